Background: an optimization exercise with open tools, aiming at a short achievable clock period and few clock cycles. Do not read the settings as production practice. The RTL was checked by simulation tests, not by an equivalence proof against the original design. Order is by start time. A run may have started before the one above it ended, and the first run may already hold edits. Not every run is shown, and edits may drop behaviour that the tests do not exercise. Power is estimated from default activity; no workload was simulated.

## flow/run.sh

```bash
#!/bin/bash
# synth_recipe.tcl (not shown) runs the flow's synth.tcl, then flattens the netlist and writes it again
# the make line also repeats each setting of config.mk as NAME=value (left out here)
make -C /OpenROAD-flow-scripts/flow DESIGN_CONFIG=/design/flow/config.mk WORK_HOME=/design/flow/orfs CLKGATE_MAP_FILE= SYNTH_SCRIPT=/design/flow/synth_recipe.tcl finish
```

## flow/config.mk

```make
export PLATFORM = sky130hd
export DESIGN_NAME = CPU
export DESIGN_NICKNAME = CPU
export VERILOG_FILES = /design/flow/design.v
export SDC_FILE = /design/flow/constraint.sdc
export NUM_CORES = 8
export LEC_CHECK = 0
export CAP_MARGIN = 40
export CORE_MARGIN = 2
export CORE_UTILIZATION = 40
export SLEW_MARGIN = 40
```

## flow/constraint.sdc

```tcl
create_clock -name core_clock -period 11.0 [get_ports {clk}]
set_input_delay 2.2000 -clock core_clock [delete_from_list [all_inputs] [get_ports {clk}]]
set_output_delay 2.2000 -clock core_clock [all_outputs]
set_load 0.01 [all_outputs]
```

## flow/design.v

```verilog
`timescale 1ns/1ps
module CPU (
  input clk,
  input rst,
  output [7:0] imem_addr,      
  input [31:0] imem_data,
  output [7:0] dmem_addr,      
  output [31:0] dmem_wdata,
  output dmem_we,
  input [31:0] dmem_rdata,
  output [7:0] io_addr,
  output [31:0] io_dout,
  output io_we,
  input [31:0] io_din,
  input [7:0] m_rf_addr,
  output [31:0] rf_data
);
localparam [6:0] OP_R = 7'b0110011, OP_I = 7'b0010011, OP_L = 7'b0000011,
                 OP_S = 7'b0100011, OP_B = 7'b1100011, OP_J = 7'b1101111;
localparam NFOLD = 8;
reg  [7:0]  pc;
reg         prev_seq;           
reg         e_wr;               
reg  [4:0]  e_rd;
reg         e_ld, e_st;
reg  [31:0] e_a, e_b, e_sd;
reg  [31:0] rf [1:31];
reg  [NFOLD-1:0] f_v;
reg  [7:0]  f_key [0:NFOLD-1];
reg  [7:0]  f_tgt [0:NFOLD-1];
reg  [2:0]  f_ptr;
wire [31:0] sum    = e_a + e_b;
wire        is_io  = sum[10];
wire [31:0] ld_data = is_io ? io_din : dmem_rdata;
wire [31:0] e_res  = e_ld ? ld_data : sum;
assign dmem_addr  = sum[9:2];
assign io_addr    = sum[7:0];
assign dmem_wdata = e_sd;
assign io_dout    = e_sd;
assign dmem_we    = e_st & ~is_io;
assign io_we      = e_st & is_io;
wire [31:0] ins = imem_data;
wire [6:0]  op  = ins[6:0];
wire [4:0]  rd  = ins[11:7];
wire [4:0]  rs1 = ins[19:15];
wire [4:0]  rs2 = ins[24:20];
wire is_r = (op == OP_R);
wire is_i = (op == OP_I);
wire is_l = (op == OP_L);
wire is_s = (op == OP_S);
wire is_b = (op == OP_B);
wire is_j = (op == OP_J);
wire [31:0] imm_i = {{20{ins[31]}}, ins[31:20]};
wire [31:0] imm_s = {{20{ins[31]}}, ins[31:25], ins[11:7]};
wire [7:0]  off_b = {ins[29:25], ins[11:9]};          
wire [7:0]  off_j = ins[29:22];                       
wire [31:0] rf1 = (rs1 == 5'd0) ? 32'd0 : rf[rs1];
wire [31:0] rf2 = (rs2 == 5'd0) ? 32'd0 : rf[rs2];
wire [31:0] r1  = (e_wr && e_rd == rs1) ? e_res : rf1;
wire [31:0] r2  = (e_wr && e_rd == rs2) ? e_res : rf2;
wire        taken  = is_j | (is_b & (r1 == r2));
wire [7:0]  target = pc + (is_j ? off_j : off_b);
reg         f_hit;
reg  [7:0]  f_hit_tgt;
integer k;
always @* begin
  f_hit = 1'b0;
  f_hit_tgt = 8'd0;
  for (k = 0; k < NFOLD; k = k + 1)
    if (f_v[k] && f_key[k] == pc) begin
      f_hit = 1'b1;
      f_hit_tgt = f_hit_tgt | f_tgt[k];
    end
end
wire [7:0] pc_seq  = pc + 8'd1;
wire [7:0] next_pc = taken ? target : (f_hit ? f_hit_tgt : pc_seq);
wire fixed = is_j | (is_b & (rs1 == rs2));
wire f_ins = fixed & prev_seq;
assign imem_addr = pc;
always @(posedge clk or posedge rst) begin
  if (rst) begin
    pc       <= 8'd0;
    prev_seq <= 1'b0;
    e_wr     <= 1'b0;
    e_rd     <= 5'd0;
    e_ld     <= 1'b0;
    e_st     <= 1'b0;
    e_a      <= 32'd0;
    e_b      <= 32'd0;
    e_sd     <= 32'd0;
  end else begin
    pc       <= next_pc;
    prev_seq <= ~taken & ~f_hit;
    e_wr     <= (is_r | is_i | is_l) & (rd != 5'd0);
    e_rd     <= rd;
    e_ld     <= is_l;
    e_st     <= is_s;
    e_a      <= r1;
    e_b      <= is_r ? r2 : (is_s ? imm_s : imm_i);
    e_sd     <= r2;
  end
end
integer i;
always @(posedge clk or posedge rst) begin
  if (rst) begin
    for (i = 1; i < 32; i = i + 1) rf[i] <= 32'd0;
  end else if (e_wr) begin
    rf[e_rd] <= e_res;
  end
end
always @(posedge clk or posedge rst) begin
  if (rst) begin
    f_v   <= {NFOLD{1'b0}};
    f_ptr <= 3'd0;
    for (i = 0; i < NFOLD; i = i + 1) begin
      f_key[i] <= 8'd0;
      f_tgt[i] <= 8'd0;
    end
  end else if (f_ins) begin
    f_v[f_ptr]   <= 1'b1;
    f_key[f_ptr] <= pc - 8'd1;
    f_tgt[f_ptr] <= target;
    f_ptr        <= f_ptr + 3'd1;
  end
end
wire [4:0] dbg = m_rf_addr[4:0];
assign rf_data = (dbg == 5'd0) ? 32'd0 : rf[dbg];
endmodule  
```

==> metrics.md, run 1 <==
| Metric | Value |
|---|---|
| Post-DR vias/cell | `7.81` |
| Initial Utilization | `0.403` |
| Die width | `417 um` |
| Max-cap violations | `0` |
| Full die area | `174,000 um2` |
| TritonCTS Buffers | `146` |
| Top FF cell, synth | `dfrtp_1` |
| Footprint of the multi-input gates | `35,300 um2` |
| P_leak | `0.0349 uW` |
| Final min period | `8.60 ns` |
| WP data required | `8.80 ns` |
| PortBufs | `221` |
| Slew @ Worst Pin | `1.03 ns` |
| Placed inst area | `74,900 um2` |
| CTS H-tree lvls | `4` |
| Seq/Total Area, Yosys | `0.455` |
| Routed wire length | `475 mm` |
| Hpwl dp | `296 mm` |
| Grt ovf | `0` |
| CP max stage cell | `nor2_4` |
| Hold Crit Class | `flip-flop to flip-flop` |
| GPL Wtd Cong | `1.11` |
| Async set-reset flop share out of synthesis | `1.00` |
| Syn_nets | `7,831` |
| Vias in the first global route | `70,300` |
| Worst Path Arrival | `6.40 ns` |
| RSZ-0062 raised after global routing | `false` |
| Tcrit/Tclk final | `0.782` |
| First-pass GRT wire length | `632 mm` |
| Final Max Slew Viols | `0` |
| Syn-to-layout area delta | `18.0%` |
| Sum Neg Setup Slack | `0 ns` |
| Run status | `timing/DRC/antenna clean` |
| Drt first pass iters | `14` |
| Core ar. | `170,000 um2` |
| I/O pins | `228` |
| Max Clock Skew | `0.0529 ns` |
| Post-synth EDFFs | `0` |
| Mapped Area | `68,400 um2` |
| PwrDens | `174 nW/um2` |
| Final Total Pwr | `14,000 uW` |
| Count of final setup violators | `0` |
| Hold Buf Count CTS | `0` |
| Row count | `151` |
| CTS tree | `yes` |
| Synth warn | `4` |
| FF/Latch Area | `31,100 um2` |
| CP max FO | `16` |
| Setup Crit Path Kind | `input pin to primary output` |
| Yosys cell types | `94` |
| Mean Syn Cell Area | `8.91 um2` |
| Largest net degree at the start of global routing | `158` |
| Reg2Reg Setup Slack | `5.05 ns` |
| Maximum vdd drop | `0.167 mV` |
| DIE HEIGHT | `417 um` |
| Via count | `78,900` |
| Rel. slew slack | `0.309` |
| FILL cells | `16,200` |
| Clock sink total | `1,244` |
| ANT nets after route | `0` |
| Reg clk slew, reported paths | `0.05 ns` |
| Startpoint types | `input pin` |
| Fmax | `116 MHz` |
| Most frequent CP cell | `clkdlybuf4s50_1` |
| Clock tree buffer depth | `3` |
| Mapped Cells | `7,674` |
| Nets | `7,829` |
| DRC Markers | `0` |
| Yosys reg bits | `1,244` |
| # Post-CTS Setup Buffers | `0` |
| Post-CTS Resized | `0` |
| Routed WL per cell | `47.1 um` |
| Max incr delay on CP | `0.90 ns` |
| CTS root buf | `clkbuf_16` |
| Gr usage total | `0.534` |
| Drt first-iter violations | `17,600` |
| CP endpoint kind | `primary output` |
| Critical path, cell by cell | `clkdlybuf4s50_1 > nand2_1 > nor2_4 > buf_4 > a221oi_1 > nand3_1 > nor3_1 > nor2_1 > clkdlybuf4s50_1` |
| Worst-Skew Late Latency | `0.91 ns` |
| Antenna violations before repair | `69` |
| Fraction of layout cells with a size suffix above 1 | `0.126` |
| Post-Layout Inst Area | `80,700 um2` |
| Endpoints failing hold | `0` |
| Min Hold Slack | `0.460 ns` |
## state kept, by name, indices dropped and copies added, names as in the netlist
signal / cells
e_a: 32
e_b: 32
e_ld: 1
e_rd: 5
e_sd: 32
e_st: 1
e_wr: 1
f_key: 64
f_ptr: 3
f_tgt: 64
f_v: 8
pc: 8
prev_seq: 1
rf: 992
## where the power goes
group / internal, uW / switching [uW]
clock: 2920 / 2290
sequential: 4820 / 352
combinational: 1090 / 2550
total: 8820 / 5190
## per-layer routing
layer  wire, um  global-route usage  vias up
li1           -                   -    28700
met2     176000               0.670     8757
met5       1270              0.0408        -
met4      52000               0.440       73
met1     165000               0.631    38200
met3      80100               0.325     3130
## cells in the mapped netlist (all sizes together), types with 39 or more instances
cell type  instances  area (um2)
a2111oi           47         463
a21oi            170         858
a221oi           250        2230
a222oi            39         390
a22o             249        2180
a22oi            683        5130
and3             162        1020
buf              193        1130
clkbuf           558        2100
dfrtp           1244       31100
ha                49         613
inv               47         176
mux2              71         811
mux2i             61         614
nand2           1316        4940
nand3            179         896
nand4            216        1350
nor2             243         957
nor3              79         395
nor4              48         322
o21ai           1203        6020
xnor2             87         762
xor2              64         561
## cell type report
class,instances,area share
tap,2218,0.0344
timing repair buffer,601,0.0749
multi-input combinational,5632,0.438
inverter,47,0.00223
sequential,1244,0.386
clock inverter,63,0.0114
clock buffer,192,0.0503
antenna,95,0.00295
## kinds of logic after synthesis
group,count (synthesis),synth area share
adders and majority gates,51,0.00955
muxes,132,0.0208
AOI/OAI and AO/OA,2867,0.281
DFF,1244,0.455
buffers and inverters,798,0.0498
xor gates and xnor gates,151,0.0193
and+or+nand+nor,2431,0.165
## stage by stage
step / setup WS (ns) / cells / util
final: 2.40 / 10100 / 0.475
after global routing: 2.56 / 10000 / 0.474
after CTS: 2.59 / 9976 / 0.471
after detailed placement: 2.60 / 9721 / 0.441
after global placement: 2.38 / 9678 / 0.435
after floorplan: -8.39 / 7674 / -
## placed cells by master, fill, tap and decap left out, drive strengths merged, types with 14 or more instances in the layout
cell type         n
a22o            249
a21oi           170
clkinv           40
a22oi           683
nand3           179
a2111oi          47
o221ai           21
nand2          1316
and4             17
nor2b            23
nand3b           15
clkdlybuf4s50   211
nor4             48
ha               49
and3            162
clkbuf          197
nor3             79
nand2b           26
buf             385
nor3b            16
a221oi          250
o211ai           14
and2             20
o21ai          1203
a222oi           39
diode            95
inv              54
nor2            243
mux2i            61
xnor2            87
dfrtp          1244
nand4           216
a221o            19
a211oi           16
mux2             71
xor2             64
## critical path, delay by kind of cell
family          cells  cell delay, ns
simple gates        5            2.05
buf+inv             3            1.90
compound gates      1            0.22
## path summary, 6_finish.rpt
check                                   from    endpoint  cells past startpoint
worst max-delay path            m_rf_addr[1]  rf_data[9]                      9
worst max register to register        e_a[0]       pc[0]                     18
max in group asynchronous                rst       pc[3]                      6
worst min-delay path                  f_v[3]      f_v[3]                      1
min in group asynchronous                rst   rf[31][4]                      3
worst min register to register        f_v[3]      f_v[3]                      1
Testbench counts, summed over its fixed seeds: cycles 38,522.
==> inputs of run 2 (changes only) <==
==> flow/design.v (replaced) <==
`timescale 1ns/1ps
module CPU (
  input clk,
  input rst,
  output [7:0] imem_addr,      
  input [31:0] imem_data,
  output [7:0] dmem_addr,      
  output [31:0] dmem_wdata,
  output dmem_we,
  input [31:0] dmem_rdata,
  output [7:0] io_addr,
  output [31:0] io_dout,
  output io_we,
  input [31:0] io_din,
  input [7:0] m_rf_addr,
  output [31:0] rf_data
);
localparam [6:0] OP_R = 7'b0110011, OP_I = 7'b0010011, OP_L = 7'b0000011,
                 OP_S = 7'b0100011, OP_B = 7'b1100011, OP_J = 7'b1101111;
localparam NFOLD = 8;
localparam NIC   = 32;         
reg  [7:0]  pc;
reg         prev_seq;           
reg         e0_wr, e1_wr;       
reg  [4:0]  e0_rd, e1_rd;
reg         e0_ld, e0_st, e1_ld, e1_st;
reg  [31:0] e0_a, e0_b, e0_sd;
reg  [31:0] e1_a, e1_b, e1_sd;
reg         e1_ca, e1_cb;       
reg  [31:0] rf [1:31];
reg  [NIC-1:0] ic_v;
reg  [2:0]  ic_tag [0:NIC-1];
reg  [31:0] ic_d   [0:NIC-1];
reg  [NFOLD-1:0] f_v;
reg  [7:0]  f_key [0:NFOLD-1];
reg  [7:0]  f_tgt [0:NFOLD-1];
reg  [2:0]  f_ptr;
wire [31:0] sum0 = e0_a + e0_b;
wire [31:0] x1a  = e1_ca ? sum0 : e1_a;
wire [31:0] x1b  = e1_cb ? sum0 : e1_b;
wire [31:0] sum1 = x1a + x1b;
wire        m0     = e0_ld | e0_st;
wire [31:0] maddr  = m0 ? sum0 : sum1;
wire [31:0] msd    = m0 ? e0_sd : e1_sd;
wire        mst    = e0_st | e1_st;
wire        is_io  = maddr[10];
wire [31:0] ld_data = is_io ? io_din : dmem_rdata;
wire [31:0] res0   = e0_ld ? ld_data : sum0;
wire [31:0] res1   = e1_ld ? ld_data : sum1;
assign dmem_addr  = maddr[9:2];
assign io_addr    = maddr[7:0];
assign dmem_wdata = msd;
assign io_dout    = msd;
assign dmem_we    = mst & ~is_io;
assign io_we      = mst & is_io;
function [8:0] fold;             
  input [7:0] a;
  integer k;
  begin
    fold = 9'd0;
    for (k = 0; k < NFOLD; k = k + 1)
      if (f_v[k] && f_key[k] == a)
        fold = fold | {1'b1, f_tgt[k]};
  end
endfunction
wire [8:0]  fo0 = fold(pc);
wire [7:0]  a1  = fo0[8] ? fo0[7:0] : pc + 8'd1;      
wire [31:0] i0 = imem_data;
wire [4:0]  ic_ix = a1[4:0];
wire        hit1 = ic_v[ic_ix] && (ic_tag[ic_ix] == a1[7:5]);
wire [31:0] i1 = ic_d[ic_ix];
wire [8:0]  fo1 = fold(a1);
wire [7:0]  a2  = fo1[8] ? fo1[7:0] : a1 + 8'd1;      
wire [6:0] op0 = i0[6:0], op1 = i1[6:0];
wire [4:0] rd0 = i0[11:7], rd1 = i1[11:7];
wire [4:0] s0a = i0[19:15], s0b = i0[24:20];
wire [4:0] s1a = i1[19:15], s1b = i1[24:20];
wire r0 = op0 == OP_R, ii0 = op0 == OP_I, l0 = op0 == OP_L, st0 = op0 == OP_S, b0 = op0 == OP_B, j0 = op0 == OP_J;
wire r1 = op1 == OP_R, ii1 = op1 == OP_I, l1 = op1 == OP_L, st1 = op1 == OP_S, b1 = op1 == OP_B, j1 = op1 == OP_J;
wire w0 = (r0 | ii0 | l0) & (rd0 != 5'd0);
wire w1 = (r1 | ii1 | l1) & (rd1 != 5'd0);
wire [31:0] immi0 = {{20{i0[31]}}, i0[31:20]};
wire [31:0] imms0 = {{20{i0[31]}}, i0[31:25], i0[11:7]};
wire [31:0] immi1 = {{20{i1[31]}}, i1[31:20]};
wire [31:0] imms1 = {{20{i1[31]}}, i1[31:25], i1[11:7]};
wire [7:0]  off0  = j0 ? i0[29:22] : {i0[29:25], i0[11:9]};    
wire [7:0]  off1  = j1 ? i1[29:22] : {i1[29:25], i1[11:9]};
function [31:0] rdreg;
  input [4:0] r;
  begin
    if (r == 5'd0)                rdreg = 32'd0;
    else if (e1_wr && e1_rd == r) rdreg = res1;
    else if (e0_wr && e0_rd == r) rdreg = res0;
    else                          rdreg = rf[r];
  end
endfunction
wire [31:0] v0a = rdreg(s0a), v0b = rdreg(s0b);
wire [31:0] v1a = rdreg(s1a), v1b = rdreg(s1b);
wire [31:0] b0v = r0 ? v0b : (st0 ? imms0 : immi0);    
wire d1a = w0 && (rd0 == s1a);
wire d1b = w0 && (rd0 == s1b) && (r1 | st1 | b1);
function eqsum;
  input [31:0] x, y, z;
  reg [31:0] c;
  begin
    c = {((x[30:0] & y[30:0]) | ((x[30:0] | y[30:0]) & ~z[30:0])), 1'b0};
    eqsum = ((x ^ y ^ z) == c);
  end
endfunction
wire taken0 = j0 | (b0 & (v0a == v0b));
wire eq1 = (d1a & d1b) ? 1'b1 :
           d1a ? eqsum(v0a, b0v, v1b) :
           d1b ? eqsum(v0a, b0v, v1a) :
           (v1a == v1b);
wire taken1 = j1 | (b1 & eq1);
wire mem0 = l0 | st0, mem1 = l1 | st1;
wire can1 = hit1 & ~(mem0 & mem1) & ~((d1a | d1b) & (l0 | mem1));
wire iss1 = can1 & ~taken0;
wire [7:0] t0 = pc + off0;
wire [7:0] t1 = a1 + off1;
wire [7:0] next_pc = taken0 ? t0 : (can1 ? (taken1 ? t1 : a2) : a1);
wire       next_seq = ~taken0 & (can1 ? (~taken1 & ~fo1[8]) : ~fo0[8]);
wire fx0 = j0 | (b0 & (s0a == s0b));
wire fx1 = j1 | (b1 & (s1a == s1b));
wire ins0 = fx0 & prev_seq;
wire ins1 = fx1 & iss1 & ~fo0[8];
wire [7:0] ins_key = ins0 ? pc - 8'd1 : pc;
wire [7:0] ins_tgt = ins0 ? t0 : t1;
assign imem_addr = pc;
always @(posedge clk or posedge rst) begin
  if (rst) begin
    pc       <= 8'd0;
    prev_seq <= 1'b0;
    e0_wr <= 1'b0; e0_rd <= 5'd0; e0_ld <= 1'b0; e0_st <= 1'b0;
    e0_a  <= 32'd0; e0_b <= 32'd0; e0_sd <= 32'd0;
    e1_wr <= 1'b0; e1_rd <= 5'd0; e1_ld <= 1'b0; e1_st <= 1'b0;
    e1_a  <= 32'd0; e1_b <= 32'd0; e1_sd <= 32'd0;
    e1_ca <= 1'b0; e1_cb <= 1'b0;
  end else begin
    pc       <= next_pc;
    prev_seq <= next_seq;
    e0_wr <= w0;
    e0_rd <= rd0;
    e0_ld <= l0;
    e0_st <= st0;
    e0_a  <= v0a;
    e0_b  <= b0v;
    e0_sd <= v0b;
    e1_wr <= w1 & iss1;
    e1_rd <= rd1;
    e1_ld <= l1 & iss1;
    e1_st <= st1 & iss1;
    e1_a  <= v1a;
    e1_b  <= r1 ? v1b : (st1 ? imms1 : immi1);
    e1_sd <= v1b;
    e1_ca <= d1a;
    e1_cb <= d1b & r1;
  end
end
integer i;
always @(posedge clk or posedge rst) begin
  if (rst) begin
    for (i = 1; i < 32; i = i + 1) rf[i] <= 32'd0;
  end else begin
    for (i = 1; i < 32; i = i + 1) begin
      if (e1_wr && e1_rd == i)      rf[i] <= res1;
      else if (e0_wr && e0_rd == i) rf[i] <= res0;
    end
  end
end
always @(posedge clk or posedge rst) begin
  if (rst) begin
    ic_v <= {NIC{1'b0}};
  end else begin
    ic_v[pc[4:0]] <= 1'b1;
  end
end
always @(posedge clk) begin
  ic_tag[pc[4:0]] <= pc[7:5];
  ic_d[pc[4:0]]   <= i0;
end
always @(posedge clk or posedge rst) begin
  if (rst) begin
    f_v   <= {NFOLD{1'b0}};
    f_ptr <= 3'd0;
    for (i = 0; i < NFOLD; i = i + 1) begin
      f_key[i] <= 8'd0;
      f_tgt[i] <= 8'd0;
    end
  end else if (ins0 | ins1) begin
    f_v[f_ptr]   <= 1'b1;
    f_key[f_ptr] <= ins_key;
    f_tgt[f_ptr] <= ins_tgt;
    f_ptr        <= f_ptr + 3'd1;
  end
end
wire [4:0] dbg = m_rf_addr[4:0];
assign rf_data = (dbg == 5'd0) ? 32'd0 : rf[dbg];
endmodule  
--- a/flow/config.mk
+++ b/flow/config.mk
@@ -9,3 +9,4 @@
 export CORE_MARGIN = 2
 export CORE_UTILIZATION = 40
+export SETUP_SLACK_MARGIN = 5
 export SLEW_MARGIN = 40
==> run 2 against run 1 <==
- the run now fails in global routing
- synthesized area grew 110%
- synthesized cell count rose by 100%
==> metrics.md, run 2 <==
| Metric | Value |
|---|---|
| Hold Buf Count CTS | `0 (unchanged)` |
| Clock tree buffer depth | `4 (+1)` |
| Grt ovf | `2` |
| Top-count cell post-synth | `nand2_1` |
| Area leader, netlist | `dfrtp_1` |
| Async set-reset flop share out of synthesis | `0.574 (-0.426)` |
| DIE HEIGHT | `604 um (+45%)` |
| Top FF cell, synth | `dfrtp_1` |
| Hpwl dp | `804 mm (+170%)` |
| CTS H-tree lvls | `5 (+1)` |
| Largest net degree at the start of global routing | `138` |
| Yosys reg bits | `2,406 (+93%)` |
| Post-synth EDFFs | `1,024 (+1,024)` |
| Area fraction of the dominant cell type after synthesis | `0.240 (-0.215)` |
| Syn_nets | `15,900 (+100%)` |
| Die width | `604 um (+45%)` |
| Initial Utilization | `0.401 (-0.00159)` |
| Most instantiated cells after synthesis | `nand2_1, dfrtp_1, clkbuf_1` |
| Clock sink total | `2,406 (+93%)` |
| Gr usage total | `0.745` |
| Area contributors post-synth | `dfrtp_1, edfxtp_1, nand2_1` |
| Run status | `stopped before the end` |
| TritonCTS Buffers | `286 (+96%)` |
| Synth warn | `36 (+32)` |
| Seq/Total Area, Yosys | `0.453 (-0.00186)` |
| Mean Syn Cell Area | `9.20 um2 (+3.3%)` |
| Placed inst area | `162,000 um2 (+120%)` |
| CTS root buf | `clkbuf_16` |
| GPL Wtd Cong | `1.17 (+5.8%)` |
| Error message | `[ERROR GRT-0232] Routing congestion too high. Check the congestion heatmap in the GUI.` |
| Yosys cell types | `107 (+14%)` |
| Mapped Cells | `15,700 (+100%)` |
| PortBufs | `221 (unchanged)` |
| Mapped Area | `144,000 um2 (+110%)` |
| I/O pins | `228 (unchanged)` |
| Failing step | `global routing` |
| Row count | `220 (+46%)` |
==> run 2: cell types whose count changed after synthesis, moves of 220 or more <==
cell / delta
edfxtp_1: +1024
nor2_1: +855
a21oi_1: +835
nand2_1: +815
o211ai_1: +687
clkbuf_1: +634
nand3_1: +384
a22oi_1: +362
a22o_1: +220
==> run 2: worst max path at each step <==
stage / start / endpoint / slack [ns] / depth (start not counted)
floorplan: rst / e0_a[0] / -10.32 / 1
global placement: pc[1] / pc[5] / -0.06 / 34
detailed placement: pc[1] / pc[0] / 0.48 / 36
CTS: e0_b[0] / f_key[6][7] / 2.23 / 43
==> run 2: kinds of logic after synthesis <==
logic type,share of synthesized area
AOI/OAI and AO/OA,0.279
xor gates and xnor gates,0.0250
adders and majority gates,0.0172
buffers and inverters,0.0487
DFF,0.453
muxes,0.0237
and+or+nand+nor,0.153
==> run 2: timing repair <==
item / 4_1_cts
resized for setup: 2279
setup endpoints to repair: 1017
pin swaps: 507
buffers inserted: 770
cloned: 89
==> run 2: through the flow <==
| stage | setup TNS (ns) | cells | setup slack, ns | hold slack (ns) |
|---|---|---|---|---|
| 2_1_floorplan | - | 15700 | -10.32 | 0.428 |
| 3_3_place_gp | -0.155 | 20300 | -0.0554 | 0.438 |
| 3_5_place_dp | 0 | 20400 | 0.482 | 0.444 |
| 4_1_cts | 0 | 21800 | 2.23 | 0.457 |
==> run 2: power by group through the flow <==
stage	combinational [uW]	sequential, uW	clock [uW]
4_1_cts	77100	12200	10000
3_5_place_dp	61500	12400	0
3_3_place_gp	61300	12400	0
2_1_floorplan	23800	11600	0
==> run 2: routing by layer <==
layer / overflow / GRT usage
met4: 2 / 0.705
met1: 0 / 0.773
met5: 0 / 0.408
met2: 0 / 0.863
met3: 0 / 0.618
Testbench counts for the RTL of run 2, summed over its fixed seeds: cycles 24,971.
==> inputs of run 3 (changes only) <==
==> flow/design.v (replaced) <==
`timescale 1ns/1ps
module CPU (
  input clk,
  input rst,
  output [7:0] imem_addr,      
  input [31:0] imem_data,
  output [7:0] dmem_addr,      
  output [31:0] dmem_wdata,
  output dmem_we,
  input [31:0] dmem_rdata,
  output [7:0] io_addr,
  output [31:0] io_dout,
  output io_we,
  input [31:0] io_din,
  input [7:0] m_rf_addr,
  output [31:0] rf_data
);
localparam W     = 3;          
localparam NQB   = 3;          
localparam NQ    = 1 << NQB;
localparam NFOLD = 8;          
localparam IXB   = 5;          
localparam NIC   = 1 << IXB;   
localparam PD    = 16;         
localparam NLP   = 4;          
localparam NA    = 2 * W;      
localparam QWB   = 32 + 11 + 8 + 1 + NLP + 8;    
localparam [6:0] OP_R = 7'b0110011, OP_I = 7'b0010011, OP_L = 7'b0000011,
                 OP_S = 7'b0100011, OP_B = 7'b1100011, OP_J = 7'b1101111;
reg  [7:0]      fa;
reg  [8*W-1:0]  adr;       
reg  [W-1:0]    sqr;       
reg  [7:0]      pf;        
reg  [QWB-1:0]  q [0:NQ-1];
reg  [NQB-1:0]  qh;        
reg  [NQB*W-1:0] qhk;      
reg  [NQB:0]    qn;        
reg  [W-1:0]    e_v, e_wr, e_ld, e_br;
reg  [W*W-1:0]  e_D1, e_D2;        
reg  [5*W-1:0]  e_rd;
reg  [32*W-1:0] e_a, e_b, e_c;     
reg  [W*W-1:0]  e_fa, e_fb, e_fc;  
reg  [32*W-1:0] lr;                
reg  [8*W-1:0]  e_tgt;             
reg  [W-1:0]    e_pt;              
reg  [W*NLP-1:0] e_lph;            
reg  [8*W-1:0]  e_pc;
reg             m_ld, m_st;        
reg  [W-1:0]    m_slot;
reg  [10:0]     m_addr;
reg  [31:0]     m_sd;
reg  [W-1:0]    m_fsd;             
reg  [31:0]     rf [1:31];
reg  [NIC-1:0]  ic_v;
reg  [7-IXB:0]  ic_tag [0:NIC-1];
reg  [31:0]     ic_d   [0:NIC-1];
reg  [10:0]     ic_p   [0:NIC-1];    
reg  [7:0]      ic_t   [0:NIC-1];    
reg  [NLP-1:0]  lp_v, lp_tv;
reg  [7:0]      lp_pc   [0:NLP-1];
reg  [3:0]      lp_cc   [0:NLP-1];
reg  [3:0]      lp_cs   [0:NLP-1];
reg  [3:0]      lp_trip [0:NLP-1];
reg  [1:0]      lp_ptr;
reg  [NFOLD-1:0] f_v;
reg  [7:0]      f_key [0:NFOLD-1];
reg  [7:0]      f_tgt [0:NFOLD-1];
reg  [8*W-1:0]  f_sc  [0:NFOLD-1];    
reg  [W-1:0]    f_sq  [0:NFOLD-1];    
reg  [2:0]      f_ptr;
reg             fi_en;                
reg  [7:0]      fi_key, fi_tgt;
wire [10:0] maddr   = m_addr;
wire        is_io   = maddr[10];
wire [31:0] ld_data = is_io ? io_din : dmem_rdata;
function [31:0] fwd;
  input [31:0] v;
  input [W-1:0] sel;
  integer q;
  begin
    fwd = v;
    for (q = 0; q < W; q = q + 1)
      if (sel[q]) fwd = lr[32*q +: 32];
  end
endfunction
reg [32*W-1:0] oa, ob, oc;
integer q3;
always @*
  for (q3 = 0; q3 < W; q3 = q3 + 1) begin
    oa[32*q3 +: 32] = fwd(e_a[32*q3 +: 32], e_fa[W*q3 +: W]);
    ob[32*q3 +: 32] = fwd(e_b[32*q3 +: 32], e_fb[W*q3 +: W]);
    oc[32*q3 +: 32] = fwd(e_c[32*q3 +: 32], e_fc[W*q3 +: W]);
  end
reg [32*W-1:0] res;
reg [31:0] ea, eb, ec, cs, cc;
integer q0;
always @* begin
  for (q0 = 0; q0 < W; q0 = q0 + 1) begin
    ea = oa[32*q0 +: 32];
    eb = ob[32*q0 +: 32];
    ec = oc[32*q0 +: 32];
    cs = ea ^ eb ^ ec;
    cc = {(ea[30:0] & eb[30:0]) | (ea[30:0] & ec[30:0]) | (eb[30:0] & ec[30:0]), 1'b0};
    res[32*q0 +: 32] = e_ld[q0] ? ld_data : (cs + cc);
  end
end
function eqsum;
  input [31:0] x, y, z;
  reg [31:0] c;
  begin
    c = {((x[30:0] & y[30:0]) | ((x[30:0] | y[30:0]) & ~z[30:0])), 1'b0};
    eqsum = ~|((x ^ y ^ z) ^ c);
  end
endfunction
reg [W-1:0] e_eq;
integer k20, j20;
always @* begin
  for (k20 = 0; k20 < W; k20 = k20 + 1) begin
    e_eq[k20] = ~|(oa[32*k20 +: 32] ^ ob[32*k20 +: 32]);
    for (j20 = 0; j20 < k20; j20 = j20 + 1) begin
      if (e_D1[k20*W+j20] && e_D2[k20*W+j20])
        e_eq[k20] = 1'b1;
      else if (e_D1[k20*W+j20])
        e_eq[k20] = eqsum(oa[32*j20 +: 32], ob[32*j20 +: 32], ob[32*k20 +: 32]);
      else if (e_D2[k20*W+j20])
        e_eq[k20] = eqsum(oa[32*j20 +: 32], ob[32*j20 +: 32], oa[32*k20 +: 32]);
    end
  end
end
reg [W-1:0] e_tk, e_kill;
reg         rdir;
reg [7:0]   rtgt, rpf, dq;
integer q1;
always @* begin
  rdir = 1'b0;
  rtgt = 8'd0;
  rpf  = 8'd0;
  for (q1 = 0; q1 < W; q1 = q1 + 1) begin
    e_kill[q1] = rdir;
    e_tk[q1]   = e_v[q1] & e_br[q1] & (e_eq[q1] ^ e_pt[q1]) & ~rdir;
    dq = pf - e_tgt[8*q1 +: 8];
    if (e_tk[q1]) begin
      rtgt = e_tgt[8*q1 +: 8];
      rpf  = (dq < PD - 1) ? pf + 8'd1 : (dq < NIC) ? pf : e_tgt[8*q1 +: 8];
    end
    rdir = rdir | e_tk[q1];
  end
end
assign dmem_addr  = maddr[9:2];
assign io_addr    = maddr[7:0];
wire [31:0] msd = fwd(m_sd, m_fsd);
assign dmem_wdata = msd;
assign io_dout    = msd;
assign dmem_we    = m_st & ~is_io;
assign io_we      = m_st & is_io;
function [8:0] nseq;             
  input [7:0] a;
  integer q;
  reg hit;
  reg [7:0] t;
  begin
    hit = 1'b0;
    t = 8'd0;
    for (q = 0; q < NFOLD; q = q + 1)
      if (f_v[q] && f_key[q] == a) begin
        hit = 1'b1;
        t = t | f_tgt[q];
      end
    nseq = hit ? {1'b0, t} : {1'b1, a + 8'd1};
  end
endfunction
reg [8*NA-1:0] A;           
reg [NA-1:0]   SQ;
reg [8*W-1:0]  PL;          
reg [W-1:0]    PH;          
reg [8*W*W-1:0] PC;         
reg [W*W-1:0]  PQ;
reg            pdone;
reg [7:0]      pkey;
integer m2, j2, q2;
always @* begin
  A[7:0] = fa;
  SQ[0]  = sqr[0];
  for (m2 = 1; m2 < W; m2 = m2 + 1) begin
    A[8*m2 +: 8] = adr[8*m2 +: 8];
    SQ[m2]       = sqr[m2];
  end
  PH = {W{1'b0}};
  PC = {8*W*W{1'b0}};
  PQ = {W*W{1'b0}};
  for (j2 = 0; j2 < W; j2 = j2 + 1) begin
    pkey = A[8*(W-1) +: 8] + j2;
    PL[8*j2 +: 8] = pkey + 8'd1;
    for (q2 = 0; q2 < NFOLD; q2 = q2 + 1)
      if (f_v[q2] && f_key[q2] == pkey) begin
        PH[j2] = 1'b1;
        PC[8*W*j2 +: 8*W] = PC[8*W*j2 +: 8*W] | f_sc[q2];
        PQ[W*j2 +: W] = PQ[W*j2 +: W] | f_sq[q2];
      end
  end
  for (m2 = 0; m2 < W; m2 = m2 + 1) begin
    A[8*(W+m2) +: 8] = PL[8*m2 +: 8];
    SQ[W+m2]         = 1'b1;
  end
  pdone = 1'b0;
  for (j2 = 0; j2 < W; j2 = j2 + 1)
    if (!pdone && PH[j2]) begin
      pdone = 1'b1;
      for (m2 = j2; m2 < W; m2 = m2 + 1) begin
        A[8*(W+m2) +: 8] = PC[8*W*j2 + 8*(m2-j2) +: 8];
        SQ[W+m2]         = (m2 == j2) ? 1'b0 : PQ[W*j2 + (m2-j2)];
      end
    end
end
function [10:0] pdec;
  input [31:0] ins;
  reg r, i, l, st, b, j;
  begin
    r  = ins[6:0] == OP_R;
    i  = ins[6:0] == OP_I;
    l  = ins[6:0] == OP_L;
    st = ins[6:0] == OP_S;
    b  = ins[6:0] == OP_B;
    j  = ins[6:0] == OP_J;
    pdec = {j | (b & (ins[19:15] == ins[24:20])),
            l | st,
            (r | st | b) & (ins[24:20] != 5'd0),
            (r | i | l | st | b) & (ins[19:15] != 5'd0),
            (r | i | l) & (ins[11:7] != 5'd0),
            j, b, st, l, i, r};
  end
endfunction
wire [10:0] imem_p = pdec(imem_data);
wire [7:0]  imem_t = pf + (imem_p[5] ? imem_data[29:22] : {imem_data[29:25], imem_data[11:9]});
reg [32*W-1:0] I;
reg [11*W-1:0] IP;
reg [8*W-1:0]  IT;
reg [W-1:0]    H, HC;
integer k3;
always @* begin
  for (k3 = 0; k3 < W; k3 = k3 + 1) begin
    HC[k3] = ic_v[A[8*k3 +: IXB]] && (ic_tag[A[8*k3 +: IXB]] == A[8*k3+IXB +: 8-IXB]);
    I[32*k3 +: 32]  = HC[k3] ? ic_d[A[8*k3 +: IXB]] : imem_data;
    IP[11*k3 +: 11] = HC[k3] ? ic_p[A[8*k3 +: IXB]] : imem_p;
    IT[8*k3 +: 8]   = HC[k3] ? ic_t[A[8*k3 +: IXB]] : imem_t;
    H[k3] = HC[k3] | (A[8*k3 +: 8] == pf);
  end
end
reg [W-1:0]    fx, fb;
reg [8*W-1:0]  T;
reg [8*W*W-1:0] TT;         
integer k4, r4;
always @* begin
  for (k4 = 0; k4 < W; k4 = k4 + 1) begin
    fx[k4] = IP[11*k4 + 10];
    fb[k4] = IP[11*k4 + 4] & ~IP[11*k4 + 10];       
    T[8*k4 +: 8] = IT[8*k4 +: 8];
    for (r4 = 0; r4 < W; r4 = r4 + 1)
      TT[8*(k4*W+r4) +: 8] = IT[8*k4 +: 8] + r4;
  end
end
reg [W*NLP-1:0] LPH;
reg [W-1:0]     pt;
integer k18, e18;
always @* begin
  for (k18 = 0; k18 < W; k18 = k18 + 1) begin
    pt[k18] = 1'b0;
    for (e18 = 0; e18 < NLP; e18 = e18 + 1) begin
      LPH[k18*NLP+e18] = fb[k18] && lp_v[e18] && (lp_pc[e18] == A[8*k18 +: 8]);
      if (LPH[k18*NLP+e18] && lp_tv[e18] && (lp_cs[e18] == lp_trip[e18])) pt[k18] = 1'b1;
    end
  end
end
wire        room = qn <= NQ - W;
reg [W-1:0] fv;
integer k6;
always @* begin
  fv[0] = H[0] & room;
  for (k6 = 1; k6 < W; k6 = k6 + 1)
    fv[k6] = fv[k6-1] & H[k6] & ~fx[k6-1] & ~pt[k6-1];
end
reg [W-1:0]   FEH;
reg [8*W*W-1:0] FES;
reg [W*W-1:0] FEQ;
reg [7:0]     fkey;
integer k23, q23;
always @* begin
  FEH = {W{1'b0}};
  FES = {8*W*W{1'b0}};
  FEQ = {W*W{1'b0}};
  for (k23 = 0; k23 < W; k23 = k23 + 1) begin
    fkey = A[8*k23 +: 8] - 8'd1;
    for (q23 = 0; q23 < NFOLD; q23 = q23 + 1)
      if (f_v[q23] && f_key[q23] == fkey) begin
        FEH[k23] = 1'b1;
        FES[8*W*k23 +: 8*W] = FES[8*W*k23 +: 8*W] | f_sc[q23];
        FEQ[W*k23 +: W] = FEQ[W*k23 +: W] | f_sq[q23];
      end
  end
end
reg [7:0]     nfa;
reg [8*W-1:0] nadr;
reg [W-1:0]   nsqr;
reg           fxgo, fxc;
reg [8*W-1:0] fxt, fxs;
reg [W-1:0]   fxq;
integer k7, m7;
always @* begin
  nfa  = A[8*W +: 8];
  nadr = {8*W{1'b0}};
  for (m7 = 1; m7 < W; m7 = m7 + 1) nadr[8*m7 +: 8] = A[8*(W+m7) +: 8];
  nsqr = SQ[W +: W];
  for (k7 = W - 1; k7 >= 0; k7 = k7 - 1)
    if (!fv[k7]) begin
      nfa = A[8*k7 +: 8];
      for (m7 = 1; m7 < W; m7 = m7 + 1) nadr[8*m7 +: 8] = A[8*(k7+m7) +: 8];
      nsqr = SQ[k7 +: W];
    end
  fxgo = 1'b0;
  fxc  = 1'b0;
  fxt  = {8*W{1'b0}};
  fxs  = {8*W{1'b0}};
  fxq  = {W{1'b0}};
  for (k7 = 0; k7 < W; k7 = k7 + 1)
    if (fv[k7] && (fx[k7] || pt[k7])) begin
      fxgo = 1'b1;
      fxt  = fxt | TT[8*k7*W +: 8*W];
      if (fx[k7] && FEH[k7]) begin
        fxc = 1'b1;
        fxs = FES[8*W*k7 +: 8*W];
        fxq = FEQ[W*k7 +: W];
      end
    end
  if (fxgo) begin
    nfa  = fxt[7:0];
    for (m7 = 1; m7 < W; m7 = m7 + 1) nadr[8*m7 +: 8] = fxc ? fxs[8*m7 +: 8] : fxt[8*m7 +: 8];
    nsqr = fxc ? {fxq[W-1:1], 1'b0} : {{(W-1){1'b1}}, 1'b0};
  end
end
reg       ins_en;
reg [7:0] ins_key, ins_tgt;
integer k8;
always @* begin
  ins_en  = 1'b0;
  ins_key = 8'd0;
  ins_tgt = 8'd0;
  for (k8 = W - 1; k8 >= 0; k8 = k8 - 1)
    if (fv[k8] && fx[k8] && SQ[k8]) begin
      ins_en  = 1'b1;
      ins_key = A[8*k8 +: 8] - 8'd1;
      ins_tgt = T[8*k8 +: 8];
    end
end
reg [8*W-1:0] fi_sc;
reg [W-1:0]   fi_sq;
reg [8:0]     fi_t9;
integer m24;
always @* begin
  fi_sc[7:0] = fi_tgt;
  fi_sq[0]   = 1'b0;
  for (m24 = 1; m24 < W; m24 = m24 + 1) begin
    fi_t9 = nseq(fi_sc[8*(m24-1) +: 8]);
    fi_sc[8*m24 +: 8] = fi_t9[7:0];
    fi_sq[m24] = fi_t9[8];
  end
end
reg fi_dup;
integer q9;
always @* begin
  fi_dup = 1'b0;
  for (q9 = 0; q9 < NFOLD; q9 = q9 + 1)
    if (f_v[q9] && f_key[q9] == fi_key) fi_dup = 1'b1;
end
reg [7:0] npf;
reg       hcw;
reg [7:0] dpf;
integer k22;
always @* begin
  hcw  = ic_v[A[8*W +: IXB]] && (ic_tag[A[8*W +: IXB]] == A[8*W+IXB +: 8-IXB]);
  dpf  = pf - A[7:0];
  npf  = (dpf < PD - 1) ? pf + 8'd1 : (dpf < PD) ? pf :
         dpf[7] ? A[8*W +: 8] : pf;
  if (!hcw && A[8*W +: 8] != pf) npf = A[8*W +: 8];
  for (k22 = W - 1; k22 >= 0; k22 = k22 - 1)
    if (!HC[k22] && A[8*k22 +: 8] != pf) npf = A[8*k22 +: 8];
  if (rdir)  npf = rpf;
end
assign imem_addr = pf;
reg [QWB*W-1:0] fq;
reg [7:0]       alt;
integer k25;
always @* begin
  for (k25 = 0; k25 < W; k25 = k25 + 1) begin
    alt = pt[k25] ? A[8*k25 +: 8] + 8'd1 : T[8*k25 +: 8];
    fq[QWB*k25 +: QWB] = {alt, LPH[k25*NLP +: NLP], pt[k25], A[8*k25 +: 8],
                          IP[11*k25 +: 11], I[32*k25 +: 32]};
  end
end
reg [QWB*W-1:0] xq;
reg [W-1:0]     xv;
reg [NQB-1:0]   xi;
integer k26;
always @* begin
  for (k26 = 0; k26 < W; k26 = k26 + 1) begin
    xi = qhk[NQB*k26 +: NQB];
    xq[QWB*k26 +: QWB] = q[xi];
    xv[k26] = qn > k26;
  end
end
reg [W-1:0]    isr, isi, isl, iss, isb, isj, wr, u1, u2, mem, xfx, xpt;
reg [5*W-1:0]  rd, s1, s2;
reg [12*W-1:0] IMMI;
reg [11*W-1:0] MIMM;
reg [8*W-1:0]  XALT, XPC;
reg [W*NLP-1:0] XLPH;
reg [31:0]     xins;
integer k27;
always @* begin
  for (k27 = 0; k27 < W; k27 = k27 + 1) begin
    xins = xq[QWB*k27 +: 32];
    {xfx[k27], mem[k27], u2[k27], u1[k27], wr[k27], isj[k27], isb[k27], iss[k27], isl[k27], isi[k27], isr[k27]}
      = xq[QWB*k27 + 32 +: 11];
    XPC[8*k27 +: 8]      = xq[QWB*k27 + 43 +: 8];
    xpt[k27]             = xq[QWB*k27 + 51];
    XLPH[NLP*k27 +: NLP] = xq[QWB*k27 + 52 +: NLP];
    XALT[8*k27 +: 8]     = xq[QWB*k27 + 52 + NLP +: 8];
    rd[5*k27 +: 5] = xins[11:7];
    s1[5*k27 +: 5] = xins[19:15];
    s2[5*k27 +: 5] = xins[24:20];
    IMMI[12*k27 +: 12] = xins[31:20];
    MIMM[11*k27 +: 11] = iss[k27] ? {xins[30:25], xins[11:7]} : xins[30:20];
  end
end
reg [W*W-1:0] D1, D2;
reg [W-1:0]   d1, d2, dep;
integer k5, j5, m5;
always @* begin
  D1 = {W*W{1'b0}};
  D2 = {W*W{1'b0}};
  for (k5 = 1; k5 < W; k5 = k5 + 1) begin
    for (j5 = 0; j5 < k5; j5 = j5 + 1) begin
      if (wr[j5] && rd[5*j5 +: 5] == s1[5*k5 +: 5] && u1[k5]) begin
        for (m5 = 0; m5 < W; m5 = m5 + 1) D1[k5*W+m5] = 1'b0;
        D1[k5*W+j5] = 1'b1;
      end
      if (wr[j5] && rd[5*j5 +: 5] == s2[5*k5 +: 5] && u2[k5]) begin
        for (m5 = 0; m5 < W; m5 = m5 + 1) D2[k5*W+m5] = 1'b0;
        D2[k5*W+j5] = 1'b1;
      end
    end
  end
  for (k5 = 0; k5 < W; k5 = k5 + 1) begin
    d1[k5]  = |D1[k5*W +: W];
    d2[k5]  = |D2[k5*W +: W];
    dep[k5] = d1[k5] | d2[k5];
  end
end
reg [W-1:0] xgo, memb4, brb4;
reg         bad;
integer k28, j28;
always @* begin
  xgo[0]   = xv[0];
  memb4[0] = 1'b0;
  brb4[0]  = 1'b0;
  for (k28 = 1; k28 < W; k28 = k28 + 1) begin
    memb4[k28] = memb4[k28-1] | mem[k28-1];
    brb4[k28]  = brb4[k28-1] | (isb[k28-1] & ~xfx[k28-1]);
    bad = ~xv[k28] | (mem[k28] & memb4[k28]) | (dep[k28] & mem[k28]) |
          (iss[k28] & brb4[k28]) |
          (d1[k28] & d2[k28] & ~isb[k28]);
    for (j28 = 0; j28 < k28; j28 = j28 + 1)
      if (D1[k28*W+j28] | D2[k28*W+j28])
        bad = bad | isl[j28] | dep[j28];
    if (isb[k28] && d1[k28] && d2[k28] && (D1[k28*W +: W] != D2[k28*W +: W]))
      bad = 1'b1;
    xgo[k28] = xgo[k28-1] & ~bad;
  end
end
function [31:0] rdreg;
  input [4:0] r;
  integer rr;
  begin
    rdreg = 32'd0;
    for (rr = 1; rr < 32; rr = rr + 1)
      rdreg = rdreg | ({32{r == rr}} & rf[rr]);
  end
endfunction
function [W-1:0] efw;
  input [4:0] r;
  integer q;
  begin
    efw = {W{1'b0}};
    for (q = 0; q < W; q = q + 1)
      if (e_wr[q] && e_rd[5*q +: 5] == r) begin
        efw = {W{1'b0}};
        efw[q] = 1'b1;
      end
  end
endfunction
reg [32*W-1:0] V1, V2, BOP;
reg [W*W-1:0]  F1, F2, FB;
integer k11;
always @* begin
  for (k11 = 0; k11 < W; k11 = k11 + 1) begin
    V1[32*k11 +: 32] = u1[k11] ? rdreg(s1[5*k11 +: 5]) : 32'd0;
    V2[32*k11 +: 32] = u2[k11] ? rdreg(s2[5*k11 +: 5]) : 32'd0;
    F1[W*k11 +: W]   = u1[k11] ? efw(s1[5*k11 +: 5]) : {W{1'b0}};
    F2[W*k11 +: W]   = u2[k11] ? efw(s2[5*k11 +: 5]) : {W{1'b0}};
    BOP[32*k11 +: 32] = isr[k11] ? V2[32*k11 +: 32] :
                        {{20{IMMI[12*k11+11]}}, IMMI[12*k11 +: 12]};
    FB[W*k11 +: W]   = isr[k11] ? F2[W*k11 +: W] : {W{1'b0}};
  end
end
reg [11*W-1:0] V1A;
integer k33, q33;
always @*
  for (k33 = 0; k33 < W; k33 = k33 + 1) begin
    V1A[11*k33 +: 11] = V1[32*k33 +: 11];
    for (q33 = 0; q33 < W; q33 = q33 + 1)
      if (F1[W*k33 + q33]) V1A[11*k33 +: 11] = res[32*q33 +: 11];
  end
reg [32*W-1:0] na, nb, nc;
reg [W*W-1:0]  nfa_, nfb, nfc;
reg [W-1:0]    xbr;
integer k13, j13;
always @* begin
  na   = V1;
  nfa_ = F1;
  nc   = {32*W{1'b0}};
  nfc  = {W*W{1'b0}};
  for (k13 = 0; k13 < W; k13 = k13 + 1) begin
    xbr[k13] = isb[k13] & ~xfx[k13];
    nb[32*k13 +: 32] = xbr[k13] ? V2[32*k13 +: 32] : BOP[32*k13 +: 32];
    nfb[W*k13 +: W]  = xbr[k13] ? F2[W*k13 +: W] : FB[W*k13 +: W];
  end
  for (k13 = 1; k13 < W; k13 = k13 + 1)
    for (j13 = 0; j13 < k13; j13 = j13 + 1) begin
      if (xbr[k13]) begin
      end else if (D1[k13*W+j13]) begin
        na[32*k13 +: 32] = V1[32*j13 +: 32];
        nb[32*k13 +: 32] = BOP[32*j13 +: 32];
        nc[32*k13 +: 32] = BOP[32*k13 +: 32];
        nfa_[W*k13 +: W] = F1[W*j13 +: W];
        nfb[W*k13 +: W]  = FB[W*j13 +: W];
        nfc[W*k13 +: W]  = FB[W*k13 +: W];
      end else if (D2[k13*W+j13] && isr[k13]) begin
        na[32*k13 +: 32] = V1[32*j13 +: 32];
        nb[32*k13 +: 32] = BOP[32*j13 +: 32];
        nc[32*k13 +: 32] = V1[32*k13 +: 32];
        nfa_[W*k13 +: W] = F1[W*j13 +: W];
        nfb[W*k13 +: W]  = FB[W*j13 +: W];
        nfc[W*k13 +: W]  = F1[W*k13 +: W];
      end
    end
end
reg [11*W-1:0] XMA;
integer k32;
always @*
  for (k32 = 0; k32 < W; k32 = k32 + 1)
    XMA[11*k32 +: 11] = V1A[11*k32 +: 11] + MIMM[11*k32 +: 11];
reg [10:0] n_maddr;
reg [31:0] n_msd;
reg        n_mld, n_mst;
reg [W-1:0] n_mslot, n_mfsd;
integer k14;
always @* begin
  n_msd = 32'd0; n_mld = 1'b0; n_mst = 1'b0; n_mfsd = {W{1'b0}};
  n_mslot = {W{1'b0}};
  n_maddr = 11'd0;
  for (k14 = W - 1; k14 >= 0; k14 = k14 - 1)
    if (xgo[k14] && mem[k14]) begin
      n_mld  = isl[k14];
      n_mst  = iss[k14];
      n_maddr = XMA[11*k14 +: 11];
      n_msd  = V2[32*k14 +: 32];
      n_mfsd = F2[W*k14 +: W];
      n_mslot = {W{1'b0}};
      n_mslot[k14] = 1'b1;
    end
end
reg [NQB:0] xn;
integer k29;
always @* begin
  xn = 0;
  for (k29 = 0; k29 < W; k29 = k29 + 1)
    if (xgo[k29]) xn = k29 + 1;
end
reg [NQB:0] fn;
integer k30;
always @* begin
  fn = 0;
  for (k30 = 0; k30 < W; k30 = k30 + 1)
    if (fv[k30]) fn = k30 + 1;
end
wire [W-1:0] x_go = xgo & {W{~rdir}};    
integer i15;
always @(posedge clk or posedge rst) begin
  if (rst) begin
    fa   <= 8'd0;
    for (i15 = 0; i15 < W; i15 = i15 + 1) adr[8*i15 +: 8] <= i15;
    sqr  <= {{(W-1){1'b1}}, 1'b0};
    qh   <= {NQB{1'b0}};
    for (i15 = 0; i15 < W; i15 = i15 + 1) qhk[NQB*i15 +: NQB] <= i15;
    qn   <= {(NQB+1){1'b0}};
    e_v  <= {W{1'b0}};
    e_wr <= {W{1'b0}};
    e_ld <= {W{1'b0}};
    e_br <= {W{1'b0}};
    e_D1 <= {W*W{1'b0}};
    e_D2 <= {W*W{1'b0}};
    e_rd <= {5*W{1'b0}};
    e_a  <= {32*W{1'b0}};
    e_b  <= {32*W{1'b0}};
    e_c  <= {32*W{1'b0}};
    e_fa <= {W*W{1'b0}};
    e_fb <= {W*W{1'b0}};
    e_fc <= {W*W{1'b0}};
    lr   <= {32*W{1'b0}};
    m_fsd <= {W{1'b0}};
    e_tgt <= {8*W{1'b0}};
    e_pt  <= {W{1'b0}};
    e_lph <= {W*NLP{1'b0}};
    e_pc  <= {8*W{1'b0}};
    m_ld <= 1'b0;
    m_st <= 1'b0;
    m_slot <= {W{1'b0}};
    m_addr <= 11'd0;
    m_sd <= 32'd0;
  end else begin
    if (rdir) begin
      fa  <= rtgt;
      for (i15 = 1; i15 < W; i15 = i15 + 1) adr[8*i15 +: 8] <= rtgt + i15;
      sqr <= {{(W-1){1'b1}}, 1'b0};
    end else begin
      fa  <= nfa;
      for (i15 = 1; i15 < W; i15 = i15 + 1) adr[8*i15 +: 8] <= nadr[8*i15 +: 8];
      sqr <= nsqr;
    end
    if (rdir) begin
      qn <= {(NQB+1){1'b0}};
    end else begin
      qh <= qh + xn[NQB-1:0];
      for (i15 = 0; i15 < W; i15 = i15 + 1) qhk[NQB*i15 +: NQB] <= qh + xn[NQB-1:0] + i15;
      qn <= qn - xn + fn;
    end
    e_v  <= x_go;
    e_wr <= x_go & wr;
    e_ld <= x_go & isl;
    e_br <= x_go & xbr;
    e_D1 <= D1;
    e_D2 <= D2;
    e_rd <= rd;
    e_a  <= na;
    e_b  <= nb;
    e_c  <= nc;
    e_fa <= nfa_;
    e_fb <= nfb;
    e_fc <= nfc;
    lr   <= res;
    m_fsd <= n_mfsd;
    e_tgt <= XALT;
    e_pt  <= xpt;
    e_lph <= XLPH;
    e_pc  <= XPC;
    m_ld <= n_mld & ~rdir;
    m_st <= n_mst & ~rdir;
    m_slot <= n_mslot;
    m_addr <= n_maddr;
    m_sd <= n_msd;
  end
end
reg [NQB-1:0] wi;
integer i31;
always @(posedge clk) begin
  for (i31 = 0; i31 < W; i31 = i31 + 1)
    if (fv[i31] && !rdir) begin
      wi = qh + qn[NQB-1:0] + i31;
      q[wi] <= fq[QWB*i31 +: QWB];
    end
end
integer i16, k16;
always @(posedge clk or posedge rst) begin
  if (rst) begin
    for (i16 = 1; i16 < 32; i16 = i16 + 1) rf[i16] <= 32'd0;
  end else begin
    for (i16 = 1; i16 < 32; i16 = i16 + 1)
      for (k16 = 0; k16 < W; k16 = k16 + 1)
        if (e_wr[k16] && !e_kill[k16] && e_rd[5*k16 +: 5] == i16) rf[i16] <= res[32*k16 +: 32];
  end
end
always @(posedge clk or posedge rst) begin
  if (rst) begin
    ic_v <= {NIC{1'b0}};
    pf   <= 8'd0;
  end else begin
    ic_v[pf[IXB-1:0]] <= 1'b1;
    pf <= npf;
  end
end
always @(posedge clk) begin
  ic_tag[pf[IXB-1:0]] <= pf[7:IXB];
  ic_d[pf[IXB-1:0]]   <= imem_data;
  ic_p[pf[IXB-1:0]]   <= imem_p;
  ic_t[pf[IXB-1:0]]   <= imem_t;
end
integer i17;
always @(posedge clk or posedge rst) begin
  if (rst) begin
    fi_en  <= 1'b0;
    fi_key <= 8'd0;
    fi_tgt <= 8'd0;
    f_v    <= {NFOLD{1'b0}};
    f_ptr  <= 3'd0;
    for (i17 = 0; i17 < NFOLD; i17 = i17 + 1) begin
      f_key[i17] <= 8'd0;
      f_tgt[i17] <= 8'd0;
      f_sc[i17]  <= {8*W{1'b0}};
      f_sq[i17]  <= {W{1'b0}};
    end
  end else begin
    fi_en  <= ins_en;
    fi_key <= ins_key;
    fi_tgt <= ins_tgt;
    if (fi_en && !fi_dup) begin
      f_v[f_ptr]   <= 1'b1;
      f_key[f_ptr] <= fi_key;
      f_tgt[f_ptr] <= fi_tgt;
      f_sc[f_ptr]  <= fi_sc;
      f_sq[f_ptr]  <= fi_sq;
      f_ptr        <= f_ptr + 3'd1;
    end
  end
end
reg [3:0] ncc [0:NLP-1];
reg [3:0] ntrip [0:NLP-1];
reg [NLP-1:0] ntv;
reg [NLP-1:0] lp_alloc;
reg [7:0] lp_apc;
integer k19, e19;
always @* begin
  for (e19 = 0; e19 < NLP; e19 = e19 + 1) begin
    ncc[e19]   = lp_cc[e19];
    ntrip[e19] = lp_trip[e19];
    ntv[e19]   = lp_tv[e19];
  end
  lp_alloc = {NLP{1'b0}};
  lp_apc   = 8'd0;
  for (k19 = 0; k19 < W; k19 = k19 + 1)
    if (e_v[k19] && e_br[k19] && !e_kill[k19]) begin
      for (e19 = 0; e19 < NLP; e19 = e19 + 1)
        if (e_lph[k19*NLP+e19]) begin
          if (e_eq[k19]) begin
            ntrip[e19] = ncc[e19];
            ntv[e19]   = 1'b1;
            ncc[e19]   = 4'd0;
          end else if (ncc[e19] != 4'd15) begin
            ncc[e19]   = ncc[e19] + 4'd1;
          end else begin
            ntv[e19]   = 1'b0;
          end
        end
      if (e_eq[k19] && !(|e_lph[k19*NLP +: NLP])) begin
        lp_alloc = {NLP{1'b0}};
        lp_alloc[lp_ptr] = 1'b1;
        lp_apc = e_pc[8*k19 +: 8];
      end
    end
end
integer e21, k21;
always @(posedge clk or posedge rst) begin
  if (rst) begin
    lp_v   <= {NLP{1'b0}};
    lp_tv  <= {NLP{1'b0}};
    lp_ptr <= 2'd0;
    for (e21 = 0; e21 < NLP; e21 = e21 + 1) begin
      lp_pc[e21]   <= 8'd0;
      lp_cc[e21]   <= 4'd0;
      lp_cs[e21]   <= 4'd0;
      lp_trip[e21] <= 4'd0;
    end
  end else begin
    for (e21 = 0; e21 < NLP; e21 = e21 + 1) begin
      if (lp_alloc[e21]) begin
        lp_v[e21]    <= 1'b1;
        lp_tv[e21]   <= 1'b0;
        lp_pc[e21]   <= lp_apc;
        lp_cc[e21]   <= 4'd0;
        lp_cs[e21]   <= 4'd0;
        lp_trip[e21] <= 4'd0;
      end else begin
        lp_cc[e21]   <= ncc[e21];
        lp_trip[e21] <= ntrip[e21];
        lp_tv[e21]   <= ntv[e21];
        if (rdir) begin
          lp_cs[e21] <= ncc[e21];
        end else begin
          for (k21 = 0; k21 < W; k21 = k21 + 1)
            if (LPH[k21*NLP+e21] && fv[k21])
              lp_cs[e21] <= pt[k21] ? 4'd0 : lp_cs[e21] + 4'd1;
        end
      end
    end
    if (|lp_alloc) lp_ptr <= lp_ptr + 2'd1;
  end
end
wire [4:0] dbg = m_rf_addr[4:0];
assign rf_data = (dbg == 5'd0) ? 32'd0 : rf[dbg];
endmodule  
--- a/flow/config.mk
+++ b/flow/config.mk
@@ -8,5 +8,5 @@
 export CAP_MARGIN = 40
 export CORE_MARGIN = 2
-export CORE_UTILIZATION = 40
+export CORE_UTILIZATION = 25
 export SETUP_SLACK_MARGIN = 5
 export SLEW_MARGIN = 40
==> run 3 against run 2 <==
- the flow again stops in global routing
- synthesized cell count rose by 88%
- synthesized area rose by 100%
==> metrics.md, run 3 <==
| Metric | Value |
|---|---|
| Clock tree buffer depth | `5 (+1)` |
| Most instantiated cells after synthesis | `clkbuf_1, nor2_1, a22oi_1` |
| GPL Wtd Cong | `1.29 (+9.9%)` |
| Post-synth EDFFs | `1,760 (+72%)` |
| Error message | `[ERROR GRT-0232] Routing congestion too high. Check the congestion heatmap in the GUI.` |
| Synth warn | `44 (+22%)` |
| Die width | `1.08 mm (+78%)` |
| PortBufs | `221 (unchanged)` |
| Area fraction of the dominant cell type after synthesis | `0.183 (-0.0568)` |
| CTS H-tree lvls | `5 (unchanged)` |
| Row count | `394 (+79%)` |
| Initial Utilization | `0.251 (-0.151)` |
| TritonCTS Buffers | `434 (+52%)` |
| Gr usage total | `0.461` |
| DIE HEIGHT | `1.08 mm (+78%)` |
| Largest net degree at the start of global routing | `138` |
| Syn_nets | `30,100 (+89%)` |
| Area leader, netlist | `edfxtp_1` |
| Hold Buf Count CTS | `0 (unchanged)` |
| Yosys cell types | `104 (-2.8%)` |
| Area contributors post-synth | `edfxtp_1, dfrtp_1, mux4_2` |
| Mapped Cells | `29,400 (+88%)` |
| Run status | `stopped before the end` |
| Mapped Area | `288,000 um2 (+100%)` |
| Async set-reset flop share out of synthesis | `0.529 (-0.0450)` |
| Top-count cell post-synth | `clkbuf_1` |
| Mean Syn Cell Area | `9.81 um2 (+6.6%)` |
| Top FF cell, synth | `dfrtp_1` |
| Failing step | `global routing` |
| Grt ovf | `5` |
| Seq/Total Area, Yosys | `0.355 (-0.0983)` |
| Clock sink total | `3,740 (+55%)` |
| I/O pins | `228 (unchanged)` |
| DP Cell Count | `42,800 (+110%)` |
| CTS root buf | `clkbuf_16` |
| Yosys reg bits | `3,740 (+55%)` |
| Hpwl dp | `1510 mm (+88%)` |
[run 3: cell types whose count changed after synthesis, sizes merged, moves of 497 or more]
cell,change
a211oi,+1149
a21oi,+667
a22oi,+1027
buf,+497
clkbuf,+1916
dfrtp,+592
edfxtp,+736
mux2,+553
mux4,+1529
nor2,+1125
[run 3: what timing repair did]
action	in CTS
hold endpoints to repair	0
pin swaps	450
gates resized for setup	2125
setup buffers	947
cloned	182
endpoints found under the setup margin	2361
[run 3: cell families after synthesis]
kind of cell    after synthesis  synth area share
mux                        2781             0.166
fa+ha+maj                   613            0.0334
flops                      3740             0.355
compound gates             9597             0.236
simple gates               6932             0.110
xor+xnor                   1258            0.0386
buf+inv                    4478            0.0609
[run 3: worst min-delay path by stage]
stage                     endpoint  slack, ns  depth (start not counted)
after CTS                  lp_v[1]       0.52                          1
after detailed placement   lp_v[1]       0.50                          1
after global placement     lp_v[1]       0.49                          1
after floorplan            lp_v[1]       0.48                          1
[run 3: metal layers]
metal  overflow  GRT usage
met2          3      0.526
met1          0      0.475
met4          1      0.415
met5          0      0.319
met3          1      0.402
[run 3: power by group through the flow]
stage               clock (uW)  sequential, uW  combinational, uW
CTS                      15200           28400             108000
detailed placement           0           29000             100000
global placement             0           29100              98400
floorplan                    0           20800              53000
[run 3: metrics by stage]
step	utilization	power (uW)	area, um2	worst slack, ns
after floorplan	-	73800	288000	-18.68
after global placement	0.274	127000	315000	1.80
after CTS	0.309	152000	355000	4.15
after detailed placement	0.277	129000	319000	2.04
Testbench counts for the RTL of run 3, summed over its fixed seeds: cycles 19,967.
==> inputs of run 4 (changes only) <==
--- a/flow/design.v
+++ b/flow/design.v
@@ -20,7 +20,7 @@
 localparam NQ    = 1 << NQB;
 localparam NFOLD = 8;          
-localparam IXB   = 5;          
+localparam IXB   = 6;          
 localparam NIC   = 1 << IXB;   
-localparam PD    = 16;         
+localparam PD    = 32;         
 localparam NLP   = 4;          
 localparam NA    = 2 * W;      
@@ -43,12 +43,28 @@
 reg  [32*W-1:0] lr;                
 reg  [8*W-1:0]  e_tgt;             
+reg  [8*W*W-1:0] e_tgtm;           
 reg  [W-1:0]    e_pt;              
 reg  [W*NLP-1:0] e_lph;            
 reg  [8*W-1:0]  e_pc;
-reg             m_ld, m_st;        
-reg  [W-1:0]    m_slot;
-reg  [10:0]     m_addr;
-reg  [31:0]     m_sd;
-reg  [W-1:0]    m_fsd;             
+reg             m_ld;              
+reg  [10:0]     m_a, m_imm;        
+reg  [W-1:0]    m_fa;
+reg             s_st;              
+reg  [W-1:0]    s_slot;
+reg  [10:0]     s_a, s_imm;        
+reg  [W-1:0]    s_fa;
+reg  [31:0]     s_d;
+reg  [W-1:0]    s_fd;              
+reg  [W-1:0]    s_dj;              
+localparam SBB = 2;
+localparam SB  = 1 << SBB;
+reg  [7:0]      sd_a [0:SB-1];
+reg  [31:0]     sd_d [0:SB-1];
+reg  [SBB-1:0]  sd_h;
+reg  [SBB:0]    sd_n;
+reg  [7:0]      si_a [0:SB-1];
+reg  [31:0]     si_d [0:SB-1];
+reg  [SBB-1:0]  si_h;
+reg  [SBB:0]    si_n;
 reg  [31:0]     rf [1:31];
 reg  [NIC-1:0]  ic_v;
@@ -71,7 +87,4 @@
 reg             fi_en;                
 reg  [7:0]      fi_key, fi_tgt;
-wire [10:0] maddr   = m_addr;
-wire        is_io   = maddr[10];
-wire [31:0] ld_data = is_io ? io_din : dmem_rdata;
 function [31:0] fwd;
   input [31:0] v;
@@ -84,4 +97,28 @@
   end
 endfunction
+function [10:0] eaddr;
+  input [10:0] a, imm;
+  input [W-1:0] sel;
+  integer q;
+  begin
+    eaddr = a;
+    for (q = 0; q < W; q = q + 1)
+      if (sel[q]) eaddr = lr[32*q +: 11] + imm;
+  end
+endfunction
+wire [10:0] m_addr = eaddr(m_a, m_imm, m_fa);
+wire [10:0] s_addr = eaddr(s_a, s_imm, s_fa);
+wire        is_io = m_addr[10];
+reg  [31:0] dm_data;
+reg  [SBB-1:0] sqi;
+integer q35;
+always @* begin
+  dm_data = dmem_rdata;
+  for (q35 = 0; q35 < SB; q35 = q35 + 1) begin
+    sqi = sd_h + q35;
+    if (q35 < sd_n && sd_a[sqi] == m_addr[9:2]) dm_data = sd_d[sqi];
+  end
+end
+wire [31:0] ld_data = is_io ? io_din : dm_data;
 reg [32*W-1:0] oa, ob, oc;
 integer q3;
@@ -131,8 +168,10 @@
 reg         rdir;
 reg [7:0]   rtgt, rpf, dq;
+reg [8*W-1:0] rtgtm;
 integer q1;
 always @* begin
   rdir = 1'b0;
   rtgt = 8'd0;
+  rtgtm = {8*W{1'b0}};
   rpf  = 8'd0;
   for (q1 = 0; q1 < W; q1 = q1 + 1) begin
@@ -142,4 +181,5 @@
     if (e_tk[q1]) begin
       rtgt = e_tgt[8*q1 +: 8];
+      rtgtm = e_tgtm[8*W*q1 +: 8*W];
       rpf  = (dq < PD - 1) ? pf + 8'd1 : (dq < NIC) ? pf : e_tgt[8*q1 +: 8];
     end
@@ -147,11 +187,20 @@
   end
 end
-assign dmem_addr  = maddr[9:2];
-assign io_addr    = maddr[7:0];
-wire [31:0] msd = fwd(m_sd, m_fsd);
-assign dmem_wdata = msd;
-assign io_dout    = msd;
-assign dmem_we    = m_st & ~is_io;
-assign io_we      = m_st & is_io;
+reg [31:0] sdat;
+integer q36;
+always @* begin
+  sdat = fwd(s_d, s_fd);
+  for (q36 = 0; q36 < W; q36 = q36 + 1)
+    if (s_dj[q36]) sdat = res[32*q36 +: 32];
+end
+wire s_go  = s_st & ~|(s_slot & e_kill);
+wire sd_out = (sd_n != 0) & ~m_ld;      
+wire si_out = (si_n != 0) & ~m_ld;
+assign dmem_addr  = m_ld ? m_addr[9:2] : sd_a[sd_h];
+assign dmem_wdata = sd_d[sd_h];
+assign dmem_we    = sd_out;
+assign io_addr    = m_ld ? m_addr[7:0] : si_a[si_h];
+assign io_dout    = si_d[si_h];
+assign io_we      = si_out;
 function [8:0] nseq;             
   input [7:0] a;
@@ -456,19 +505,20 @@
   end
 end
-reg [W-1:0] xgo, memb4, brb4;
+wire sroom = (sd_n <= SB - 2) & (si_n <= SB - 2);
+reg [W-1:0] xgo, ldb4, stb4;
 reg         bad;
 integer k28, j28;
 always @* begin
-  xgo[0]   = xv[0];
-  memb4[0] = 1'b0;
-  brb4[0]  = 1'b0;
+  xgo[0]   = xv[0] & ~(iss[0] & ~sroom);
+  ldb4[0]  = 1'b0;
+  stb4[0]  = 1'b0;
   for (k28 = 1; k28 < W; k28 = k28 + 1) begin
-    memb4[k28] = memb4[k28-1] | mem[k28-1];
-    brb4[k28]  = brb4[k28-1] | (isb[k28-1] & ~xfx[k28-1]);
-    bad = ~xv[k28] | (mem[k28] & memb4[k28]) | (dep[k28] & mem[k28]) |
-          (iss[k28] & brb4[k28]) |
+    ldb4[k28] = ldb4[k28-1] | isl[k28-1];
+    stb4[k28] = stb4[k28-1] | iss[k28-1];
+    bad = ~xv[k28] | (isl[k28] & (ldb4[k28] | stb4[k28])) |
+          (iss[k28] & (stb4[k28] | ~sroom)) | (mem[k28] & d1[k28]) |
           (d1[k28] & d2[k28] & ~isb[k28]);
     for (j28 = 0; j28 < k28; j28 = j28 + 1)
-      if (D1[k28*W+j28] | D2[k28*W+j28])
+      if (D1[k28*W+j28] | (D2[k28*W+j28] & ~iss[k28]))
         bad = bad | isl[j28] | dep[j28];
     if (isb[k28] && d1[k28] && d2[k28] && (D1[k28*W +: W] != D2[k28*W +: W]))
@@ -512,12 +562,4 @@
   end
 end
-reg [11*W-1:0] V1A;
-integer k33, q33;
-always @*
-  for (k33 = 0; k33 < W; k33 = k33 + 1) begin
-    V1A[11*k33 +: 11] = V1[32*k33 +: 11];
-    for (q33 = 0; q33 < W; q33 = q33 + 1)
-      if (F1[W*k33 + q33]) V1A[11*k33 +: 11] = res[32*q33 +: 11];
-  end
 reg [32*W-1:0] na, nb, nc;
 reg [W*W-1:0]  nfa_, nfb, nfc;
@@ -554,28 +596,33 @@
     end
 end
-reg [11*W-1:0] XMA;
-integer k32;
-always @*
-  for (k32 = 0; k32 < W; k32 = k32 + 1)
-    XMA[11*k32 +: 11] = V1A[11*k32 +: 11] + MIMM[11*k32 +: 11];
-reg [10:0] n_maddr;
-reg [31:0] n_msd;
-reg        n_mld, n_mst;
-reg [W-1:0] n_mslot, n_mfsd;
+reg [10:0] n_ma, n_mimm, n_sa, n_simm;
+reg [W-1:0] n_mfa, n_sfa;
+reg [31:0] n_sd;
+reg        n_mld, n_sst;
+reg [W-1:0] n_sslot, n_sfd, n_sdj;
 integer k14;
 always @* begin
-  n_msd = 32'd0; n_mld = 1'b0; n_mst = 1'b0; n_mfsd = {W{1'b0}};
-  n_mslot = {W{1'b0}};
-  n_maddr = 11'd0;
-  for (k14 = W - 1; k14 >= 0; k14 = k14 - 1)
-    if (xgo[k14] && mem[k14]) begin
-      n_mld  = isl[k14];
-      n_mst  = iss[k14];
-      n_maddr = XMA[11*k14 +: 11];
-      n_msd  = V2[32*k14 +: 32];
-      n_mfsd = F2[W*k14 +: W];
-      n_mslot = {W{1'b0}};
-      n_mslot[k14] = 1'b1;
+  n_mld = 1'b0; n_ma = 11'd0; n_mimm = 11'd0; n_mfa = {W{1'b0}};
+  n_sst = 1'b0; n_sa = 11'd0; n_simm = 11'd0; n_sfa = {W{1'b0}}; n_sd = 32'd0;
+  n_sslot = {W{1'b0}}; n_sfd = {W{1'b0}}; n_sdj = {W{1'b0}};
+  for (k14 = W - 1; k14 >= 0; k14 = k14 - 1) begin
+    if (xgo[k14] && isl[k14]) begin
+      n_mld   = 1'b1;
+      n_ma    = V1[32*k14 +: 11] + MIMM[11*k14 +: 11];
+      n_mimm  = MIMM[11*k14 +: 11];
+      n_mfa   = F1[W*k14 +: W];
+    end
+    if (xgo[k14] && iss[k14]) begin
+      n_sst   = 1'b1;
+      n_sa    = V1[32*k14 +: 11] + MIMM[11*k14 +: 11];
+      n_simm  = MIMM[11*k14 +: 11];
+      n_sfa   = F1[W*k14 +: W];
+      n_sd    = V2[32*k14 +: 32];
+      n_sfd   = F2[W*k14 +: W];
+      n_sdj   = D2[k14*W +: W];
+      n_sslot = {W{1'b0}};
+      n_sslot[k14] = 1'b1;
     end
+  end
 end
 reg [NQB:0] xn;
@@ -594,5 +641,5 @@
 end
 wire [W-1:0] x_go = xgo & {W{~rdir}};    
-integer i15;
+integer i15, j15;
 always @(posedge clk or posedge rst) begin
   if (rst) begin
@@ -617,18 +664,25 @@
     e_fc <= {W*W{1'b0}};
     lr   <= {32*W{1'b0}};
-    m_fsd <= {W{1'b0}};
     e_tgt <= {8*W{1'b0}};
+    e_tgtm <= {8*W*W{1'b0}};
     e_pt  <= {W{1'b0}};
     e_lph <= {W*NLP{1'b0}};
     e_pc  <= {8*W{1'b0}};
     m_ld <= 1'b0;
-    m_st <= 1'b0;
-    m_slot <= {W{1'b0}};
-    m_addr <= 11'd0;
-    m_sd <= 32'd0;
+    m_a <= 11'd0;
+    m_imm <= 11'd0;
+    m_fa <= {W{1'b0}};
+    s_st <= 1'b0;
+    s_slot <= {W{1'b0}};
+    s_a <= 11'd0;
+    s_imm <= 11'd0;
+    s_fa <= {W{1'b0}};
+    s_d <= 32'd0;
+    s_fd <= {W{1'b0}};
+    s_dj <= {W{1'b0}};
   end else begin
     if (rdir) begin
       fa  <= rtgt;
-      for (i15 = 1; i15 < W; i15 = i15 + 1) adr[8*i15 +: 8] <= rtgt + i15;
+      for (i15 = 1; i15 < W; i15 = i15 + 1) adr[8*i15 +: 8] <= rtgtm[8*i15 +: 8];
       sqr <= {{(W-1){1'b1}}, 1'b0};
     end else begin
@@ -658,14 +712,23 @@
     e_fc <= nfc;
     lr   <= res;
-    m_fsd <= n_mfsd;
     e_tgt <= XALT;
+    for (i15 = 0; i15 < W; i15 = i15 + 1)
+      for (j15 = 0; j15 < W; j15 = j15 + 1)
+        e_tgtm[8*(i15*W+j15) +: 8] <= XALT[8*i15 +: 8] + j15;
     e_pt  <= xpt;
     e_lph <= XLPH;
     e_pc  <= XPC;
     m_ld <= n_mld & ~rdir;
-    m_st <= n_mst & ~rdir;
-    m_slot <= n_mslot;
-    m_addr <= n_maddr;
-    m_sd <= n_msd;
+    m_a <= n_ma;
+    m_imm <= n_mimm;
+    m_fa <= n_mfa;
+    s_st <= n_sst & ~rdir;
+    s_slot <= n_sslot;
+    s_a <= n_sa;
+    s_imm <= n_simm;
+    s_fa <= n_sfa;
+    s_d <= n_sd;
+    s_fd <= n_sfd;
+    s_dj <= n_sdj;
   end
 end
@@ -674,9 +737,36 @@
 always @(posedge clk) begin
   for (i31 = 0; i31 < W; i31 = i31 + 1)
-    if (fv[i31] && !rdir) begin
+    if (fv[i31]) begin
       wi = qh + qn[NQB-1:0] + i31;
       q[wi] <= fq[QWB*i31 +: QWB];
     end
 end
+reg [SBB-1:0] sqw;
+integer i37;
+always @(posedge clk or posedge rst) begin
+  if (rst) begin
+    sd_h <= {SBB{1'b0}};
+    sd_n <= {(SBB+1){1'b0}};
+    si_h <= {SBB{1'b0}};
+    si_n <= {(SBB+1){1'b0}};
+  end else begin
+    sd_h <= sd_h + sd_out;
+    sd_n <= sd_n - sd_out + (s_go & ~s_addr[10]);
+    si_h <= si_h + si_out;
+    si_n <= si_n - si_out + (s_go & s_addr[10]);
+  end
+end
+always @(posedge clk) begin
+  if (s_go && !s_addr[10]) begin
+    sqw = sd_h + sd_n[SBB-1:0];
+    sd_a[sqw] <= s_addr[9:2];
+    sd_d[sqw] <= sdat;
+  end
+  if (s_go && s_addr[10]) begin
+    sqw = si_h + si_n[SBB-1:0];
+    si_a[sqw] <= s_addr[7:0];
+    si_d[sqw] <= sdat;
+  end
+end
 integer i16, k16;
 always @(posedge clk or posedge rst) begin
@@ -804,5 +894,25 @@
   end
 end
+reg  [31:0] rfd [1:31];
+reg  [W-1:0]    dw;
+reg  [5*W-1:0]  dwr;
+reg  [32*W-1:0] dwd;
+integer i34, k34;
+always @(posedge clk or posedge rst) begin
+  if (rst) begin
+    dw  <= {W{1'b0}};
+    dwr <= {5*W{1'b0}};
+    dwd <= {32*W{1'b0}};
+    for (i34 = 1; i34 < 32; i34 = i34 + 1) rfd[i34] <= 32'd0;
+  end else begin
+    dw  <= e_wr & ~e_kill;
+    dwr <= e_rd;
+    dwd <= res;
+    for (i34 = 1; i34 < 32; i34 = i34 + 1)
+      for (k34 = 0; k34 < W; k34 = k34 + 1)
+        if (dw[k34] && dwr[5*k34 +: 5] == i34) rfd[i34] <= dwd[32*k34 +: 32];
+  end
+end
 wire [4:0] dbg = m_rf_addr[4:0];
-assign rf_data = (dbg == 5'd0) ? 32'd0 : rf[dbg];
+assign rf_data = (dbg == 5'd0) ? 32'd0 : rfd[dbg];
 endmodule  
--- a/flow/config.mk
+++ b/flow/config.mk
@@ -9,4 +9,5 @@
 export CORE_MARGIN = 2
 export CORE_UTILIZATION = 25
+export PLACE_DENSITY = 0.4
 export SETUP_SLACK_MARGIN = 5
 export SLEW_MARGIN = 40
==> run 4 against run 3 <==
- synthesized cell count grew 35%
- the flow again stops in global routing
- synthesized area is 49% higher
==> metrics.md, run 4 <==
| Metric | Value |
|---|---|
| Run status | `stopped before the end` |
| Failing step | `global routing` |
| Error message | `[ERROR GRT-0232] Routing congestion too high. Check the congestion heatmap in the GUI.` |
| Top-count cell post-synth | `nand2_1` |
| Synth warn | `45 (+2.3%)` |
| Gr usage total | `0.391` |
| Mapped Area | `431,000 um2 (+49%)` |
| Syn_nets | `40,600 (+35%)` |
| Yosys reg bits | `6,481 (+73%)` |
| Area fraction of the dominant cell type after synthesis | `0.234 (+0.0509)` |
| DIE HEIGHT | `1.32 mm (+22%)` |
| Largest net degree at the start of global routing | `135` |
| Grt ovf | `4` |
| Mapped Cells | `39,800 (+35%)` |
| Die width | `1.32 mm (+22%)` |
| Top FF cell, synth | `edfxtp_1` |
| Placed inst area | `477,000 um2 (+50%)` |
| I/O pins | `228 (unchanged)` |
| Async set-reset flop share out of synthesis | `0.482 (-0.0479)` |
| Clock tree buffer depth | `5 (unchanged)` |
| Area contributors post-synth | `edfxtp_1, dfrtp_1, mux4_2` |
| Seq/Total Area, Yosys | `0.415 (+0.0604)` |
| Clock sink total | `6,481 (+73%)` |
| CTS H-tree lvls | `6 (+1)` |
| Initial Utilization | `0.250 (-0.000262)` |
| Mean Syn Cell Area | `10.8 um2 (+10%)` |
| PortBufs | `221 (unchanged)` |
| GPL Wtd Cong | `1.13 (-12%)` |
| Pre-CTS setup slack | `1.72 ns (-0.324 ns)` |
| Row count | `482 (+22%)` |
| Most instantiated cells after synthesis | `nand2_1, edfxtp_1, clkbuf_1` |
| TritonCTS Buffers | `821 (+89%)` |
| Area leader, netlist | `edfxtp_1` |
| Hpwl dp | `2250 mm (+49%)` |
| Post-synth EDFFs | `3,360 (+91%)` |
| CTS root buf | `clkbuf_16` |
| Yosys cell types | `114 (+9.6%)` |
-- run 4: metrics by stage --
| step | instances | hold WS (ns) | total power, uW | utilization |
|---|---|---|---|---|
| 4_1_cts | 64300 | 0.483 | 220000 | 0.309 |
| 3_5_place_dp | 61600 | 0.469 | 177000 | 0.277 |
| 3_3_place_gp | 61400 | 0.462 | 176000 | 0.275 |
| 2_1_floorplan | 39800 | 0.352 | 101000 | - |
-- run 4: how the worst min path moves through the flow --
stage / start / slack, ns / endpoint
after floorplan: e_rd[0] / 0.35 / dwr[0]
after CTS: rfd[7][28] / 0.48 / rfd[7][28]
after detailed placement: rfd[1][17] / 0.47 / rfd[1][17]
after global placement: rfd[2][29] / 0.46 / rfd[2][29]
-- run 4: metal layers --
layer / track usage / GRT overflow
met1: 0.446 / 0
met2: 0.534 / 4
met3: 0.203 / 0
met4: 0.320 / 0
met5: 0.0752 / 0
-- run 4: power by group through the flow --
stage	clock, uW	sequential, uW	combinational, uW
2_1_floorplan	0	36800	64600
3_3_place_gp	0	43000	133000
3_5_place_dp	0	42600	134000
4_1_cts	28800	41900	149000
-- run 4: cell families after synthesis --
family / count (synthesis) / share of synthesized area
AO/OA/AOI/OAI: 11400 / 0.182
AND/OR/NAND/NOR: 10000 / 0.102
flip-flops: 6481 / 0.415
multiplexers: 5170 / 0.206
buffers and inverters: 4624 / 0.0414
XOR/XNOR: 1368 / 0.0279
adder cells (fa/ha/maj): 693 / 0.0248
-- run 4: repair_timing --
action	in CTS
hold buffers	0
gates resized for setup	3150
pin swaps	540
setup endpoints to repair	3105
gates cloned	126
buffers inserted	1099
Testbench counts for the RTL of run 4, summed over its fixed seeds: cycles 18,707.
==> inputs of run 5 (changes only) <==
--- a/flow/design.v
+++ b/flow/design.v
@@ -42,4 +42,9 @@
 reg  [W*W-1:0]  e_fa, e_fb, e_fc;  
 reg  [32*W-1:0] lr;                
+reg  [W-1:0]    w_wr;              
+reg  [5*W-1:0]  w_rd;
+reg             w_st;              
+reg  [10:0]     w_sa;
+reg  [31:0]     w_sd;
 reg  [8*W-1:0]  e_tgt;             
 reg  [8*W*W-1:0] e_tgtm;           
@@ -48,14 +53,17 @@
 reg  [8*W-1:0]  e_pc;
 reg             m_ld;              
-reg  [10:0]     m_a, m_imm;        
+reg             m_dm, m_io;        
+reg  [10:0]     m_a;               
+reg  [11*W-1:0] m_fs;
 reg  [W-1:0]    m_fa;
 reg             s_st;              
 reg  [W-1:0]    s_slot;
-reg  [10:0]     s_a, s_imm;        
+reg  [10:0]     s_a;               
+reg  [11*W-1:0] s_fs;
 reg  [W-1:0]    s_fa;
 reg  [31:0]     s_d;
 reg  [W-1:0]    s_fd;              
 reg  [W-1:0]    s_dj;              
-localparam SBB = 2;
+localparam SBB = 3;
 localparam SB  = 1 << SBB;
 reg  [7:0]      sd_a [0:SB-1];
@@ -98,5 +106,6 @@
 endfunction
 function [10:0] eaddr;
-  input [10:0] a, imm;
+  input [10:0] a;
+  input [11*W-1:0] fs;
   input [W-1:0] sel;
   integer q;
@@ -104,19 +113,33 @@
     eaddr = a;
     for (q = 0; q < W; q = q + 1)
-      if (sel[q]) eaddr = lr[32*q +: 11] + imm;
+      if (sel[q]) eaddr = fs[11*q +: 11];
   end
 endfunction
-wire [10:0] m_addr = eaddr(m_a, m_imm, m_fa);
-wire [10:0] s_addr = eaddr(s_a, s_imm, s_fa);
+wire [10:0] m_addr = eaddr(m_a, m_fs, m_fa);
+wire [10:0] s_addr = eaddr(s_a, s_fs, s_fa);
 wire        is_io = m_addr[10];
-reg  [31:0] dm_data;
+reg  [31:0] dm_data, fq_data;
+reg  [SB-1:0] smatch, snewer;
 reg  [SBB-1:0] sqi;
+reg          fq_hit;
 integer q35;
 always @* begin
-  dm_data = dmem_rdata;
   for (q35 = 0; q35 < SB; q35 = q35 + 1) begin
     sqi = sd_h + q35;
-    if (q35 < sd_n && sd_a[sqi] == m_addr[9:2]) dm_data = sd_d[sqi];
+    smatch[q35] = (q35 < sd_n) && (sd_a[sqi] == m_addr[9:2]);
   end
+  snewer[SB-1] = 1'b0;
+  for (q35 = SB - 2; q35 >= 0; q35 = q35 - 1)
+    snewer[q35] = snewer[q35+1] | smatch[q35+1];
+  fq_data = 32'd0;
+  fq_hit  = 1'b0;
+  for (q35 = 0; q35 < SB; q35 = q35 + 1) begin
+    sqi = sd_h + q35;
+    if (smatch[q35] && !snewer[q35]) fq_data = fq_data | sd_d[sqi];
+    fq_hit = fq_hit | smatch[q35];
+  end
+  if (w_st && !w_sa[10] && w_sa[9:2] == m_addr[9:2]) dm_data = w_sd;
+  else if (fq_hit)                                    dm_data = fq_data;
+  else                                                dm_data = dmem_rdata;
 end
 wire [31:0] ld_data = is_io ? io_din : dm_data;
@@ -195,10 +218,10 @@
 end
 wire s_go  = s_st & ~|(s_slot & e_kill);
-wire sd_out = (sd_n != 0) & ~m_ld;      
-wire si_out = (si_n != 0) & ~m_ld;
-assign dmem_addr  = m_ld ? m_addr[9:2] : sd_a[sd_h];
+wire sd_out = (sd_n != 0) & ~m_dm;      
+wire si_out = (si_n != 0) & ~m_io;
+assign dmem_addr  = m_dm ? m_addr[9:2] : sd_a[sd_h];
 assign dmem_wdata = sd_d[sd_h];
 assign dmem_we    = sd_out;
-assign io_addr    = m_ld ? m_addr[7:0] : si_a[si_h];
+assign io_addr    = m_io ? m_addr[7:0] : si_a[si_h];
 assign io_dout    = si_d[si_h];
 assign io_we      = si_out;
@@ -505,5 +528,5 @@
   end
 end
-wire sroom = (sd_n <= SB - 2) & (si_n <= SB - 2);
+wire sroom = (sd_n <= SB - 3) & (si_n <= SB - 3);
 reg [W-1:0] xgo, ldb4, stb4;
 reg         bad;
@@ -529,9 +552,11 @@
 function [31:0] rdreg;
   input [4:0] r;
-  integer rr;
+  integer rr, q;
   begin
     rdreg = 32'd0;
     for (rr = 1; rr < 32; rr = rr + 1)
       rdreg = rdreg | ({32{r == rr}} & rf[rr]);
+    for (q = 0; q < W; q = q + 1)
+      if (w_wr[q] && w_rd[5*q +: 5] == r) rdreg = lr[32*q +: 32];
   end
 endfunction
@@ -597,11 +622,12 @@
 end
 reg [10:0] n_ma, n_mimm, n_sa, n_simm;
+reg [11*W-1:0] n_mfs, n_sfs;
 reg [W-1:0] n_mfa, n_sfa;
 reg [31:0] n_sd;
-reg        n_mld, n_sst;
+reg        n_mld, n_sst, n_mdm, n_mio;
 reg [W-1:0] n_sslot, n_sfd, n_sdj;
 integer k14;
 always @* begin
-  n_mld = 1'b0; n_ma = 11'd0; n_mimm = 11'd0; n_mfa = {W{1'b0}};
+  n_mld = 1'b0; n_mdm = 1'b0; n_mio = 1'b0; n_ma = 11'd0; n_mimm = 11'd0; n_mfa = {W{1'b0}};
   n_sst = 1'b0; n_sa = 11'd0; n_simm = 11'd0; n_sfa = {W{1'b0}}; n_sd = 32'd0;
   n_sslot = {W{1'b0}}; n_sfd = {W{1'b0}}; n_sdj = {W{1'b0}};
@@ -610,4 +636,6 @@
       n_mld   = 1'b1;
       n_ma    = V1[32*k14 +: 11] + MIMM[11*k14 +: 11];
+      n_mdm   = |F1[W*k14 +: W] | ~n_ma[10];
+      n_mio   = |F1[W*k14 +: W] | n_ma[10];
       n_mimm  = MIMM[11*k14 +: 11];
       n_mfa   = F1[W*k14 +: W];
@@ -625,4 +653,8 @@
     end
   end
+  for (k14 = 0; k14 < W; k14 = k14 + 1) begin
+    n_mfs[11*k14 +: 11] = res[32*k14 +: 11] + n_mimm;
+    n_sfs[11*k14 +: 11] = res[32*k14 +: 11] + n_simm;
+  end
 end
 reg [NQB:0] xn;
@@ -664,4 +696,9 @@
     e_fc <= {W*W{1'b0}};
     lr   <= {32*W{1'b0}};
+    w_wr <= {W{1'b0}};
+    w_rd <= {5*W{1'b0}};
+    w_st <= 1'b0;
+    w_sa <= 11'd0;
+    w_sd <= 32'd0;
     e_tgt <= {8*W{1'b0}};
     e_tgtm <= {8*W*W{1'b0}};
@@ -670,11 +707,13 @@
     e_pc  <= {8*W{1'b0}};
     m_ld <= 1'b0;
+    m_dm <= 1'b0;
+    m_io <= 1'b0;
     m_a <= 11'd0;
-    m_imm <= 11'd0;
+    m_fs <= {11*W{1'b0}};
     m_fa <= {W{1'b0}};
     s_st <= 1'b0;
     s_slot <= {W{1'b0}};
     s_a <= 11'd0;
-    s_imm <= 11'd0;
+    s_fs <= {11*W{1'b0}};
     s_fa <= {W{1'b0}};
     s_d <= 32'd0;
@@ -712,4 +751,9 @@
     e_fc <= nfc;
     lr   <= res;
+    w_wr <= e_wr & ~e_kill;
+    w_rd <= e_rd;
+    w_st <= s_go;
+    w_sa <= s_addr;
+    w_sd <= sdat;
     e_tgt <= XALT;
     for (i15 = 0; i15 < W; i15 = i15 + 1)
@@ -720,11 +764,13 @@
     e_pc  <= XPC;
     m_ld <= n_mld & ~rdir;
+    m_dm <= n_mld & n_mdm;
+    m_io <= n_mld & n_mio;
     m_a <= n_ma;
-    m_imm <= n_mimm;
+    m_fs <= n_mfs;
     m_fa <= n_mfa;
     s_st <= n_sst & ~rdir;
     s_slot <= n_sslot;
     s_a <= n_sa;
-    s_imm <= n_simm;
+    s_fs <= n_sfs;
     s_fa <= n_sfa;
     s_d <= n_sd;
@@ -752,19 +798,19 @@
   end else begin
     sd_h <= sd_h + sd_out;
-    sd_n <= sd_n - sd_out + (s_go & ~s_addr[10]);
+    sd_n <= sd_n - sd_out + (w_st & ~w_sa[10]);
     si_h <= si_h + si_out;
-    si_n <= si_n - si_out + (s_go & s_addr[10]);
+    si_n <= si_n - si_out + (w_st & w_sa[10]);
   end
 end
 always @(posedge clk) begin
-  if (s_go && !s_addr[10]) begin
+  if (w_st && !w_sa[10]) begin
     sqw = sd_h + sd_n[SBB-1:0];
-    sd_a[sqw] <= s_addr[9:2];
-    sd_d[sqw] <= sdat;
+    sd_a[sqw] <= w_sa[9:2];
+    sd_d[sqw] <= w_sd;
   end
-  if (s_go && s_addr[10]) begin
+  if (w_st && w_sa[10]) begin
     sqw = si_h + si_n[SBB-1:0];
-    si_a[sqw] <= s_addr[7:0];
-    si_d[sqw] <= sdat;
+    si_a[sqw] <= w_sa[7:0];
+    si_d[sqw] <= w_sd;
   end
 end
@@ -776,5 +822,5 @@
     for (i16 = 1; i16 < 32; i16 = i16 + 1)
       for (k16 = 0; k16 < W; k16 = k16 + 1)
-        if (e_wr[k16] && !e_kill[k16] && e_rd[5*k16 +: 5] == i16) rf[i16] <= res[32*k16 +: 32];
+        if (w_wr[k16] && w_rd[5*k16 +: 5] == i16) rf[i16] <= lr[32*k16 +: 32];
   end
 end
@@ -906,7 +952,7 @@
     for (i34 = 1; i34 < 32; i34 = i34 + 1) rfd[i34] <= 32'd0;
   end else begin
-    dw  <= e_wr & ~e_kill;
-    dwr <= e_rd;
-    dwd <= res;
+    dw  <= w_wr;
+    dwr <= w_rd;
+    dwd <= lr;
     for (i34 = 1; i34 < 32; i34 = i34 + 1)
       for (k34 = 0; k34 < W; k34 = k34 + 1)
@@ -915,4 +961,16 @@
 end
 wire [4:0] dbg = m_rf_addr[4:0];
-assign rf_data = (dbg == 5'd0) ? 32'd0 : rfd[dbg];
+reg  [31:0] dbu0 [0:15];
+reg  [31:0] dbu1 [0:7];
+reg  [31:0] dbu2 [0:3];
+reg  [31:0] dbu3 [0:1];
+integer r40;
+always @* begin
+  for (r40 = 0; r40 < 16; r40 = r40 + 1)
+    dbu0[r40] = dbg[4] ? rfd[r40+16] : ((r40 == 0) ? 32'd0 : rfd[r40]);
+  for (r40 = 0; r40 < 8; r40 = r40 + 1) dbu1[r40] = dbg[3] ? dbu0[r40+8] : dbu0[r40];
+  for (r40 = 0; r40 < 4; r40 = r40 + 1) dbu2[r40] = dbg[2] ? dbu1[r40+4] : dbu1[r40];
+  for (r40 = 0; r40 < 2; r40 = r40 + 1) dbu3[r40] = dbg[1] ? dbu2[r40+2] : dbu2[r40];
+end
+assign rf_data = dbg[0] ? dbu3[1] : dbu3[0];
 endmodule  
--- a/flow/config.mk
+++ b/flow/config.mk
@@ -7,7 +7,8 @@
 export LEC_CHECK = 0
 export CAP_MARGIN = 40
+export CELL_PAD_IN_SITES_GLOBAL_PLACEMENT = 2
 export CORE_MARGIN = 2
 export CORE_UTILIZATION = 25
-export PLACE_DENSITY = 0.4
+export PLACE_DENSITY = 0.3
 export SETUP_SLACK_MARGIN = 5
 export SLEW_MARGIN = 40
==> run 5 against run 4 <==
- the layout now fails its checks (antenna violations)
- synthesized cell count rose by 11%
- synthesized area rose by 9.7%
==> metrics.md, run 5 <==
| Metric | Value |
|---|---|
| Commonest non-fill, non-tap cell in the layout | `nand2_1` |
| Antenna violations before repair | `526` |
| Clock sink total | `7,008 (+8.1%)` |
| Seq/Total Area, Yosys | `0.410 (-0.00535)` |
| FILL cells | `191,000` |
| Vias in the first global route | `420,000` |
| GPL Wtd Cong | `1.01 (-11%)` |
| Full die area | `1,900,000 um2` |
| ANT nets after route | `4` |
| Drt first pass iters | `14` |
| Core ar. | `1,890,000 um2` |
| DRC Markers | `0` |
| Row count | `505 (+4.8%)` |
| Top FF cell, synth | `edfxtp_1` |
| TritonCTS Buffers | `952 (+16%)` |
| Slew @ Worst Pin | `1.16 ns` |
| Fmax | `141 MHz` |
| CP max FO | `7` |
| Final Max Slew Viols | `0` |
| First-pass GRT wire length | `4770 mm` |
| Gr usage total | `0.384` |
| CTS H-tree lvls | `6 (unchanged)` |
| Mapped Area | `473,000 um2 (+9.7%)` |
| Setup Crit Path Kind | `flip-flop to flip-flop` |
| Reg clk slew, reported paths | `0.06 ns` |
| CP endpoint kind | `flip-flop` |
| Synth warn | `17 (-62%)` |
| Area leader, netlist | `edfxtp_1` |
| SO Faults | `antenna violations` |
| Max FFs per register | `1,408` |
| Reg2Reg Setup Slack | `3.92 ns` |
| Via count | `452,000` |
| Syn_nets | `44,900 (+11%)` |
| I/O pins | `228 (unchanged)` |
| Most frequent cells in the layout | `nand2_1, o21ai_0, edfxtp_1, mux4_2, dfrtp_1` |
| Startpoint types | `flip-flop` |
| Syn-to-layout area delta | `24.7%` |
| CTS root buf | `clkbuf_16` |
| Yosys cell types | `114 (unchanged)` |
| PwrDens | `368 nW/um2` |
| Worst Path Arrival | `8.29 ns` |
| Most instantiated cells after synthesis | `nand2_1, o21ai_0, edfxtp_1` |
| Clock tree buffer depth | `5 (unchanged)` |
| Mean Syn Cell Area | `10.7 um2 (-0.92%)` |
| Count of final setup violators | `0` |
| Max Clock Skew | `0.159 ns` |
| Routed WL per cell | `52.7 um` |
| Grt ovf | `0` |
| Fraction of layout cells with a size suffix above 1 | `0.272` |
| PortBufs | `221 (unchanged)` |
| Maximum vdd drop | `0.405 mV` |
| Async set-reset flop share out of synthesis | `0.475 (-0.00668)` |
| Mapped Cells | `44,000 (+11%)` |
| RSZ-0062 raised after global routing | `true` |
| Top-count cell post-synth | `nand2_1` |
| Area contributors post-synth | `edfxtp_1, dfrtp_1, mux4_2` |
| CTS tree | `yes` |
| Worst-Skew Late Latency | `1.40 ns` |
| Tcrit/Tclk final | `0.643` |
| Final min period | `7.08 ns` |
| CP max stage cell | `mux4_2` |
| DIE HEIGHT | `1.38 mm (+4.7%)` |
| WP data required | `12.21 ns` |
| Post-DR vias/cell | `6.30` |
| Area fraction of the dominant cell type after synthesis | `0.234 (-0.000324)` |
| Hpwl dp | `2460 mm (+9.5%)` |
| P_leak | `0.224 uW` |
| Post-synth EDFFs | `3,680 (+9.5%)` |
| Endpoints failing hold | `0` |
| Nets | `45,700` |
| Yosys reg bits | `7,008 (+8.1%)` |
| Placed inst area | `519,000 um2 (+8.9%)` |
| Initial Utilization | `0.250 (about the same)` |
| Routed wire length | `3780 mm` |
| Hold Crit Class | `flip-flop to flip-flop` |
| Max incr delay on CP | `0.54 ns` |
| Die width | `1.38 mm (+4.7%)` |
| Largest net degree at the start of global routing | `123` |
| Drt first-iter violations | `65,500` |
| Rel. slew slack | `0.228` |
| Post-Layout Inst Area | `589,000 um2` |
| Max-cap violations | `0` |
| Run status | `failed layout checks` |
| Sum Neg Setup Slack | `0 ns` |
-- run 5: cell count changes after synthesis, sizes merged, moves of 291 or more --
cell,before,now
nand2,4510,6458
o21ai,2827,4253
mux2i,1860,2653
mux4,2929,3494
nor2,2612,2148
a221oi,1121,660
a21oi,1739,2125
o22ai,464,101
a22o,1023,694
edfxtp,3360,3680
buf,830,1138
o221ai,372,77
clkbuf,3185,3476
-- run 5: critical path: cells and delay by family (launching register included) --
family	cells	cell delay [ns]
AO/OA/AOI/OAI	11	1.89
XOR/XNOR	3	0.58
adder cells (fa/ha/maj)	2	0.55
buffers and inverters	8	1.10
flip-flops	1	0.50
multiplexers	3	1.08
AND/OR/NAND/NOR	5	1.17
-- run 5: kinds of logic after synthesis --
logic type	synth area share
compound gates	0.157
xor+xnor	0.0286
fa+ha+maj	0.0230
buf+inv	0.0421
flops	0.410
mux	0.235
simple gates	0.104
-- run 5: worst paths after layout --
path	startpoint	end	cells past startpoint
min in group asynchronous	rst	si_n[1]	2
min reg2reg	rfd[16][4]	rfd[16][4]	2
max in group asynchronous	rst	rfd[10][15]	8
max	sd_h[0]	m_fs[10]	32
max reg2reg	sd_h[0]	m_fs[10]	32
min	rfd[16][4]	rfd[16][4]	2
-- run 5: cell type report --
class | count | area (um2) | area share
Multi-Input combinational cell | 31900 | 275000 | 0.467
Sequential cell | 7008 | 194000 | 0.330
Timing Repair Buffer | 4485 | 51700 | 0.0877
Tap cell | 25100 | 31400 | 0.0533
Clock buffer | 1278 | 26400 | 0.0448
Clock inverter | 494 | 5940 | 0.0101
Antenna cell | 929 | 2320 | 0.00395
Inverter | 496 | 1970 | 0.00334
-- run 5: what timing repair did --
action                                  in CTS  in global routing
gates resized for setup                   2759                959
pin swaps                                  542                436
endpoints found under the hold margin        0                  0
hold buffers                                 0                  0
endpoints found under the setup margin    1691                626
gates cloned                               139                 17
setup buffers                             1163                441
-- run 5: metrics by stage --
step | hold WS, ns | utilization | power [uW] | cells | worst slack, ns
6_report | 0.471 | 0.312 | 217000 | 71700 | 3.92
5_1_grt | 0.499 | 0.311 | 220000 | 71100 | 3.92
4_1_cts | 0.479 | 0.306 | 209000 | 70300 | 4.18
3_5_place_dp | 0.465 | 0.275 | 164000 | 67200 | 1.00
3_3_place_gp | 0.456 | 0.272 | 163000 | 67100 | 0.766
2_1_floorplan | 0.349 | - | 98900 | 44000 | -37.53
-- run 5: report_power, final --
part | internal, uW | leakage, uW | total (uW) | switching [uW]
Combinational | 47200 | 0.131 | 139000 | 91900
Sequential | 34500 | 0.0774 | 44500 | 9950
Clock | 19000 | 0.0156 | 33200 | 14200
-- run 5: routing by layer --
metal	routed length, um	track usage	up-vias
met5	1720	0.00689	-
met4	316000	0.258	108
met3	330000	0.115	9980
met2	1640000	0.578	31900
met1	1490000	0.474	239000
li1	-	-	171000
Testbench counts for the RTL of run 5, summed over its fixed seeds: cycles 18,589.
==> inputs of run 6 (changes only) <==
--- a/flow/design.v
+++ b/flow/design.v
@@ -16,5 +16,5 @@
   output [31:0] rf_data
 );
-localparam W     = 3;          
+localparam W     = 4;          
 localparam NQB   = 3;          
 localparam NQ    = 1 << NQB;
--- a/flow/config.mk
+++ b/flow/config.mk
@@ -9,5 +9,5 @@
 export CELL_PAD_IN_SITES_GLOBAL_PLACEMENT = 2
 export CORE_MARGIN = 2
-export CORE_UTILIZATION = 25
+export CORE_UTILIZATION = 20
 export PLACE_DENSITY = 0.3
 export SETUP_SLACK_MARGIN = 5
==> run 6 against run 5 <==
- the flow now stops in global routing
- synthesized cell count is 32% higher
- synthesized area is 23% higher
==> metrics.md, run 6 <==
| Metric | Value |
|---|---|
| PortBufs | `221 (unchanged)` |
| Grt ovf | `1` |
| Hpwl dp | `4080 mm (+66%)` |
| Synth warn | `17 (unchanged)` |
| Pre-CTS setup slack | `0.845 ns (-0.156 ns)` |
| Most instantiated cells after synthesis | `clkbuf_1, nand2_1, nor2_1` |
| Top-count cell post-synth | `clkbuf_1` |
| Post-synth EDFFs | `3,680 (unchanged)` |
| Mapped Area | `583,000 um2 (+23%)` |
| DIE HEIGHT | `1.71 mm (+24%)` |
| CTS root buf | `clkbuf_16` |
| Top FF cell, synth | `dfrtp_1` |
| Yosys cell types | `112 (-1.8%)` |
| TritonCTS Buffers | `1,148 (+21%)` |
| Initial Utilization | `0.200 (-0.0500)` |
| GPL Wtd Cong | `1.02 (+1.1%)` |
| Yosys reg bits | `7,389 (+5.4%)` |
| Gr usage total | `0.398` |
| Error message | `[ERROR GRT-0232] Routing congestion too high. Check the congestion heatmap in the GUI.` |
| Run status | `stopped before the end` |
| Row count | `627 (+24%)` |
| Area leader, netlist | `edfxtp_1` |
| Clock tree buffer depth | `6 (+1)` |
| Mean Syn Cell Area | `9.99 um2 (-6.9%)` |
| Area contributors post-synth | `edfxtp_1, mux4_2, dfrtp_1` |
| Async set-reset flop share out of synthesis | `0.502 (+0.0271)` |
| Syn_nets | `59,500 (+33%)` |
| Die width | `1.71 mm (+24%)` |
| Area fraction of the dominant cell type after synthesis | `0.190 (-0.0442)` |
| I/O pins | `228 (unchanged)` |
| Seq/Total Area, Yosys | `0.349 (-0.0611)` |
| Mapped Cells | `58,300 (+32%)` |
| Failing step | `global routing` |
| CTS H-tree lvls | `7 (+1)` |
| Largest net degree at the start of global routing | `113` |
| Clock sink total | `7,389 (+5.4%)` |
-- run 6: cell types whose count changed after synthesis, moves of 1058 or more --
cell | before | now
a21oi_1 | 2122 | 4243
nor2_1 | 2141 | 5022
nand2_1 | 6456 | 5398
a22oi_1 | 1962 | 3200
clkbuf_1 | 3476 | 5995
a211oi_1 | 427 | 2401
-- run 6: worst min-delay path by stage --
stage,startpoint,end,slack (ns),depth (start not counted)
after CTS,s_fs[40],w_sa[7],0.45,2
after floorplan,w_wr[2],dw[2],0.35,0
after detailed placement,rfd[19][11],rfd[19][11],0.46,2
after global placement,rfd[24][17],rfd[24][17],0.46,2
-- run 6: power groups by stage --
stage               Sequential [uW]  Clock, uW  Combinational (uW)
CTS                           49400      39300              208000
detailed placement            50700          0              180000
global placement              51000          0              178000
floorplan                     40600          0               86400
-- run 6: metal layers --
layer | overflow | track usage
met1 | 1 | 0.486
met2 | 0 | 0.588
met3 | 0 | 0.134
met4 | 0 | 0.275
met5 | 0 | 0.0186
-- run 6: stage by stage --
| step | std cells | power [uW] | cell area, um2 | hold WS, ns |
|---|---|---|---|---|
| global placement | 94200 | 229000 | 650000 | 0.455 |
| floorplan | 58300 | 127000 | 583000 | 0.352 |
| detailed placement | 94400 | 231000 | 658000 | 0.465 |
| CTS | 99900 | 297000 | 766000 | 0.446 |
-- run 6: cell families after synthesis --
kind of cell	synth area share
flops	0.349
mux	0.239
xor+xnor	0.0345
buf+inv	0.0532
fa+ha+maj	0.0290
simple gates	0.106
compound gates	0.190
-- run 6: timing repair --
item,in CTS
hold buffers,0
cloned,299
setup endpoints to repair,1958
buffers inserted,3076
resized for setup,8117
pin swaps,1881
Testbench counts for the RTL of run 6, summed over its fixed seeds: cycles 17,082.

==> re-timing with driven ports <==
The results above use ideal ports. As a check the final layouts listed here were re-extracted and re-timed, cells and wires unchanged.
Step 1 assumes that a clkbuf_16 drives the clock port and a buf_2 every other input.
Step 2 times the ports against the registers' clock, not the clock port: input delays grow and output delays shrink by t, the midpoint of the rising clock arrivals with the driver on.
Three values: ideal ports, drivers, drivers and shift; two values: the first two.
| run | t (ns) | setup WS [ns] | worst setup path after step 2 | worst data-port slew with drivers (ns) |
|---|---|---|---|---|
| run 1 | 0.982 | 2.399 / 2.372 / 2.057 | input to register | 0.12 |
| run 5 | 1.518 | 3.922 / 3.922 / 3.640 | input to register | 0.33 |
For run 1, which loses most, drivers alone change the setup slack by -0.027 ns; drivers and shift together by -0.342 ns.
